From an optimization exercise on the open Yosys and OpenROAD flow, aimed at small area, a short achievable clock period and few clock cycles; shortcuts taken in it are not production practice.
In this exercise RTL edits were held to simulation tests only and were not proved equivalent to the original.
Order is by start time. A run may have started before the one above it ended, and the first run may already hold edits.
The series may have gaps, and a smaller design here may also do less where the tests do not look.
Power is estimated from default activity; no workload was simulated.

**flow/config.mk**
```make
export PLATFORM = sky130hd
export DESIGN_NAME = speedflow_core
export DESIGN_NICKNAME = speedflow_core
export VERILOG_FILES = /design/flow/design.v
export SDC_FILE = /design/flow/constraint.sdc
export NUM_CORES = 4
export LEC_CHECK = 0
export CAP_MARGIN = 20
export CORE_MARGIN = 2
export CORE_UTILIZATION = 35
export PLACE_DENSITY = 0.55
export SETUP_SLACK_MARGIN = 0.4
export SLEW_MARGIN = 20
```
**flow/constraint.sdc**
```tcl
create_clock -name core_clock -period 11.0 [get_ports {clk}]
set_input_delay 2.2000 -clock core_clock [delete_from_list [all_inputs] [get_ports {clk}]]
set_output_delay 2.2000 -clock core_clock [all_outputs]
set_load 0.01 [all_outputs]
```
**flow/design.v**
```verilog
`timescale 1ns / 1ps
module alu(
        input logic [3:0] op,
        input logic [31:0] a_i,
        input logic [31:0] b_i,
        output logic [31:0] out
    );
    logic [31:16]     shift_right_fill_r;
    logic [31:0]      shift_right_1_r;
    logic [31:0]      shift_right_2_r;
    logic [31:0]      shift_right_4_r;
    logic [31:0]      shift_right_8_r;
    logic [31:0]      shift_left_1_r;
    logic [31:0]      shift_left_2_r;
    logic [31:0]      shift_left_4_r;
    logic [31:0]      shift_left_8_r;
always_comb begin
    shift_right_fill_r = 16'b0;
    shift_right_1_r = a_i;
    shift_right_2_r = a_i;
    shift_right_4_r = a_i;
    shift_right_8_r = a_i;
    shift_left_1_r = a_i;
    shift_left_2_r = a_i;
    shift_left_4_r = a_i;
    shift_left_8_r = a_i;
    case(op)
        4'b0001: begin
            if (b_i[0]) 
                shift_left_1_r = {a_i[30:0], 1'b0};
            else shift_left_1_r = a_i;
            if (b_i[1]) 
                shift_left_2_r = {shift_left_1_r[29:0], 2'b00};
            else shift_left_2_r = shift_left_1_r;
            if (b_i[2]) 
                shift_left_4_r = {shift_left_2_r[27:0], 4'h0};
            else shift_left_4_r = shift_left_2_r;
            if (b_i[3]) 
                shift_left_8_r = {shift_left_4_r[23:0], 8'h00};
            else shift_left_8_r = shift_left_4_r;
            if (b_i[4]) 
                out = {shift_left_8_r[15:0], 16'h0000};
            else out = shift_left_8_r;
        end
        4'b0010, 4'b0011: begin
            if (a_i[31] == 1'b1 && op == 4'b0011)
                shift_right_fill_r = 16'b1111111111111111;
            else
                shift_right_fill_r = 16'b0000000000000000;
            if (b_i[0] == 1'b1)
                shift_right_1_r = {shift_right_fill_r[31], a_i[31:1]};
            else
                shift_right_1_r = a_i;
            if (b_i[1] == 1'b1)
                shift_right_2_r = {shift_right_fill_r[31:30], shift_right_1_r[31:2]};
            else
                shift_right_2_r = shift_right_1_r;
            if (b_i[2] == 1'b1)
                shift_right_4_r = {shift_right_fill_r[31:28], shift_right_2_r[31:4]};
            else
                shift_right_4_r = shift_right_2_r;
            if (b_i[3] == 1'b1)
                shift_right_8_r = {shift_right_fill_r[31:24], shift_right_4_r[31:8]};
            else
                shift_right_8_r = shift_right_4_r;
            if (b_i[4] == 1'b1)
                out = {shift_right_fill_r[31:16], shift_right_8_r[31:16]};
            else
                out = shift_right_8_r;
        end
        4'b0100: begin
            out = a_i + b_i;
        end
        4'b0110: begin
            out = a_i - b_i;
        end
        4'b0111: begin
            out = a_i & b_i;
        end
        4'b1000: begin
            out = a_i | b_i;
        end
        4'b1001: begin
            out = a_i ^ b_i;
        end
        4'b1010: begin
            out = (a_i < b_i) ? 32'h1 : 32'h0;
        end
        4'b1011: begin
            if (a_i[31]==b_i[31]) out = (a_i < b_i) ? 32'h1 : 32'h0;
            else out = a_i[31] ? 32'h1 : 32'h0;
        end
        4'b0000: begin
            out = a_i;
        end
        default: begin
            out = a_i;
        end
    endcase
    if(op != 4'b0001) begin
        shift_left_1_r = a_i;
        shift_left_2_r = a_i;
        shift_left_4_r = a_i;
        shift_left_8_r = a_i;
    end
    if(op != 4'b0010 && op != 4'b0011) begin
        shift_right_fill_r = 16'b0;
        shift_right_1_r = a_i;
        shift_right_2_r = a_i;
        shift_right_4_r = a_i;
        shift_right_8_r = a_i;
    end
end
endmodule
`timescale 1ns / 1ps
module csr_file(
    input wire clk,
    input wire rst,
    input wire pipeline_en,
    input wire csr_we,
    input wire [2:0] func3,
    input wire [4:0] rs1,
    input wire [31:0] reg1,
    input wire [31:0] pc,
    input wire [11:0] csr_addr,
    output reg [31:0] csr,
    output wire [31:0] mepc_out,
    output wire [31:0] mtvec_out
);
    reg [31:0] mepc;
    reg [31:0] mtvec;
    reg [31:0] mcause;
    reg [31:0] mstatus;
    assign mepc_out = mepc;
    assign mtvec_out = mtvec;
    always_comb begin
        case (csr_addr)
            12'h300: csr = mstatus;
            12'h341: csr = mepc;
            12'h305: csr = mtvec;
            12'h342: csr = mcause;
            default: csr = 32'h0000_0000;
        endcase
    end
    reg [31:0] csr_wdata;
    always_comb begin
        case (func3)
            3'b001:  csr_wdata = reg1;
            3'b101: csr_wdata = {27'b0, rs1};
            3'b010:  csr_wdata = reg1 | csr;
            3'b110: csr_wdata = {27'b0, rs1} | csr;
            3'b011:  csr_wdata = ~reg1 & csr;
            3'b111: csr_wdata = ~{27'b0, rs1} & csr;
            default: csr_wdata = 32'h0000_0000;
        endcase
    end
    always_ff @(posedge clk) begin
        if (rst) begin
            mepc    <= 32'h0000_0000;
            mtvec   <= 32'h0000_0000;
            mcause  <= 32'h0000_0000;
            mstatus <= 32'h0000_0000;
        end else if (pipeline_en && csr_we) begin
            if(func3 != 3'b000) begin 
                case (csr_addr)
                    12'h300: mstatus <= csr_wdata;
                    12'h341: mepc    <= csr_wdata;
                    12'h305: mtvec   <= csr_wdata;
                    12'h342: mcause  <= csr_wdata;
                    default: ;
                endcase
            end else begin
                mepc <= pc;
                mcause <= 32'd11;
            end
        end
    end
endmodule
`timescale 1ns / 1ps
module dcache( 
    input               clk,
    input               rst,
    input               pipeline_en,
    input               ren,
    input       [31:0]  addr,
    input       [2:0]   rwidth,
    input               rsign,  
    output reg  [31:0]  rdata,
    input               wen,
    input       [2:0]   wwidth,
    input       [31:0]  wdata,
    output wire         valid,
    output wire [31:0]  dmem_addr,
    output reg  [3:0]   dmem_wstrb,
    output reg  [31:0]  dmem_wdata,
    input       [31:0]  dmem_rdata
);
    assign valid = 1'b1;
    reg        _ren;    
    reg [31:0] _addr;
    reg [2:0]  _rwidth;
    reg        _rsign;
    reg        _wen; 
    reg [2:0]  _wwidth;
    reg [31:0] _wdata;
    always @(posedge clk) begin
        if(rst) begin
            _ren <= 0;
            _wen <= 0;
            _addr <= 0;
        end
        else if(pipeline_en || valid == 1'b0) begin
            _ren    <= ren;   
            _wen    <= wen;   
            if(ren || wen) begin
                _addr   <= addr;  
                _rwidth <= rwidth;
                _rsign  <= rsign; 
                _wwidth <= wwidth;
                _wdata  <= wdata;
            end
        end
    end
    assign dmem_addr = _addr;
    always_comb begin
        dmem_wstrb = 4'b0000;
        dmem_wdata = _wdata;
        if(_wen) begin
            case(_wwidth)
            3'd1: begin
                dmem_wstrb = 4'b0001 << _addr[1:0];
                dmem_wdata = {4{_wdata[7:0]}};
            end
            3'd2: begin
                dmem_wstrb = _addr[1] ? 4'b1100 : 4'b0011;
                dmem_wdata = {2{_wdata[15:0]}};
            end
            default: begin
                dmem_wstrb = 4'b1111;
                dmem_wdata = _wdata;
            end
            endcase
        end
    end
    wire [31:0] rword = dmem_rdata >> {_addr[1:0], 3'b000};
    always_comb begin
        case(_rwidth)
        3'd1: rdata = {{24{_rsign & rword[7]}}, rword[7:0]};
        3'd2: rdata = {{16{_rsign & rword[15]}}, rword[15:0]};
        default: rdata = rword;
        endcase
    end
endmodule
`timescale 1ns/1ps
module dcache_decoder(
    input       [3:0]   decode_Mctl,
    output reg          ren,
    output reg  [2:0]   rwidth,
    output reg          rsign,
    output reg          wen,
    output reg  [2:0]   wwidth
);
    always_comb begin
        case(decode_Mctl)
        4'b1100: begin
            ren = 0;
            rwidth = 0;
            rsign = 0;
            wen = 0;
            wwidth = 0;
        end
        4'b1111: begin
            ren = 0;
            rwidth = 0;
            rsign = 0;
            wen = 0;
            wwidth = 0;
        end
        4'b0000: begin
            ren = 1;
            rwidth = 1;
            rsign = 1;
            wen = 0;
            wwidth = 0;
        end
        4'b0001: begin
            ren = 1;
            rwidth = 2;
            rsign = 1;
            wen = 0;
            wwidth = 0;
        end
        4'b0010: begin
            ren = 1;
            rwidth = 4;
            rsign = 1;
            wen = 0;
            wwidth = 0;
        end
        4'b0100: begin
            ren = 1;
            rwidth = 1;
            rsign = 0;
            wen = 0;
            wwidth = 0;
        end
        4'b0101: begin
            ren = 1;
            rwidth = 2;
            rsign = 0;
            wen = 0;
            wwidth = 0;
        end
        4'b1000: begin
            ren = 0;
            rwidth = 0;
            rsign = 0;
            wen = 1;
            wwidth = 1;
        end
        4'b1001: begin
            ren = 0;
            rwidth = 0;
            rsign = 0;
            wen = 1;
            wwidth = 2;
        end
        4'b1010: begin
            ren = 0;
            rwidth = 0;
            rsign = 0;
            wen = 1;
            wwidth = 4;
        end
        default: begin
            ren = 0;
            rwidth = 0;
            rsign = 0;
            wen = 0;
            wwidth = 0;
        end
        endcase
    end
endmodule
`timescale 1ns / 1ps
module decoder(
        input [31:0] inst_i,
        output wire [2:0] pc_ctrl, 
        output wire [2:0] imm_type, 
        output wire [3:0] mem_ctrl,
        output wire [3:0] alu_ctrl, 
        output wire [1:0] alu_a_sel, 
        output wire       alu_b_sel, 
        output wire       reg_w_en,
        output wire [1:0] reg_rd_sel,
        output wire [4:0] rs1,
        output wire [4:0] rs2,
        output wire [4:0] rd,
        output wire        csr_we,
        output wire [2:0]  func3,
        output wire [11:0] csr_addr,
        output wire        target_en,
        output wire        target_jump
    );
assign rs1 = inst_i[19:15];
assign rs2 = inst_i[24:20];
assign rd  = inst_i[11:7];
assign func3 = inst_i[14:12];
assign csr_addr = inst_i[31:20];
wire [6:0] opcode = inst_i[6:0];
wire [6:0] func7 = inst_i[31:25];
assign target_en = (opcode == 7'b1100011 || opcode == 7'b1101111);  
assign target_jump = (opcode == 7'b1101111);
reg [20:0] ctrl_signals;
assign                              {pc_ctrl,    imm_type,   mem_ctrl,   alu_ctrl,   alu_a_sel,  alu_b_sel,  reg_w_en,   reg_rd_sel, csr_we} = ctrl_signals;
always_comb begin
    ctrl_signals = {3'b000,   3'b001,     4'b1100,  4'b0000,  2'b10,   1'b1,1'b0,      2'b00,      1'b0};
    case(opcode)
        7'b0110111: begin  
                    ctrl_signals = {3'b000,   3'b100,     4'b1100,  4'b0100,   2'b10,   1'b0, 1'b1,       2'b00,     1'b0};    
        end
        7'b0010111: begin  
                    ctrl_signals = {3'b000,   3'b100,     4'b1100,  4'b0100,   2'b01,  1'b0, 1'b1,       2'b00,     1'b0};    
        end
        7'b1101111: begin  
                    ctrl_signals = {3'b100,   3'b101,     4'b1100,  4'b0000,  2'b10,   1'b0, 1'b1,       2'b10,    1'b0};    
        end
        7'b1100111: begin  
                    ctrl_signals = {3'b101,  3'b001,     4'b1100,  4'b0100,   2'b00,1'b0, 1'b1,       2'b10,    1'b0};    
        end
        7'b1100011: begin  
            case(func3)
                3'b000: begin  
                    ctrl_signals = {3'b011,  3'b011,     4'b1100,  4'b1001,   2'b00,1'b1,1'b0,      2'b00,      1'b0};    
                end
                3'b001: begin  
                    ctrl_signals = {3'b010,      3'b011,     4'b1100,  4'b1001,   2'b00,1'b1,1'b0,      2'b00,      1'b0};    
                end
                3'b100: begin  
                    ctrl_signals = {3'b010,      3'b011,     4'b1100,  4'b1011,   2'b00,1'b1,1'b0,      2'b00,      1'b0};    
                end
                3'b101: begin  
                    ctrl_signals = {3'b011,  3'b011,     4'b1100,  4'b1011,   2'b00,1'b1,1'b0,      2'b00,      1'b0};    
                end
                3'b110: begin  
                    ctrl_signals = {3'b010,      3'b011,     4'b1100,  4'b1010,  2'b00,1'b1,1'b0,      2'b00,      1'b0};    
                end
                3'b111: begin  
                    ctrl_signals = {3'b011,  3'b011,     4'b1100,  4'b1010,  2'b00,1'b1,1'b0,      2'b00,      1'b0};
                end
                default: begin  
                    ctrl_signals = {3'b000,   3'b001,     4'b1100,  4'b0000,  2'b10,   1'b1,1'b0,      2'b00,      1'b0};
                end
            endcase
        end
        7'b0000011: begin  
            case(func3)
                3'b000: begin  
                    ctrl_signals = {3'b000,   3'b001,     4'b0000, 4'b0100,   2'b00,1'b0, 1'b1,      2'b01,      1'b0};
                end
                3'b001: begin  
                    ctrl_signals = {3'b000,   3'b001,     4'b0001, 4'b0100,   2'b00,1'b0, 1'b1,      2'b01,      1'b0};
                end
                3'b010: begin  
                    ctrl_signals = {3'b000,   3'b001,     4'b0010, 4'b0100,   2'b00,1'b0, 1'b1,      2'b01,      1'b0};
                end
                3'b100: begin  
                    ctrl_signals = {3'b000,   3'b001,     4'b0100,4'b0100,   2'b00,1'b0, 1'b1,      2'b01,      1'b0};
                end
                3'b101: begin  
                    ctrl_signals = {3'b000,   3'b001,     4'b0101,4'b0100,   2'b00,1'b0, 1'b1,      2'b01,      1'b0};
                end
                default: begin  
                    ctrl_signals = {3'b000,   3'b001,     4'b1100,  4'b0000,  2'b10,   1'b1,1'b0,      2'b00,      1'b0};
                end
            endcase
        end
        7'b0100011: begin  
            case(func3)
                3'b000: begin  
                    ctrl_signals = {3'b000,   3'b010,     4'b1000,4'b0100,   2'b00,1'b0, 1'b0,      2'b00,      1'b0};
                end
                3'b001: begin  
                    ctrl_signals = {3'b000,   3'b010,     4'b1001,4'b0100,   2'b00,1'b0, 1'b0,      2'b00,      1'b0};
                end
                3'b010: begin  
                    ctrl_signals = {3'b000,   3'b010,     4'b1010,4'b0100,   2'b00,1'b0, 1'b0,      2'b00,      1'b0};
                end
                default: begin  
                    ctrl_signals = {3'b000,   3'b001,     4'b1100,  4'b0000,  2'b10,   1'b1,1'b0,      2'b00,      1'b0};
                end
            endcase
        end
        7'b0010011: begin  
            case(func3)
                3'b000: begin  
                    ctrl_signals = {3'b000,   3'b001,     4'b1100,  4'b0100,   2'b00,1'b0, 1'b1,      2'b00,      1'b0};
                end
                3'b010: begin  
                    ctrl_signals = {3'b000,   3'b001,     4'b1100,  4'b1011,   2'b00,1'b0, 1'b1,      2'b00,      1'b0};
                end
                3'b011: begin  
                    ctrl_signals = {3'b000,   3'b001,     4'b1100,  4'b1010,  2'b00,1'b0, 1'b1,      2'b00,      1'b0};
                end
                3'b100: begin  
                    ctrl_signals = {3'b000,   3'b001,     4'b1100,  4'b1001,   2'b00,1'b0, 1'b1,      2'b00,      1'b0};
                end
                3'b110: begin  
                    ctrl_signals = {3'b000,   3'b001,     4'b1100,  4'b1000,    2'b00,1'b0, 1'b1,      2'b00,      1'b0};
                end
                3'b111: begin  
                    ctrl_signals = {3'b000,   3'b001,     4'b1100,  4'b0111,   2'b00,1'b0, 1'b1,      2'b00,      1'b0};
                end
                3'b001: begin  
                    ctrl_signals = {3'b000,   3'b001,     4'b1100,  4'b0001,   2'b00,1'b0, 1'b1,      2'b00,      1'b0};
                end
                3'b101: begin  
                    if (func7 == 7'b0000000)  
                    ctrl_signals = {3'b000,   3'b001,     4'b1100,  4'b0010,   2'b00,1'b0, 1'b1,      2'b00,      1'b0};
                    else if (func7 == 7'b0100000)  
                    ctrl_signals = {3'b000,   3'b001,     4'b1100,  4'b0011,   2'b00,1'b0, 1'b1,      2'b00,      1'b0};
                end
                default: begin  
                    ctrl_signals = {3'b000,   3'b001,     4'b1100,  4'b0000,  2'b10,   1'b1,1'b0,      2'b00,      1'b0};
                end
            endcase
        end
        7'b0110011: begin  
            case(func3)
                3'b000: begin  
                    if (func7 == 7'b0000000)  
                    ctrl_signals = {3'b000,   3'b001,     4'b1100,  4'b0100,   2'b00,1'b1,1'b1,      2'b00,      1'b0};
                    else if (func7 == 7'b0100000)  
                    ctrl_signals = {3'b000,   3'b001,     4'b1100,  4'b0110,   2'b00,1'b1,1'b1,      2'b00,      1'b0};
                end
                3'b001: begin  
                    ctrl_signals = {3'b000,   3'b001,     4'b1100,  4'b0001,   2'b00,1'b1,1'b1,      2'b00,      1'b0};
                end
                3'b010: begin  
                    ctrl_signals = {3'b000,   3'b001,     4'b1100,  4'b1011,   2'b00,1'b1,1'b1,      2'b00,      1'b0};
                end
                3'b011: begin  
                    ctrl_signals = {3'b000,   3'b001,     4'b1100,  4'b1010,  2'b00,1'b1,1'b1,      2'b00,      1'b0};
                end
                3'b100: begin  
                    ctrl_signals = {3'b000,   3'b001,     4'b1100,  4'b1001,   2'b00,1'b1,1'b1,      2'b00,      1'b0};
                end
                3'b101: begin  
                    if (func7 == 7'b0000000)  
                    ctrl_signals = {3'b000,   3'b001,     4'b1100,  4'b0010,   2'b00,1'b1,1'b1,      2'b00,      1'b0};
                    else if (func7 == 7'b0100000)  
                    ctrl_signals = {3'b000,   3'b001,     4'b1100,  4'b0011,   2'b00,1'b1,1'b1,      2'b00,      1'b0};
                    else  
                    ctrl_signals = {3'b000,   3'b001,     4'b1100,  4'b0000,  2'b10,   1'b1,1'b0,      2'b00,      1'b0};
                end
                3'b110: begin  
                    ctrl_signals = {3'b000,   3'b001,     4'b1100,  4'b1000,    2'b00,1'b1,1'b1,      2'b00,      1'b0};
                end
                3'b111: begin  
                    ctrl_signals = {3'b000,   3'b001,     4'b1100,  4'b0111,   2'b00,1'b1,1'b1,      2'b00,      1'b0};
                end
                default: begin  
                    ctrl_signals = {3'b000,   3'b001,     4'b1100,  4'b0000,  2'b10,   1'b1,1'b0,      2'b00,      1'b0};
                end
            endcase
        end
        7'b0001111: begin  
            ctrl_signals =         {3'b000,   3'b001,     4'b1100,  4'b0000,  2'b10,   1'b1,1'b0,      2'b00,      1'b0};
        end
        7'b1110011: begin  
            if(inst_i == 32'h00100073) begin 
                ctrl_signals =     {3'b000,   3'b001,     4'b1100,  4'b0000,  2'b10,   1'b1,1'b0,      2'b00,      1'b0};
            end else if(inst_i == 32'h00000073)  
                ctrl_signals =     {3'b111,   3'b001,     4'b1100,  4'b0000,  2'b10,   1'b1,1'b0,      2'b00,      1'b1};
            else if(|func3) 
                ctrl_signals =     {3'b000,   3'b001,     4'b1100,  4'b0000,  2'b10,   1'b1,1'b1,      2'b11,      1'b1};
            else if(inst_i == 32'h30200073)  
                ctrl_signals =     {3'b110,    3'b001,     4'b1100,  4'b0000,  2'b10,   1'b1,1'b0,      2'b00,      1'b0};
        end
        default: 
                ctrl_signals =     {3'b000,   3'b001,     4'b1100,  4'b0000,  2'b10,   1'b1,1'b0,      2'b00,      1'b0};
    endcase
end
endmodule
`timescale 1ns/1ps
module forwarding(
    input [4:0] ex_rs1,
    input [4:0] ex_rs2,
    input [4:0] wb_rd,
    input       wb_reg_wen,
    output bypass_reg1,
    output bypass_reg2
);
assign bypass_reg1 = wb_reg_wen && ex_rs1 == wb_rd && wb_rd != 5'b0;
assign bypass_reg2 = wb_reg_wen && ex_rs2 == wb_rd && wb_rd != 5'b0;
endmodule
`timescale 1ns/1ps
module icache( 
    input               clk,
    input               rst,
    input               pipeline_en,
    input       [31:0]  pc,
    output wire [31:0]  inst,
    output wire         valid,
    output wire [31:0]  imem_addr,
    input       [31:0]  imem_rdata
);
    reg [31:0] id_pc;
    assign valid = 1'b1;
    always @(posedge clk) begin
        if(rst) begin
            id_pc <= 32'h80000000;
        end
        else if(pipeline_en || valid==1'b0) begin
            id_pc <= pc;
        end
    end
    assign imem_addr = id_pc;
    assign inst = imem_rdata;
endmodule
`timescale 1ns / 1ps
module immext(
    input [31:7] inst,
    input [2:0] imm_type,
    output logic [31:0] ext
);
always_comb begin
    case(imm_type)
    3'b001: ext = {{21{inst[31]}}, inst[30:20]};
    3'b010: ext = {{21{inst[31]}}, inst[30:25], inst[11:7]};
    3'b011: ext = {{20{inst[31]}}, inst[7], inst[30:25], inst[11:8], 1'b0};
    3'b100: ext = {inst[31:12], 12'b0};
    3'b101: ext = {{12{inst[31]}}, inst[19:12], inst[20], inst[30:21], 1'b0};
    default: ext = 32'b0;
    endcase
end
endmodule
`timescale 1ns / 1ps
module pc_sys(
        input [31:0] pc, 
        input [2:0] pc_ctrl,
        input alu_o,  
        input [31:0] reg1,
        input [31:0] offset,  
        input [31:0] epc,
        input [31:0] mtvec,
        output reg [31:0] dnpc,
        output wire       is_br,
        output wire       is_br_taken
    );
    wire [31:0] snpc;
    assign snpc = pc + 4;
    assign is_br = ((pc_ctrl == 3'b010) || (pc_ctrl == 3'b011));
    assign is_br_taken = (((pc_ctrl == 3'b010) && alu_o) || ((pc_ctrl == 3'b011) && !alu_o));
    always_comb begin
        case (pc_ctrl)
        3'b000:
            dnpc = snpc;
        3'b100:
            dnpc = pc + offset;
        3'b101:
            dnpc = reg1 + offset;
        3'b010:
            if (alu_o) begin 
                dnpc = pc + offset;
            end
            else begin 
                dnpc = snpc;
            end
        3'b011:
            if (!alu_o) begin 
                dnpc = pc + offset;
            end
            else begin 
                dnpc = snpc;
            end
        3'b110:
            dnpc = epc;
        3'b111:
            dnpc = mtvec;
        default:  
            dnpc = pc;
        endcase
    end
endmodule
`timescale 1ns/1ps
module pred(
    input               clk,
    input               rst,
    input               pipeline_en,
    input       [7:0]   ex_pc7_0,
    input       [31:0]  ex_dnpc,  
    input               is_ex_br,  
    input               is_br_taken,  
    input       [31:0]  id_target,
    input               id_target_en,  
    input               id_target_jump,  
    input       [31:0]  id_pc,
    output reg  [31:0]  pc_out,  
    output wire         id_invalid  
);
    reg         [7:0]   BHT_addr;  
    reg                 BHT_tag;   
    reg         [1:0]   work_state;
    wire                id_correct;
    wire                predict_taken;
    localparam S_VII = 2'd0;
    localparam S_PVI = 2'd2;
    localparam S_XPV = 2'd3;
    always @(posedge clk) begin
        if(rst) begin
            work_state <= S_VII;
            BHT_tag    <= 1'b0;
        end
        else if(pipeline_en) begin 
            case(work_state)
            S_VII: work_state <= S_PVI;
            S_PVI: work_state <= S_XPV;
            S_XPV: begin
                if(!id_correct) begin  
                    work_state <= S_PVI;
                end  
                if(is_ex_br) begin
                    BHT_addr <= ex_pc7_0;
                    BHT_tag  <= is_br_taken;
                end
            end
            default work_state <= S_VII; 
            endcase
        end 
    end
    always @(*) begin
        case(work_state)
        S_VII: pc_out = 32'h80000000;
        S_PVI: pc_out = id_target_jump?id_target:
                    (predict_taken?id_target:(id_pc+4));
        S_XPV: if(!id_correct) pc_out = ex_dnpc;  
            else pc_out =   id_target_jump?id_target:  
                            (predict_taken?id_target:(id_pc+4));
        default: pc_out = 32'h80000000;
        endcase
    end
    assign id_correct = (id_pc==ex_dnpc);  
    assign predict_taken = id_target_en & (id_pc[7:0] == BHT_addr) & BHT_tag;
    assign id_invalid = (work_state == S_XPV && !id_correct);
endmodule
`timescale 1ns / 1ps
module reg_file(
        input clk,
        input rst,
        input pipeline_en,
        input [4:0] rs1,
        input [4:0] rs2,
        input [4:0] rd,
        input [31:0] wdata,
        input wen,
        output wire [31:0] reg1,
        output wire [31:0] reg2
    );
    reg  [31:0] gpr [31:0];
    always_ff @(posedge clk) begin
        if (rst) begin
            gpr[0] <= 32'h0;
            gpr[1] <= 32'h0;
            gpr[2] <= 32'h0;
            gpr[3] <= 32'h0;
            gpr[4] <= 32'h0;
            gpr[5] <= 32'h0;
            gpr[6] <= 32'h0;
            gpr[7] <= 32'h0;
            gpr[8] <= 32'h0;
            gpr[9] <= 32'h0;
            gpr[10] <= 32'h0;
            gpr[11] <= 32'h0;
            gpr[12] <= 32'h0;
            gpr[13] <= 32'h0;
            gpr[14] <= 32'h0;
            gpr[15] <= 32'h0;
            gpr[16] <= 32'h0;
            gpr[17] <= 32'h0;
            gpr[18] <= 32'h0;
            gpr[19] <= 32'h0;
            gpr[20] <= 32'h0;
            gpr[21] <= 32'h0;
            gpr[22] <= 32'h0;
            gpr[23] <= 32'h0;
            gpr[24] <= 32'h0;
            gpr[25] <= 32'h0;
            gpr[26] <= 32'h0;
            gpr[27] <= 32'h0;
            gpr[28] <= 32'h0;
            gpr[29] <= 32'h0;
            gpr[30] <= 32'h0;
            gpr[31] <= 32'h0;
        end
        else if (pipeline_en && wen && rd != 0) begin
            gpr[rd] <= wdata;
        end
    end
    assign reg1 = (wen && rs1 == rd && |rd)?wdata:gpr[rs1];
    assign reg2 = (wen && rs2 == rd && |rd)?wdata:gpr[rs2];
endmodule
`timescale 1ns / 1ps
module speedflow_core(
    input               clk,
    input               rst,
    output wire [31:0]  imem_addr,
    input       [31:0]  imem_rdata,
    output wire [31:0]  dmem_addr,
    output wire [3:0]   dmem_wstrb,
    output wire [31:0]  dmem_wdata,
    input       [31:0]  dmem_rdata
);
    wire pipeline_en;  
    wire    [31:0]      if_pc;
    reg     [31:0]      id_pc;
    wire    [31:0]      id_inst;
    wire                id_icache_valid;
    wire    [2:0]       id_pc_ctrl;
    wire    [2:0]       id_imm_type;
    wire    [3:0]       id_mem_ctrl;
    wire    [3:0]       id_alu_ctrl;
    wire    [1:0]       id_alu_a_sel;
    wire                id_alu_b_sel;
    wire                id_reg_w_en;
    wire    [1:0]       id_rd_sel;
    wire    [4:0]       id_rs1;
    wire    [4:0]       id_rs2;
    wire    [4:0]       id_rd;
    wire                id_csr_we;
    wire    [2:0]       id_func3;
    wire    [11:0]      id_csr_addr;
    wire                id_target_en;
    wire                id_target_jump;
    wire                bpu_id_invalid;
    wire    [31:0]      id_reg1;
    wire    [31:0]      id_reg2;
    wire    [31:0]      id_imm;
    wire    [31:0]      id_target;
    reg     [31:0]      ex_pc;
    reg     [2:0]       ex_pc_ctrl;
    reg     [3:0]       ex_mem_ctrl;
    reg     [3:0]       ex_alu_ctrl;
    reg     [1:0]       ex_alu_a_sel;
    reg                 ex_alu_b_sel;
    reg                 ex_reg_w_en;
    reg     [1:0]       ex_rd_sel;
    reg     [4:0]       ex_rs1;
    reg     [4:0]       ex_rs2;
    reg     [4:0]       ex_rd;
    reg                 ex_csr_we;
    reg     [2:0]       ex_func3;
    reg     [11:0]      ex_csr_addr;
    reg     [31:0]      ex_reg1_id;  
    wire    [31:0]      ex_reg1;
    reg     [31:0]      ex_reg2_id;
    wire    [31:0]      ex_reg2;
    reg     [31:0]      ex_imm;
    wire                ex_bypass_reg1;
    wire                ex_bypass_reg2;
    reg     [31:0]      ex_alu_a;  
    reg     [31:0]      ex_alu_b;  
    wire    [31:0]      ex_alu_o;
    wire                ex_dcache_ren;
    wire    [2:0]       ex_dcache_rwidth;
    wire                ex_dcache_rsign;
    wire                ex_dcache_wen;
    wire    [2:0]       ex_dcache_wwidth;
    wire    [31:0]      ex_csr;
    wire    [31:0]      ex_mepc;
    wire    [31:0]      ex_mtvec;
    wire    [31:0]      ex_dnpc;
    wire                ex_is_br;
    wire                ex_is_br_taken;
    reg     [31:0]      wb_pc;
    reg     [1:0]       wb_rd_sel;
    wire    [31:0]      wb_dcache_rdata;
    wire                wb_dcache_valid;
    reg     [31:0]      wb_alu_o;
    reg     [4:0]       wb_rd;
    reg                 wb_reg_w_en;
    reg     [31:0]      wb_csr;
    reg     [31:0]      wb_wdata;  
    assign pipeline_en = id_icache_valid && wb_dcache_valid;
    always @(posedge clk) begin
        if (rst) begin
            ex_mem_ctrl         <= 4'b1100;
            ex_reg_w_en         <= 1'b0;
            ex_csr_we           <= 1'b0;
            wb_reg_w_en         <= 1'b0;
        end else if(pipeline_en) begin
            id_pc               <= if_pc;
            ex_pc               <= id_pc;
            ex_pc_ctrl          <= id_pc_ctrl;
            ex_mem_ctrl         <= bpu_id_invalid?4'b1100:id_mem_ctrl;
            ex_alu_ctrl         <= id_alu_ctrl;
            ex_alu_a_sel        <= id_alu_a_sel;
            ex_alu_b_sel        <= id_alu_b_sel;
            ex_reg_w_en         <= bpu_id_invalid?1'b0:id_reg_w_en;
            ex_rd_sel           <= id_rd_sel;
            ex_rs1              <= id_rs1;
            ex_rs2              <= id_rs2;
            ex_rd               <= id_rd;
            ex_csr_we           <= bpu_id_invalid?1'b0:id_csr_we;
            ex_func3            <= id_func3;
            ex_csr_addr         <= id_csr_addr;
            ex_reg1_id          <= id_reg1;
            ex_reg2_id          <= id_reg2;
            ex_imm              <= id_imm; 
            wb_pc               <= ex_pc;
            wb_rd_sel           <= ex_rd_sel;
            wb_alu_o            <= ex_alu_o;
            wb_rd               <= ex_rd;
            wb_reg_w_en         <= ex_reg_w_en;
            wb_csr              <= ex_csr;
        end
    end
    pred u_pred(
        .clk            	(clk             ),
        .rst            	(rst             ),
        .pipeline_en    	(pipeline_en     ),
        .ex_pc7_0          	(ex_pc[7:0]           ),
        .ex_dnpc        	(ex_dnpc         ),
        .is_ex_br       	(ex_is_br        ),
        .is_br_taken    	(ex_is_br_taken  ),
        .id_target      	(id_target       ),
        .id_target_en   	(id_target_en    ),
        .id_target_jump 	(id_target_jump  ),
        .id_pc          	(id_pc           ),
        .pc_out         	(if_pc           ),
        .id_invalid     	(bpu_id_invalid  )
    );
    icache u_icache(
        .clk            	(clk             ),
        .rst            	(rst             ),
        .pipeline_en 	    (pipeline_en     ),
        .pc             	(if_pc           ),
        .inst           	(id_inst         ),
        .valid          	(id_icache_valid ),
        .imem_addr      	(imem_addr       ),
        .imem_rdata     	(imem_rdata      )
    );
    decoder u_decoder(
        .inst_i           	(id_inst         ),
        .pc_ctrl         	(id_pc_ctrl       ),
        .imm_type       	(id_imm_type     ),
        .mem_ctrl       	(id_mem_ctrl     ),
        .alu_ctrl       	(id_alu_ctrl     ),
        .alu_a_sel      	(id_alu_a_sel    ),
        .alu_b_sel      	(id_alu_b_sel    ),
        .reg_w_en    	    (id_reg_w_en     ),
        .reg_rd_sel     	(id_rd_sel       ),
        .rs1            	(id_rs1          ),
        .rs2            	(id_rs2          ),
        .rd             	(id_rd           ),
        .csr_we         	(id_csr_we       ),
        .func3          	(id_func3        ),
        .csr_addr       	(id_csr_addr     ),
        .target_en      	(id_target_en    ),
        .target_jump 	    (id_target_jump  )
    );
    reg_file u_reg_file(
        .clk            	(clk             ),
        .rst            	(rst             ),
        .pipeline_en    	(pipeline_en     ),
        .rs1            	(id_rs1          ),
        .rs2            	(id_rs2          ),
        .rd             	(wb_rd           ),
        .wdata          	(wb_wdata        ),
        .wen            	(wb_reg_w_en     ),
        .reg1           	(id_reg1         ),
        .reg2           	(id_reg2         )
    );
    immext u_immext(
        .inst           	(id_inst[31:7]   ),
        .imm_type       	(id_imm_type     ),
        .ext            	(id_imm          )
    );
    assign id_target = id_pc + id_imm;
    dcache_decoder u_dcache_decoder(
        .decode_Mctl 	    (ex_mem_ctrl     ),
        .ren         	    (ex_dcache_ren   ),
        .rwidth      	    (ex_dcache_rwidth),
        .rsign       	    (ex_dcache_rsign ),
        .wen         	    (ex_dcache_wen   ),
        .wwidth      	    (ex_dcache_wwidth)
    );
    alu u_alu(
        .op  	            (ex_alu_ctrl     ),
        .a_i 	            (ex_alu_a        ),
        .b_i 	            (ex_alu_b        ),
        .out 	            (ex_alu_o        )
    );
    csr_file u_csr_file(
        .clk            	(clk             ),
        .rst            	(rst             ),
        .pipeline_en    	(pipeline_en     ),
        .csr_we         	(ex_csr_we       ),
        .func3          	(ex_func3        ),
        .rs1            	(ex_rs1          ),
        .reg1           	(ex_reg1         ),
        .pc             	(ex_pc           ),
        .csr_addr       	(ex_csr_addr     ),
        .csr            	(ex_csr          ),
        .mepc_out       	(ex_mepc         ),
        .mtvec_out      	(ex_mtvec        )
    );
    pc_sys u_pc_sys(
        .pc          	    (ex_pc           ),
        .pc_ctrl      	    (ex_pc_ctrl      ),
        .alu_o       	    (|ex_alu_o       ),
        .reg1        	    (ex_reg1         ),
        .offset      	    (ex_imm          ),
        .epc         	    (ex_mepc         ),
        .mtvec       	    (ex_mtvec        ),
        .dnpc        	    (ex_dnpc         ),
        .is_br       	    (ex_is_br        ),
        .is_br_taken 	    (ex_is_br_taken  )
    );
    dcache u_dcache(
        .clk         	    (clk             ),
        .rst         	    (rst             ),
        .pipeline_en 	    (pipeline_en     ),
        .ren         	    (ex_dcache_ren   ),
        .addr        	    (ex_alu_o        ),
        .rwidth      	    (ex_dcache_rwidth),
        .rsign       	    (ex_dcache_rsign ),
        .rdata       	    (wb_dcache_rdata ),
        .wen         	    (ex_dcache_wen   ),
        .wwidth      	    (ex_dcache_wwidth),
        .wdata       	    (ex_reg2         ),
        .valid       	    (wb_dcache_valid ),
        .dmem_addr   	    (dmem_addr       ),
        .dmem_wstrb  	    (dmem_wstrb      ),
        .dmem_wdata  	    (dmem_wdata      ),
        .dmem_rdata  	    (dmem_rdata      )
    );
    forwarding u_forwarding(
        .ex_rs1      	    (ex_rs1          ),
        .ex_rs2      	    (ex_rs2          ),
        .wb_rd       	    (wb_rd           ),
        .wb_reg_wen  	    (wb_reg_w_en      ),
        .bypass_reg1 	    (ex_bypass_reg1  ),
        .bypass_reg2 	    (ex_bypass_reg2  )
    );
    assign ex_reg1 = ex_bypass_reg1?wb_wdata:ex_reg1_id;
    assign ex_reg2 = ex_bypass_reg2?wb_wdata:ex_reg2_id;
    always @ (*) begin
        case(ex_alu_a_sel)
            2'b00: ex_alu_a = ex_reg1;
            2'b10: ex_alu_a = 0;
            2'b01: ex_alu_a = ex_pc;
            default: ex_alu_a = 0;
        endcase
    end
    always @ (*) begin
        case(ex_alu_b_sel)
            1'b1: ex_alu_b = ex_reg2;
            1'b0: ex_alu_b = ex_imm;
            default: ex_alu_b = 0;
        endcase
    end
    always @ (*) begin
        case(wb_rd_sel)
            2'b00: wb_wdata = wb_alu_o;
            2'b01: wb_wdata = wb_dcache_rdata;
            2'b10: wb_wdata = wb_pc+4;
            2'b11: wb_wdata = wb_csr;
            default: wb_wdata = 0;
        endcase
    end
endmodule
```
**flow/run.sh**
```bash
#!/bin/bash
# synth_recipe.tcl (not shown) runs the flow's synth.tcl, then flattens the netlist and writes it again
# the make line also repeats each setting of config.mk as NAME=value (left out here)
make -C /OpenROAD-flow-scripts/flow DESIGN_CONFIG=/design/flow/config.mk WORK_HOME=/design/flow/orfs CLKGATE_MAP_FILE= SYNTH_SCRIPT=/design/flow/synth_recipe.tcl finish
```
==> results.json, run 1 <==
{
  "switching_power_w": 0.00580,
  "worstRegToRegCells": 37,
  "nNetsFinal": 9666,
  "via_count": 83400,
  "place_hpwl_um": 347000,
  "routabilityCongestion": 1.03,
  "drcViolationCount": 0,
  "cts_hold_buffers": 0,
  "dieWidth_um": 527,
  "insertion_delay_ps": 950,
  "worstPathArrival_ps": 11420,
  "worst_slew_pin_slew_ps": 1330,
  "antenna_found_initial": 32,
  "min_period_over_period": 0.985,
  "initial_utilization": 0.352,
  "p_seq_frac": 0.395,
  "synthArstFlopShare": 0,
  "maxSlewHeadroom": 0.113,
  "dr.pass1.iters": 6,
  "rsz0062_at_grt": "yes",
  "final_common_cell": "nor2_1",
  "grt_max_degree": 151,
  "syn_area_mm2": 0.0956,
  "grtUsageMet1": 0.460,
  "grt_pass1_vias": 79200,
  "setup_ws_ps": 166,
  "path_clk_slew_ps": 70,
  "fin_crit_ps": 10830,
  "die_h_um": 527,
  "min_path_type": "flip-flop to flip-flop",
  "drt-total-wl_um": 486000,
  "rows": 191,
  "placed_cells": 12700,
  "use_met3": 0.0673,
  "cp-start-kind": "input port",
  "syn_area_per_cell_um2": 11.2,
  "sw_frac_of_total": 0.327,
  "critPathTopFamily": "simple AND/OR/NAND/NOR gates",
  "power_frac_clock": 0.351,
  "synth-seq-area-share": 0.474,
  "outcome": "finished clean",
  "powerDensity_mw_per_mm2": 153,
  "finalHoldViolCount": 0,
  "end_kind": "flip-flop",
  "ctsRootBufferMaster": "clkbuf_16",
  "instances_no_fill": 13100,
  "cp_max_fo": 6,
  "slowest_delay_ps": 620,
  "skew_ps": 122,
  "maxCapViolations": 0,
  "worstPathRequired_ps": 11580,
  "num_io_pins": 166,
  "regMostFlops": "u_reg_file.gpr",
  "die_area_mm2": 0.277,
  "n_fill_cell": 25500,
  "detail_route.wl_per_cell_um": 37.0,
  "reg2reg_slack_ps": 660,
  "max_freq_mhz": 92.3,
  "cp_num_buf_inv": 8,
  "tns_ps": 0,
  "reg2reg_from": "wb_rd_sel[1]$_DFFE_PN_",
  "internal-power_w": 0.0119,
  "mostFrequentLayoutCells": "nor2_1, edfxtp_1, buf_4, mux4_2, nand2_1",
  "p_leak_nw": 43.3,
  "grt_usage": 0.341,
  "cts_max_level": 4,
  "area_delta_synth_final_pct": 21.5,
  "cts_tree": "done",
  "syn_inst": 8535,
  "ys_types": 113,
  "crit_path_top_delay_cell": "nor4_4",
  "ys_ff_latch": 1579,
  "slew_viol_final": 0,
  "pre_cts_ws_ps": -2580,
  "path_class": "input port to flip-flop",
  "holdPathEnd": "u_dcache._wwidth[1]$_DFFE_PP_",
  "synth-edff-count": 1371,
  "ys.warnings.count": 11,
  "ys.flop_type": "edfxtp_1",
  "ir_worst_vdd_uv": 143,
  "min_path_cells": 0,
  "met2_usage": 0.513,
  "portBuffers": 165,
  "hold_start": "u_dcache.wwidth[1]$_SDFF_PP0_",
  "cts_sinks": 1579,
  "overflow": 0,
  "whs_ps": 376,
  "cts.path.max_buffers": 4,
  "via_per_inst": 6.35,
  "cts_made_buffers": 184,
  "largest_reg_flops": 1024,
  "layout-drive-gt1-share": 0.275,
  "finalSetupViolations": 0,
  "r2r-end": "id_pc[21]$_DFFE_PN_",
  "comb_power_share": 0.254,
  "antenna_left": 0,
  "drt_iter0_drc": 13100,
  "grt_pass1_wl_um": 660000,
  "fp.coreArea_mm2": 0.271,
  "busiest_layer": "met2"
}
worst max-delay path by stage:
stage / start / to / slack (ps) / depth (start not counted)
after global placement: dmem_rdata[31] / id_pc[1]$_DFFE_PN_ / -2660 / 41
after detailed placement: dmem_rdata[31] / u_icache.id_pc[17]$_SDFF_PP0_ / -2580 / 42
after CTS: dmem_rdata[0] / id_pc[31]$_DFFE_PN_ / 410 / 37
after global routing: dmem_rdata[31] / id_pc[21]$_DFFE_PN_ / 50 / 37
final: dmem_rdata[4] / id_pc[21]$_DFFE_PN_ / 170 / 34
after floorplan: dmem_rdata[26] / id_pc[8]$_DFFE_PN_ / 480 / 33
synthesized netlist by cell type, types with 50 or more instances:
cell	count	area (um2)
ha_1	193	2410
o22ai_1	71	444
a21o_1	81	608
buf_2	62	310
o211ai_1	64	480
a22o_1	56	490
dfxtp_1	208	4160
xnor2_1	134	1170
nor2_1	1532	5750
clkbuf_1	574	2150
a22oi_1	50	375
xor2_1	55	482
mux2_2	88	991
nand3_1	120	601
nor3_1	146	731
edfxtp_1	1371	41200
o21ai_0	348	1740
a211oi_1	180	1350
a21oi_1	329	1650
nand2_1	679	2550
mux2i_1	122	1220
a32o_1	51	510
mux4_2	654	14700
buf_1	96	360
a31oi_1	95	594
inv_1	174	653
nor4_1	52	325
cell families after synthesis:
logic type | after synthesis | synth area share
flip-flops | 1579 | 0.474
XOR/XNOR | 189 | 0.0173
buffers and inverters | 953 | 0.0394
multiplexers | 868 | 0.178
AO/OA/AOI/OAI | 1865 | 0.135
AND/OR/NAND/NOR | 2882 | 0.129
other | 1 | 0.0000392
adder cells (fa/ha/maj) | 198 | 0.0263
repair_timing:
item	4_1_cts	5_1_grt
endpoints found under the setup margin	76	76
pin swaps	67	71
resized for setup	206	79
gates cloned	5	6
setup buffers	30	18
layer usage:
| metal | wire, um | vias to the layer above |
|---|---|---|
| met5 | 408 | - |
| met4 | 32200 | 24 |
| met3 | 50000 | 1021 |
| met2 | 213000 | 5413 |
| met1 | 191000 | 42600 |
| li1 | - | 34300 |
power groups by stage:
stage	clock network [W]	registers [W]	logic (W)
finish	0.00622	0.00701	0.00450
global route	0.00647	0.00701	0.00461
CTS	0.00626	0.00699	0.00432
detailed placement	0	0.00712	0.00422
global placement	0	0.00710	0.00424
floorplan	0	0.00698	0.00206
area by class of cell:
cell class	count	area, um2	share of cell area
inverters	199	763	0.00658
diodes	10	25.0	0.000216
clock inverters	103	1040	0.00897
repair buffers	1399	11400	0.0981
clock buffers	230	4850	0.0418
well taps	3570	4470	0.0385
flip-flops and latches	1579	45300	0.391
multi-input cells	6039	48200	0.415
per-stage QoR:
stage | util | instance area [um2] | power, W
after floorplan | - | 95700 | 0.00904
after global placement | 0.400 | 108000 | 0.0113
after detailed placement | 0.400 | 108000 | 0.0113
after CTS | 0.425 | 115000 | 0.0176
after global routing | 0.428 | 116000 | 0.0181
final | 0.428 | 116000 | 0.0177
Testbench counts, summed over its fixed seeds: cycles 106,489.
==> run 2: changes to the inputs <==
==> flow/design.v (replaced) <==
`timescale 1ns / 1ps
module reg_file(
    input               clk,
    input       [4:0]   ra1,
    input       [4:0]   ra2,
    output wire [31:0]  rd1,
    output wire [31:0]  rd2,
    input               we,      
    input       [4:0]   wa,
    input       [31:0]  wd
);
    reg [31:0] gpr [1:31];
    always @(posedge clk) begin
        if (we) gpr[wa] <= wd;
    end
    assign rd1 = (ra1 == 5'd0) ? 32'd0 : gpr[ra1];
    assign rd2 = (ra2 == 5'd0) ? 32'd0 : gpr[ra2];
endmodule
`timescale 1ns / 1ps
module speedflow_core(
    input               clk,
    input               rst,
    output wire [31:0]  imem_addr,
    input       [31:0]  imem_rdata,
    output wire [31:0]  dmem_addr,
    output wire [3:0]   dmem_wstrb,
    output wire [31:0]  dmem_wdata,
    input       [31:0]  dmem_rdata
);
    reg  [29:0] pc_f;            
    reg         d_valid;
    reg  [31:0] d_ir;
    reg  [29:0] d_pc;
    reg         d_hit0, d_hit1;  
    reg  [31:0] e_a, e_b, e_s;   
    reg  [29:0] e_alt;           
    reg         e_we, e_load, e_store, e_br, e_jalr, e_ecall, e_mret, e_csr;
    reg         e_pt;            
    reg  [4:0]  e_rd;
    reg  [2:0]  e_f3;
    reg         e_sub, e_sra;
    reg         e_r_add, e_r_sll, e_r_slt, e_r_sltu, e_r_xor, e_r_sr, e_r_or, e_r_and, e_r_link, e_r_csr;
    reg         e_fa_m, e_fa_w, e_fb_m, e_fb_w, e_fs_m, e_fs_w;
    reg  [3:0]  e_csel;          
    reg  [31:0] m_res;
    reg         m_we, m_load;
    reg  [4:0]  m_rd;
    reg  [2:0]  m_f3;
    reg  [3:0]  m_wstrb;
    reg  [31:0] m_wdata;
    reg  [31:0] w_val;
    reg         w_we;
    reg  [4:0]  w_rd;
    reg  [31:0] mstatus, mtvec, mepc, mcause;
    reg         b_v0, b_v1, b_rr;
    reg  [7:0]  b_tag0, b_tag1;
    reg  [11:0] b_tgt0, b_tgt1;
    assign imem_addr = {pc_f, 2'b00};
    wire hit0 = b_v0 && (b_tag0 == pc_f[7:0]);
    wire hit1 = b_v1 && (b_tag1 == pc_f[7:0]) && !hit0;
    wire [29:0] pc_f1 = pc_f + 30'd1;
    wire [29:0] pc_pred = hit0 ? {pc_f[29:12], b_tgt0} :
                          hit1 ? {pc_f[29:12], b_tgt1} : pc_f1;
    wire [6:0] opc = d_ir[6:0];
    wire [2:0] f3  = d_ir[14:12];
    wire [4:0] rs1 = d_ir[19:15];
    wire [4:0] rs2 = d_ir[24:20];
    wire [4:0] rd  = d_ir[11:7];
    wire is_lui   = opc == 7'b0110111;
    wire is_auipc = opc == 7'b0010111;
    wire is_jal   = opc == 7'b1101111;
    wire is_jalr  = opc == 7'b1100111;
    wire is_br    = opc == 7'b1100011;
    wire is_load  = opc == 7'b0000011;
    wire is_store = opc == 7'b0100011;
    wire is_opimm = opc == 7'b0010011;
    wire is_op    = opc == 7'b0110011;
    wire is_sys   = opc == 7'b1110011;
    wire is_csr   = is_sys && (f3 != 3'b000);
    wire is_ecall = is_sys && (d_ir[31:7] == 25'd0);
    wire is_mret  = is_sys && (d_ir[31:7] == 25'b0011000_00010_00000_000_00000);
    wire is_alu   = is_op || is_opimm;
    wire use1 = is_jalr || is_br || is_load || is_store || is_alu || (is_csr && !f3[2]);
    wire use2 = is_br || is_store || is_op;
    wire wr   = (is_lui || is_auipc || is_jal || is_jalr || is_load || is_alu || is_csr) && (rd != 5'd0);
    wire [31:0] imm_i = {{20{d_ir[31]}}, d_ir[31:20]};
    wire [31:0] imm_s = {{20{d_ir[31]}}, d_ir[31:25], d_ir[11:7]};
    wire [31:0] imm_u = {d_ir[31:12], 12'b0};
    wire [29:0] off_b = {{20{d_ir[31]}}, d_ir[7], d_ir[30:25], d_ir[11:9]};    
    wire [29:0] off_j = {{12{d_ir[31]}}, d_ir[19:12], d_ir[20], d_ir[30:22]};  
    wire [29:0] off   = is_jal ? off_j : off_b;
    wire [29:0] d_tgt = d_pc + off;
    wire [29:0] d_pc1 = d_pc + 30'd1;
    wire        d_taken = is_jal || (is_br && d_ir[31]);
    wire [29:0] cx = d_pc ^ off ^ pc_f;
    wire [29:0] ck = (d_pc & off) | ((d_pc ^ off) & ~pc_f);
    wire        tgt_ok = (cx == {ck[28:0], 1'b0});
    wire        d_pred = d_hit0 || d_hit1;
    wire        mismatch = d_valid && (d_taken ? !tgt_ok : d_pred);
    wire [29:0] d_next = d_taken ? d_tgt : d_pc1;
    wire [31:0] rf1, rf2;
    reg_file u_reg_file(
        .clk (clk),
        .ra1 (rs1),
        .ra2 (rs2),
        .rd1 (rf1),
        .rd2 (rf2),
        .we  (w_we),
        .wa  (w_rd),
        .wd  (w_val)
    );
    wire [31:0] r1 = (w_we && w_rd == rs1) ? w_val : rf1;
    wire [31:0] r2 = (w_we && w_rd == rs2) ? w_val : rf2;
    wire m1 = e_we && (e_rd == rs1);    
    wire m2 = e_we && (e_rd == rs2);
    wire w1 = m_we && (m_rd == rs1);
    wire w2 = m_we && (m_rd == rs2);
    wire stall = d_valid && e_load && ((use1 && m1) || (use2 && m2));
    wire [31:0] a = e_fa_m ? m_res : e_fa_w ? w_val : e_a;
    wire [31:0] b = e_fb_m ? m_res : e_fb_w ? w_val : e_b;
    wire [31:0] s = e_fs_m ? m_res : e_fs_w ? w_val : e_s;
    wire [31:0] bx  = b ^ {32{e_sub}};
    wire [32:0] sum = {1'b0, a} + {1'b0, bx} + {32'd0, e_sub};
    wire        ltu = !sum[32];
    wire        lt  = (a[31] ^ b[31]) ? a[31] : sum[31];
    wire        eq  = (a == b);
    wire [31:0] sll_r = a << b[4:0];
    wire [31:0] sr_r  = (a >> b[4:0]) | ({32{e_sra & a[31]}} & ~(32'hffffffff >> b[4:0]));
    wire [31:0] csr_old = ({32{e_csel[0]}} & mstatus) | ({32{e_csel[1]}} & mtvec) |
                          ({32{e_csel[2]}} & mepc)    | ({32{e_csel[3]}} & mcause);
    wire [31:0] res = ({32{e_r_add}}  & sum[31:0]) |
                      ({32{e_r_sll}}  & sll_r) |
                      ({32{e_r_slt}}  & {31'd0, lt}) |
                      ({32{e_r_sltu}} & {31'd0, ltu}) |
                      ({32{e_r_xor}}  & (a ^ b)) |
                      ({32{e_r_sr}}   & sr_r) |
                      ({32{e_r_or}}   & (a | b)) |
                      ({32{e_r_and}}  & (a & b)) |
                      ({32{e_r_link}} & e_s) |
                      ({32{e_r_csr}}  & csr_old);
    reg cond;
    always @(*) begin
        case (e_f3)
            3'b000:  cond = eq;
            3'b001:  cond = !eq;
            3'b100:  cond = lt;
            3'b101:  cond = !lt;
            3'b110:  cond = ltu;
            3'b111:  cond = !ltu;
            default: cond = 1'b0;
        endcase
    end
    wire br_miss  = e_br && (cond != e_pt);
    wire ex_redir = br_miss || e_jalr || e_ecall || e_mret;
    wire [29:0] ex_tgt = e_jalr  ? sum[31:2] :
                         e_ecall ? mtvec[31:2] :
                         e_mret  ? mepc[31:2] : e_alt;
    wire [31:0] csr_new = (e_f3[1:0] == 2'b01) ? a :
                          (e_f3[1:0] == 2'b10) ? (csr_old | a) : (csr_old & ~a);
    reg [3:0] strb;
    always @(*) begin
        case (e_f3[1:0])
            2'b00:   strb = 4'b0001 << sum[1:0];
            2'b01:   strb = sum[1] ? 4'b1100 : 4'b0011;
            default: strb = 4'b1111;
        endcase
    end
    wire [31:0] wdata = (e_f3[1:0] == 2'b00) ? {4{s[7:0]}} :
                        (e_f3[1:0] == 2'b01) ? {2{s[15:0]}} : s;
    assign dmem_addr  = m_res;
    assign dmem_wstrb = m_wstrb;
    assign dmem_wdata = m_wdata;
    wire [31:0] rword = dmem_rdata >> {m_res[1:0], 3'b000};
    reg  [31:0] ldata;
    always @(*) begin
        case (m_f3)
            3'b000:  ldata = {{24{rword[7]}}, rword[7:0]};
            3'b001:  ldata = {{16{rword[15]}}, rword[15:0]};
            3'b100:  ldata = {24'd0, rword[7:0]};
            3'b101:  ldata = {16'd0, rword[15:0]};
            default: ldata = rword;
        endcase
    end
    wire d_adv = !ex_redir && !stall;    
    wire id_redir = mismatch && d_adv;
    always @(posedge clk) begin
        if (rst) begin
            pc_f    <= 32'h80000000 >> 2;
            d_valid <= 1'b0;
        end else if (ex_redir) begin
            pc_f    <= ex_tgt;
            d_valid <= 1'b0;
        end else if (!stall) begin
            if (id_redir) begin
                pc_f    <= d_next;
                d_valid <= 1'b0;
            end else begin
                pc_f    <= pc_pred;
                d_valid <= 1'b1;
            end
        end
    end
    always @(posedge clk) begin
        if (!stall) begin
            d_ir   <= imem_rdata;
            d_pc   <= pc_f;
            d_hit0 <= hit0;
            d_hit1 <= hit1;
        end
    end
    always @(posedge clk) begin
        if (rst) begin
            b_v0 <= 1'b0;
            b_v1 <= 1'b0;
            b_rr <= 1'b0;
        end else if (id_redir) begin
            if (d_taken) begin
                if (d_hit0 || (!d_hit1 && !b_rr)) begin
                    b_v0   <= 1'b1;
                    b_tag0 <= d_pc[7:0];
                    b_tgt0 <= d_tgt[11:0];
                end else begin
                    b_v1   <= 1'b1;
                    b_tag1 <= d_pc[7:0];
                    b_tgt1 <= d_tgt[11:0];
                end
                if (!d_pred) b_rr <= !b_rr;
            end else begin
                if (d_hit0) b_v0 <= 1'b0;
                if (d_hit1) b_v1 <= 1'b0;
            end
        end
    end
    wire go = d_valid && d_adv;
    always @(posedge clk) begin
        if (rst) begin
            e_we <= 1'b0; e_load <= 1'b0; e_store <= 1'b0; e_br <= 1'b0;
            e_jalr <= 1'b0; e_ecall <= 1'b0; e_mret <= 1'b0; e_csr <= 1'b0;
        end else begin
            e_we    <= go && wr;
            e_load  <= go && is_load;
            e_store <= go && is_store;
            e_br    <= go && is_br;
            e_jalr  <= go && is_jalr;
            e_ecall <= go && is_ecall;
            e_mret  <= go && is_mret;
            e_csr   <= go && is_csr;
        end
    end
    always @(posedge clk) begin
        e_a <= is_lui ? 32'd0 :
               (is_auipc || is_ecall) ? {d_pc, 2'b00} :
               (is_csr && f3[2]) ? {27'd0, rs1} : r1;
        e_b <= (is_op || is_br) ? r2 :
               is_store ? imm_s :
               (is_lui || is_auipc) ? imm_u : imm_i;
        e_s <= (is_jal || is_jalr) ? {d_pc1, 2'b00} : r2;
        e_alt <= d_taken ? d_pc1 : d_tgt;
        e_pt  <= d_taken;
        e_rd  <= rd;
        e_f3  <= f3;
        e_sub <= is_br || (is_alu && (f3 == 3'b010 || f3 == 3'b011)) || (is_op && f3 == 3'b000 && d_ir[30]);
        e_sra <= d_ir[30];
        e_r_add  <= is_lui || is_auipc || is_load || is_store || (is_alu && f3 == 3'b000);
        e_r_sll  <= is_alu && f3 == 3'b001;
        e_r_slt  <= is_alu && f3 == 3'b010;
        e_r_sltu <= is_alu && f3 == 3'b011;
        e_r_xor  <= is_alu && f3 == 3'b100;
        e_r_sr   <= is_alu && f3 == 3'b101;
        e_r_or   <= is_alu && f3 == 3'b110;
        e_r_and  <= is_alu && f3 == 3'b111;
        e_r_link <= is_jal || is_jalr;
        e_r_csr  <= is_csr;
        e_csel   <= {d_ir[31:20] == 12'h342, d_ir[31:20] == 12'h341,
                     d_ir[31:20] == 12'h305, d_ir[31:20] == 12'h300};
        e_fa_m <= use1 && !(is_csr && f3[2]) && m1;
        e_fa_w <= use1 && !(is_csr && f3[2]) && !m1 && w1;
        e_fb_m <= (is_op || is_br) && m2;
        e_fb_w <= (is_op || is_br) && !m2 && w2;
        e_fs_m <= is_store && m2;
        e_fs_w <= is_store && !m2 && w2;
    end
    always @(posedge clk) begin
        if (rst) begin
            mstatus <= 32'd0;
            mtvec   <= 32'd0;
            mepc    <= 32'd0;
            mcause  <= 32'd0;
        end else if (e_ecall) begin
            mepc    <= {e_a[31:2], 2'b00};
            mcause  <= 32'd11;
        end else if (e_csr) begin
            if (e_csel[0]) mstatus <= csr_new;
            if (e_csel[1]) mtvec   <= csr_new;
            if (e_csel[2]) mepc    <= csr_new;
            if (e_csel[3]) mcause  <= csr_new;
        end
    end
    always @(posedge clk) begin
        if (rst) begin
            m_we    <= 1'b0;
            m_load  <= 1'b0;
            m_wstrb <= 4'b0000;
        end else begin
            m_we    <= e_we;
            m_load  <= e_load;
            m_wstrb <= e_store ? strb : 4'b0000;
        end
    end
    always @(posedge clk) begin
        m_res   <= res;
        m_rd    <= e_rd;
        m_f3    <= e_f3;
        m_wdata <= wdata;
    end
    always @(posedge clk) begin
        if (rst) w_we <= 1'b0;
        else     w_we <= m_we;
        w_rd  <= m_rd;
        w_val <= m_load ? ldata : m_res;
    end
endmodule
==> flow/config.mk (replaced) <==
export PLATFORM = sky130hd
export DESIGN_NAME = speedflow_core
export DESIGN_NICKNAME = speedflow_core
export VERILOG_FILES = /design/flow/design.v
export SDC_FILE = /design/flow/constraint.sdc
export NUM_CORES = 4
export LEC_CHECK = 0
export ABC_CLOCK_PERIOD_IN_PS = 3500
export CAP_MARGIN = 20
export CORE_MARGIN = 2
export CORE_UTILIZATION = 40
export PLACE_DENSITY = 0.6
export SETUP_SLACK_MARGIN = 5
export SLEW_MARGIN = 20
==> run 2 against run 1 <==
Against the previous run: setup slack better by 5000 ps; power is 19% lower; register-to-register slack better by 4500 ps; sequential share of layout area is 6.3 points higher; sequential power is 7.4% lower; final cell count is 27% lower; via count is 27% lower; highest routed layer unchanged; die area is 25% lower; critical path depth is 17 lower; maximum frequency is 85% higher.
==> results.json, run 2 <==
{
  "cts_made_buffers": 173,
  "num_io_pins": 166,
  "critPathTopFamily": "compound AO/OA/AOI/OAI gates",
  "r2r-end": "b_tag0[6]$_DFFE_PP_",
  "cts.path.max_buffers": 3,
  "cp_max_fo": 65,
  "antenna_found_initial": 23,
  "maxCapViolations": 0,
  "max_freq_mhz": 171,
  "cp-start-kind": "flip-flop",
  "fin_crit_ps": 5850,
  "synth-seq-area-share": 0.514,
  "worstPathRequired_ps": 11530,
  "grt_max_degree": 123,
  "grtUsageMet1": 0.391,
  "end_kind": "flip-flop",
  "grt_pass1_wl_um": 462000,
  "routabilityCongestion": 1.00,
  "finalSetupViolations": 0,
  "drcViolationCount": 0,
  "ir_worst_vdd_uv": 184,
  "slowest_delay_ps": 480,
  "largest_reg_flops": 992,
  "ys.warnings.count": 2,
  "die_area_mm2": 0.208,
  "mostFrequentLayoutCells": "edfxtp_1, nand2_1, nor2_1, a21oi_1, mux4_2",
  "final_cell_area_mm2": 0.0926,
  "via_count": 61100,
  "place_hpwl_um": 223000,
  "worstRegToRegCells": 17,
  "die_h_um": 456,
  "ys_ff_latch": 1549,
  "regMostFlops": "u_reg_file.gpr",
  "drt_iter0_drc": 8279,
  "worstPathArrival_ps": 6380,
  "cts_tree": "done",
  "min_period_over_period": 0.532,
  "dieWidth_um": 456,
  "crit_end": "b_tag0[6]$_DFFE_PP_",
  "final_common_cell": "edfxtp_1",
  "outcome": "finished clean",
  "critPathMostFrequentCell": "a21oi_1",
  "placed_cell_area_mm2": 0.0866,
  "synth.top_cells.by_area": "edfxtp_1, mux4_2, dfxtp_1",
  "seq_area_mm2": 0.0421,
  "cts_max_level": 4,
  "drt-total-wl_um": 333000,
  "multiInputGateArea_mm2": 0.0376,
  "crit_chain": "buf_8 -> mux2_4 -> buf_6 -> a21o_1 -> fa_1 -> a21oi_1 -> o211ai_1 -> nand4_1 -> a21oi_1 -> o21a_1 -> o31ai_1 -> mux2i_1 -> o311ai_4 -> and3b_4 -> nand2_1 -> nor4_4 -> buf_4",
  "cp.depth": 17,
  "syn_area_mm2": 0.0817,
  "yosysMostFrequentCell": "edfxtp_1",
  "n_fill_cell": 18000,
  "area_delta_synth_final_pct": 13.4,
  "overflow": 0,
  "p_leak_nw": 31.6,
  "ctsRootBufferMaster": "clkbuf_16",
  "layout-drive-gt1-share": 0.176,
  "initial_utilization": 0.403,
  "dr.pass1.iters": 8,
  "cp_num_buf_inv": 3,
  "nNetsFinal": 6931,
  "reg2reg_from": "e_fb_m$_DFF_P_",
  "rsz0062_at_grt": "no",
  "tns_ps": 0,
  "busiest_layer": "met2",
  "met2_usage": 0.496,
  "worst_slew_pin_slew_ps": 1330,
  "ys_types": 89,
  "maxSlewHeadroom": 0.107,
  "synthArstFlopShare": 0,
  "synth-edff-count": 1096,
  "grt_usage": 0.313,
  "finalHoldViolCount": 0,
  "rows": 165,
  "powerDensity_mw_per_mm2": 156,
  "skew_ps": 58.7,
  "crit_path_top_delay_cell": "o311ai_4",
  "detail_route.wl_per_cell_um": 34.9,
  "path_class": "flip-flop to flip-flop",
  "syn_inst": 6684,
  "insertion_delay_ps": 870,
  "cts_sinks": 1549,
  "use_met3": 0.0606,
  "via_per_inst": 6.40,
  "syn_area_per_cell_um2": 12.2,
  "slew_viol_final": 0,
  "path_clk_slew_ps": 60,
  "synth_top_area_frac": 0.403,
  "fp.coreArea_mm2": 0.203,
  "cts_hold_buffers": 0,
  "portBuffers": 163,
  "ys.flop_type": "edfxtp_1",
  "synthTopCellsByCount": "edfxtp_1, nand2_1, nor2_1, a21oi_1, mux4_2",
  "antenna_left": 0,
  "grt_pass1_vias": 59100,
  "synth.largest_area_cell": "edfxtp_1",
  "min_path_type": "flip-flop to flip-flop",
  "reg2reg_slack_ps": 5150,
  "startpoint": "e_fb_m$_DFF_P_"
}
run 2: cell count changes after synthesis, sizes merged, moves of 73 or more:
cell    delta
mux2i    +224
nor3      -95
edfxtp   -275
a21oi    +250
dfxtp    +245
mux4      -99
nor2     -906
clkbuf   -197
a31oi     -73
run 2: per-layer routing:
| layer | routed length [um] | up-vias |
|---|---|---|
| li1 | - | 25600 |
| met1 | 124000 | 31000 |
| met2 | 154000 | 3541 |
| met3 | 29400 | 863 |
| met4 | 26400 | 12 |
| met5 | 86 | - |
run 2: final cells by class:
cell class / instances / share of cell area
timing repair buffer: 359 / 0.0350
tap: 2672 / 0.0361
antenna: 15 / 0.000405
multi-input combinational: 4478 / 0.406
inverter: 146 / 0.00593
sequential: 1549 / 0.454
clock inverter: 89 / 0.0121
clock buffer: 229 / 0.0504
run 2: power by group:
group / switching, W / internal, W
logic: 0.00129 / 0.000679
clock network: 0.00256 / 0.00340
registers: 0.000180 / 0.00631
run 2: cells by family after synthesis:
group           after synthesis  synth area share
xor+xnor                    230            0.0247
simple gates               1631            0.0847
compound gates             1518             0.118
buf+inv                     659            0.0311
flops                      1549             0.514
other cells                   1         0.0000459
fa+ha+maj                   158            0.0271
mux                         938             0.201
run 2: how the worst min path moves through the flow:
stage / startpoint / end / depth (start not counted)
after floorplan: e_f3[0]$_DFF_P_ / m_f3[0]$_DFF_P_ / 0
after global placement: m_rd[0]$_DFF_P_ / w_rd[0]$_DFF_P_ / 0
after detailed placement: e_rd[1]$_DFF_P_ / m_rd[1]$_DFF_P_ / 0
after CTS: m_rd[3]$_DFF_P_ / w_rd[3]$_DFF_P_ / 0
after global routing: m_rd[3]$_DFF_P_ / w_rd[3]$_DFF_P_ / 0
final: m_rd[0]$_DFF_P_ / w_rd[0]$_DFF_P_ / 0
run 2: stage by stage:
| stage | instances | hold WS, ps | setup WS (ps) | util | power [W] |
|---|---|---|---|---|---|
| after floorplan | 6685 | 329 | 4600 | - | 0.00762 |
| after global placement | 9200 | 391 | 4070 | 0.428 | 0.00852 |
| after detailed placement | 9201 | 389 | 4010 | 0.428 | 0.00852 |
| after CTS | 9522 | 388 | 5030 | 0.457 | 0.0144 |
| after global routing | 9526 | 393 | 5000 | 0.457 | 0.0148 |
| final | 9537 | 396 | 5150 | 0.457 | 0.0144 |
run 2: timing repair:
action                                 CTS  global route
setup endpoints to repair               82            70
pin swaps                                1             0
resized for setup                       14            23
endpoints found under the hold margin    0             0
cloned                                   1             0
setup buffers                            2             0
Testbench counts for the RTL of run 2, summed over its fixed seeds: cycles 113,962.
==> run 3: changes to the inputs <==
--- a/flow/design.v
+++ b/flow/design.v
@@ -1,4 +1,56 @@
 `timescale 1ns / 1ps
+module ks_add #(parameter N = 32, parameter L = 5) (
+    input  [N-1:0] a,
+    input  [N-1:0] b,
+    input          ci,
+    output [N-1:0] s
+);
+    wire [N-1:0] p0 = a ^ b;
+    wire [N-1:0] g [0:L];
+    wire [N-1:0] p [0:L];
+    assign g[0] = (a & b) | {{(N-1){1'b0}}, p0[0] & ci};
+    assign p[0] = p0;
+    genvar i, k;
+    generate
+        for (k = 0; k < L; k = k + 1) begin : lvl
+            for (i = 0; i < N; i = i + 1) begin : bit_
+                if (i >= (1 << k)) begin : comb
+                    assign g[k+1][i] = g[k][i] | (p[k][i] & g[k][i - (1 << k)]);
+                    assign p[k+1][i] = p[k][i] & p[k][i - (1 << k)];
+                end else begin : pass
+                    assign g[k+1][i] = g[k][i];
+                    assign p[k+1][i] = p[k][i];
+                end
+            end
+        end
+    endgenerate
+    assign s = p0 ^ {g[L][N-2:0], ci};
+endmodule
+module lt_cmp #(parameter N = 32, parameter L = 5) (
+    input  [N-1:0] a,
+    input  [N-1:0] b,
+    output         lt
+);
+    wire [N-1:0] l [0:L];    
+    wire [N-1:0] e [0:L];    
+    assign l[0] = ~a & b;
+    assign e[0] = ~(a ^ b);
+    genvar i, k;
+    generate
+        for (k = 0; k < L; k = k + 1) begin : lvl
+            for (i = 0; i < (N >> (k + 1)); i = i + 1) begin : grp
+                assign l[k+1][i] = l[k][2*i+1] | (e[k][2*i+1] & l[k][2*i]);
+                assign e[k+1][i] = e[k][2*i+1] & e[k][2*i];
+            end
+            for (i = (N >> (k + 1)); i < N; i = i + 1) begin : unused
+                assign l[k+1][i] = 1'b0;
+                assign e[k+1][i] = 1'b0;
+            end
+        end
+    endgenerate
+    assign lt = l[L][0];
+endmodule
+`timescale 1ns / 1ps
 module reg_file(
     input               clk,
     input       [4:0]   ra1,
@@ -32,15 +84,17 @@
     reg  [31:0] d_ir;
     reg  [29:0] d_pc;
     reg         d_hit0, d_hit1;  
+    reg         d_lui, d_auipc, d_jal, d_jalr, d_br, d_load, d_store, d_opimm, d_op, d_sys, d_taken;
     reg  [31:0] e_a, e_b, e_s;   
     reg  [29:0] e_alt;           
-    reg         e_we, e_load, e_store, e_br, e_jalr, e_ecall, e_mret, e_csr;
-    reg         e_pt;            
+    reg         e_we, e_load, e_store, e_jalr, e_ecall, e_mret, e_csr;
     reg  [4:0]  e_rd;
     reg  [2:0]  e_f3;
     reg         e_sub, e_sra;
     reg         e_r_add, e_r_sll, e_r_slt, e_r_sltu, e_r_xor, e_r_sr, e_r_or, e_r_and, e_r_link, e_r_csr;
-    reg         e_fa_m, e_fa_w, e_fb_m, e_fb_w, e_fs_m, e_fs_w;
+    reg         e_fa_m, e_fa_w, e_fa_n, e_fb_m, e_fb_w, e_fb_n, e_fs_m, e_fs_w, e_fs_n;
+    reg         e_ceq1, e_ceq0, e_clt1, e_clt0, e_cltu1, e_cltu0;  
+    reg         kill;            
     reg  [3:0]  e_csel;          
     reg  [31:0] m_res;
     reg         m_we, m_load;
@@ -61,21 +115,23 @@
     wire [29:0] pc_f1 = pc_f + 30'd1;
     wire [29:0] pc_pred = hit0 ? {pc_f[29:12], b_tgt0} :
                           hit1 ? {pc_f[29:12], b_tgt1} : pc_f1;
-    wire [6:0] opc = d_ir[6:0];
     wire [2:0] f3  = d_ir[14:12];
     wire [4:0] rs1 = d_ir[19:15];
     wire [4:0] rs2 = d_ir[24:20];
     wire [4:0] rd  = d_ir[11:7];
-    wire is_lui   = opc == 7'b0110111;
-    wire is_auipc = opc == 7'b0010111;
-    wire is_jal   = opc == 7'b1101111;
-    wire is_jalr  = opc == 7'b1100111;
-    wire is_br    = opc == 7'b1100011;
-    wire is_load  = opc == 7'b0000011;
-    wire is_store = opc == 7'b0100011;
-    wire is_opimm = opc == 7'b0010011;
-    wire is_op    = opc == 7'b0110011;
-    wire is_sys   = opc == 7'b1110011;
+    wire [4:0] p_opc = imem_rdata[6:2];
+    wire p_jal = p_opc == 7'b1101111 >> 2;
+    wire p_br  = p_opc == 7'b1100011 >> 2;
+    wire is_lui   = d_lui;
+    wire is_auipc = d_auipc;
+    wire is_jal   = d_jal;
+    wire is_jalr  = d_jalr;
+    wire is_br    = d_br;
+    wire is_load  = d_load;
+    wire is_store = d_store;
+    wire is_opimm = d_opimm;
+    wire is_op    = d_op;
+    wire is_sys   = d_sys;
     wire is_csr   = is_sys && (f3 != 3'b000);
     wire is_ecall = is_sys && (d_ir[31:7] == 25'd0);
     wire is_mret  = is_sys && (d_ir[31:7] == 25'b0011000_00010_00000_000_00000);
@@ -89,14 +145,15 @@
     wire [29:0] off_b = {{20{d_ir[31]}}, d_ir[7], d_ir[30:25], d_ir[11:9]};    
     wire [29:0] off_j = {{12{d_ir[31]}}, d_ir[19:12], d_ir[20], d_ir[30:22]};  
     wire [29:0] off   = is_jal ? off_j : off_b;
-    wire [29:0] d_tgt = d_pc + off;
+    wire [29:0] d_tgt;
+    ks_add #(.N(30), .L(5)) u_tgt(.a(d_pc), .b(off), .ci(1'b0), .s(d_tgt));
     wire [29:0] d_pc1 = d_pc + 30'd1;
-    wire        d_taken = is_jal || (is_br && d_ir[31]);
     wire [29:0] cx = d_pc ^ off ^ pc_f;
     wire [29:0] ck = (d_pc & off) | ((d_pc ^ off) & ~pc_f);
     wire        tgt_ok = (cx == {ck[28:0], 1'b0});
     wire        d_pred = d_hit0 || d_hit1;
-    wire        mismatch = d_valid && (d_taken ? !tgt_ok : d_pred);
+    wire        dv = d_valid && !kill;
+    wire        mismatch = dv && (d_taken ? !tgt_ok : d_pred);
     wire [29:0] d_next = d_taken ? d_tgt : d_pc1;
     wire [31:0] rf1, rf2;
     reg_file u_reg_file(
@@ -115,20 +172,21 @@
     wire m2 = e_we && (e_rd == rs2);
     wire w1 = m_we && (m_rd == rs1);
     wire w2 = m_we && (m_rd == rs2);
-    wire stall = d_valid && e_load && ((use1 && m1) || (use2 && m2));
-    wire [31:0] a = e_fa_m ? m_res : e_fa_w ? w_val : e_a;
-    wire [31:0] b = e_fb_m ? m_res : e_fb_w ? w_val : e_b;
-    wire [31:0] s = e_fs_m ? m_res : e_fs_w ? w_val : e_s;
-    wire [31:0] bx  = b ^ {32{e_sub}};
-    wire [32:0] sum = {1'b0, a} + {1'b0, bx} + {32'd0, e_sub};
-    wire        ltu = !sum[32];
-    wire        lt  = (a[31] ^ b[31]) ? a[31] : sum[31];
+    wire stall = dv && e_load && ((use1 && m1) || (use2 && m2));
+    wire [31:0] a = ({32{e_fa_m}} & m_res) | ({32{e_fa_w}} & w_val) | ({32{e_fa_n}} & e_a);
+    wire [31:0] b = ({32{e_fb_m}} & m_res) | ({32{e_fb_w}} & w_val) | ({32{e_fb_n}} & e_b);
+    wire [31:0] s = ({32{e_fs_m}} & m_res) | ({32{e_fs_w}} & w_val) | ({32{e_fs_n}} & e_s);
+    wire [31:0] sum;
+    ks_add #(.N(32), .L(5)) u_add(.a(a), .b(b ^ {32{e_sub}}), .ci(e_sub), .s(sum));
+    wire ltu, lt;
+    lt_cmp #(.N(32), .L(5)) u_ltu(.a(a), .b(b), .lt(ltu));
+    lt_cmp #(.N(32), .L(5)) u_lt(.a({~a[31], a[30:0]}), .b({~b[31], b[30:0]}), .lt(lt));
     wire        eq  = (a == b);
     wire [31:0] sll_r = a << b[4:0];
     wire [31:0] sr_r  = (a >> b[4:0]) | ({32{e_sra & a[31]}} & ~(32'hffffffff >> b[4:0]));
     wire [31:0] csr_old = ({32{e_csel[0]}} & mstatus) | ({32{e_csel[1]}} & mtvec) |
                           ({32{e_csel[2]}} & mepc)    | ({32{e_csel[3]}} & mcause);
-    wire [31:0] res = ({32{e_r_add}}  & sum[31:0]) |
+    wire [31:0] res = ({32{e_r_add}}  & sum) |
                       ({32{e_r_sll}}  & sll_r) |
                       ({32{e_r_slt}}  & {31'd0, lt}) |
                       ({32{e_r_sltu}} & {31'd0, ltu}) |
@@ -138,20 +196,10 @@
                       ({32{e_r_and}}  & (a & b)) |
                       ({32{e_r_link}} & e_s) |
                       ({32{e_r_csr}}  & csr_old);
-    reg cond;
-    always @(*) begin
-        case (e_f3)
-            3'b000:  cond = eq;
-            3'b001:  cond = !eq;
-            3'b100:  cond = lt;
-            3'b101:  cond = !lt;
-            3'b110:  cond = ltu;
-            3'b111:  cond = !ltu;
-            default: cond = 1'b0;
-        endcase
-    end
-    wire br_miss  = e_br && (cond != e_pt);
-    wire ex_redir = br_miss || e_jalr || e_ecall || e_mret;
+    wire br_miss  = !kill && ((e_ceq1 & eq) | (e_ceq0 & !eq) | (e_clt1 & lt) | (e_clt0 & !lt) |
+                              (e_cltu1 & ltu) | (e_cltu0 & !ltu));
+    wire ex_jump  = !kill && (e_jalr || e_ecall || e_mret);
+    wire ex_redir = br_miss || ex_jump;
     wire [29:0] ex_tgt = e_jalr  ? sum[31:2] :
                          e_ecall ? mtvec[31:2] :
                          e_mret  ? mepc[31:2] : e_alt;
@@ -181,23 +229,16 @@
             default: ldata = rword;
         endcase
     end
-    wire d_adv = !ex_redir && !stall;    
-    wire id_redir = mismatch && d_adv;
+    wire [29:0] pc_n0 = stall ? pc_f : mismatch ? d_next : pc_pred;
     always @(posedge clk) begin
         if (rst) begin
             pc_f    <= 32'h80000000 >> 2;
             d_valid <= 1'b0;
-        end else if (ex_redir) begin
-            pc_f    <= ex_tgt;
-            d_valid <= 1'b0;
-        end else if (!stall) begin
-            if (id_redir) begin
-                pc_f    <= d_next;
-                d_valid <= 1'b0;
-            end else begin
-                pc_f    <= pc_pred;
-                d_valid <= 1'b1;
-            end
+            kill    <= 1'b0;
+        end else begin
+            pc_f    <= ex_redir ? ex_tgt : pc_n0;
+            kill    <= ex_redir;
+            if (!stall) d_valid <= !mismatch;
         end
     end
     always @(posedge clk) begin
@@ -206,6 +247,17 @@
             d_pc   <= pc_f;
             d_hit0 <= hit0;
             d_hit1 <= hit1;
+            d_lui   <= p_opc == 7'b0110111 >> 2;
+            d_auipc <= p_opc == 7'b0010111 >> 2;
+            d_jal   <= p_jal;
+            d_jalr  <= p_opc == 7'b1100111 >> 2;
+            d_br    <= p_br;
+            d_load  <= p_opc == 7'b0000011 >> 2;
+            d_store <= p_opc == 7'b0100011 >> 2;
+            d_opimm <= p_opc == 7'b0010011 >> 2;
+            d_op    <= p_opc == 7'b0110011 >> 2;
+            d_sys   <= p_opc == 7'b1110011 >> 2;
+            d_taken <= p_jal || (p_br && imem_rdata[31]);
         end
     end
     always @(posedge clk) begin
@@ -213,7 +265,7 @@
             b_v0 <= 1'b0;
             b_v1 <= 1'b0;
             b_rr <= 1'b0;
-        end else if (id_redir) begin
+        end else if (mismatch && !stall) begin
             if (d_taken) begin
                 if (d_hit0 || (!d_hit1 && !b_rr)) begin
                     b_v0   <= 1'b1;
@@ -231,20 +283,28 @@
             end
         end
     end
-    wire go = d_valid && d_adv;
+    wire fa = use1 && !(is_csr && f3[2]);
+    wire fb = is_op || is_br;
+    wire go = dv && !stall;
     always @(posedge clk) begin
         if (rst) begin
-            e_we <= 1'b0; e_load <= 1'b0; e_store <= 1'b0; e_br <= 1'b0;
+            e_we <= 1'b0; e_load <= 1'b0; e_store <= 1'b0;
+            e_ceq1 <= 1'b0; e_ceq0 <= 1'b0; e_clt1 <= 1'b0; e_clt0 <= 1'b0; e_cltu1 <= 1'b0; e_cltu0 <= 1'b0;
             e_jalr <= 1'b0; e_ecall <= 1'b0; e_mret <= 1'b0; e_csr <= 1'b0;
         end else begin
             e_we    <= go && wr;
             e_load  <= go && is_load;
             e_store <= go && is_store;
-            e_br    <= go && is_br;
             e_jalr  <= go && is_jalr;
             e_ecall <= go && is_ecall;
             e_mret  <= go && is_mret;
             e_csr   <= go && is_csr;
+            e_ceq1  <= go && is_br && (f3[2:1] == 2'b00) && !(f3[0] ^ d_taken);
+            e_ceq0  <= go && is_br && (f3[2:1] == 2'b00) &&  (f3[0] ^ d_taken);
+            e_clt1  <= go && is_br && (f3[2:1] == 2'b10) && !(f3[0] ^ d_taken);
+            e_clt0  <= go && is_br && (f3[2:1] == 2'b10) &&  (f3[0] ^ d_taken);
+            e_cltu1 <= go && is_br && (f3[2:1] == 2'b11) && !(f3[0] ^ d_taken);
+            e_cltu0 <= go && is_br && (f3[2:1] == 2'b11) &&  (f3[0] ^ d_taken);
         end
     end
     always @(posedge clk) begin
@@ -256,10 +316,9 @@
                (is_lui || is_auipc) ? imm_u : imm_i;
         e_s <= (is_jal || is_jalr) ? {d_pc1, 2'b00} : r2;
         e_alt <= d_taken ? d_pc1 : d_tgt;
-        e_pt  <= d_taken;
         e_rd  <= rd;
         e_f3  <= f3;
-        e_sub <= is_br || (is_alu && (f3 == 3'b010 || f3 == 3'b011)) || (is_op && f3 == 3'b000 && d_ir[30]);
+        e_sub <= is_op && f3 == 3'b000 && d_ir[30];
         e_sra <= d_ir[30];
         e_r_add  <= is_lui || is_auipc || is_load || is_store || (is_alu && f3 == 3'b000);
         e_r_sll  <= is_alu && f3 == 3'b001;
@@ -273,12 +332,15 @@
         e_r_csr  <= is_csr;
         e_csel   <= {d_ir[31:20] == 12'h342, d_ir[31:20] == 12'h341,
                      d_ir[31:20] == 12'h305, d_ir[31:20] == 12'h300};
-        e_fa_m <= use1 && !(is_csr && f3[2]) && m1;
-        e_fa_w <= use1 && !(is_csr && f3[2]) && !m1 && w1;
-        e_fb_m <= (is_op || is_br) && m2;
-        e_fb_w <= (is_op || is_br) && !m2 && w2;
+        e_fa_m <= fa && m1;
+        e_fa_w <= fa && !m1 && w1;
+        e_fa_n <= !(fa && (m1 || w1));
+        e_fb_m <= fb && m2;
+        e_fb_w <= fb && !m2 && w2;
+        e_fb_n <= !(fb && (m2 || w2));
         e_fs_m <= is_store && m2;
         e_fs_w <= is_store && !m2 && w2;
+        e_fs_n <= !(is_store && (m2 || w2));
     end
     always @(posedge clk) begin
         if (rst) begin
@@ -286,6 +348,7 @@
             mtvec   <= 32'd0;
             mepc    <= 32'd0;
             mcause  <= 32'd0;
+        end else if (kill) begin
         end else if (e_ecall) begin
             mepc    <= {e_a[31:2], 2'b00};
             mcause  <= 32'd11;
@@ -302,9 +365,9 @@
             m_load  <= 1'b0;
             m_wstrb <= 4'b0000;
         end else begin
-            m_we    <= e_we;
+            m_we    <= e_we && !kill;
             m_load  <= e_load;
-            m_wstrb <= e_store ? strb : 4'b0000;
+            m_wstrb <= (e_store && !kill) ? strb : 4'b0000;
         end
     end
     always @(posedge clk) begin
==> flow/flow/run.sh (new file) <==
#!/bin/bash
set -euo pipefail
bash standard.sh SETUP_SLACK_MARGIN=7 finish > flow_make.log 2>&1
==> flow/standard.sh (new file) <==
#!/bin/bash
# synth_recipe.tcl (not shown) runs the flow's synth.tcl, then flattens the netlist and writes it again
# the make line also repeats each setting of config.mk as NAME=value (left out here)
make -C /OpenROAD-flow-scripts/flow DESIGN_CONFIG=/design/flow/config.mk WORK_HOME=/design/flow/orfs CLKGATE_MAP_FILE= SYNTH_SCRIPT=/design/flow/synth_recipe.tcl "${@:-finish}"
--- a/flow/config.mk
+++ b/flow/config.mk
@@ -5,10 +5,8 @@
 export SDC_FILE = /design/flow/constraint.sdc
 export NUM_CORES = 4
 export LEC_CHECK = 0
-export ABC_CLOCK_PERIOD_IN_PS = 3500
 export CAP_MARGIN = 20
 export CORE_MARGIN = 2
 export CORE_UTILIZATION = 40
 export PLACE_DENSITY = 0.6
-export SETUP_SLACK_MARGIN = 5
 export SLEW_MARGIN = 20
removed: flow/run.sh
==> run 3 against run 2 <==
Against the previous run: power is 6.9% higher; sequential share of layout area down 1.5 points; critical path type unchanged; synthesized area up 0.41%; synthesized cell count is 2.6% lower; largest cell class unchanged; final area grew 4.5%.
==> results.json, run 3 <==
{
  "outcome": "finished clean",
  "tns_ps": 0,
  "p_total_w": 0.0154,
  "mostFrequentLayoutCells": "edfxtp_1, mux4_2, nand2_1, a21oi_1, nor2_1",
  "syn_inst": 6512,
  "cts_max_level": 4,
  "internal-power_w": 0.0108,
  "synth.largest_area_cell": "edfxtp_1",
  "synth-adder-area-share": 0.0315,
  "antenna_left": 0,
  "max_freq_mhz": 217,
  "dieWidth_um": 457,
  "synth_mux_area_frac": 0.200,
  "grt_max_degree": 102,
  "placed_cells": 9051,
  "ctsRootBufferMaster": "clkbuf_16",
  "cp_max_fo": 16,
  "worstPathArrival_ps": 5290,
  "rsz0062_at_grt": "yes",
  "setup_ws_ps": 6400,
  "worst_slew_pin_slew_ps": 1340,
  "antenna_found_initial": 29,
  "routabilityCongestion": 1.02,
  "rows": 166,
  "synth-simple-area-share": 0.0792,
  "ys.warnings.count": 5,
  "comb_power_share": 0.186,
  "switching_power_w": 0.00460,
  "maxSlewHeadroom": 0.107,
  "sw_frac_of_total": 0.298,
  "worstPathRequired_ps": 11700,
  "synth-seq-area-share": 0.515,
  "grt_usage": 0.322,
  "p_seq_frac": 0.436,
  "insertion_delay_ps": 880,
  "portBuffers": 161,
  "via_per_inst": 6.55,
  "ys_types": 83,
  "finalHoldViolCount": 0,
  "num_io_pins": 166,
  "n_fill_cell": 18000,
  "cts_sinks": 1561,
  "overflow": 0,
  "skew_ps": 82.0,
  "layout-drive-gt1-share": 0.244,
  "nNetsFinal": 7009,
  "ir_worst_vdd_uv": 152,
  "cts_tree": "done",
  "final_common_cell": "edfxtp_1",
  "min_period_over_period": 0.418,
  "m1WireLength_um": 126000,
  "grt_pass1_wl_um": 475000,
  "synth_top_area_frac": 0.403,
  "instances_no_fill": 9600,
  "synthTopCellsByCount": "edfxtp_1, nand2_1, mux4_2, nor2_1, a21oi_1",
  "ys_ff_latch": 1561,
  "initial_utilization": 0.402,
  "fin_crit_ps": 4600,
  "end_kind": "flip-flop",
  "drt-total-wl_um": 345000,
  "cts_made_buffers": 172,
  "place_hpwl_um": 224000,
  "p_leak_nw": 34.1,
  "dr.pass1.iters": 8,
  "drcViolationCount": 0,
  "path_clk_slew_ps": 70,
  "syn_area_per_cell_um2": 12.6,
  "slew_viol_final": 0,
  "maxCapViolations": 0,
  "fp.coreArea_mm2": 0.204,
  "whs_ps": 325,
  "synth.top_cells.by_area": "edfxtp_1, mux4_2, dfxtp_1",
  "path_class": "flip-flop to flip-flop",
  "cts.path.max_buffers": 3,
  "synthArstFlopShare": 0,
  "topRoutingLayerUsed": "met5",
  "min_path_type": "flip-flop to flip-flop",
  "die_area_mm2": 0.209,
  "area_delta_synth_final_pct": 18.0,
  "ys.flop_type": "edfxtp_1",
  "synth_compound_area_frac": 0.119,
  "wl_met2_um": 156000,
  "pre_cts_ws_ps": 5180,
  "synth-xor-area-share": 0.0241,
  "die_h_um": 457,
  "wl_met3_um": 35300,
  "synth-edff-count": 1100,
  "detail_route.wl_per_cell_um": 36.0,
  "yosysMostFrequentCell": "edfxtp_1",
  "power_frac_clock": 0.378,
  "regMostFlops": "u_reg_file.gpr",
  "cp-start-kind": "flip-flop",
  "grt_pass1_vias": 60600,
  "cts_hold_buffers": 0,
  "via_count": 62900,
  "syn_area_mm2": 0.0820,
  "synth_top_family_by_area": "multiplexers",
  "drt_iter0_drc": 9547,
  "powerDensity_mw_per_mm2": 159,
  "finalSetupViolations": 0,
  "largest_reg_flops": 992
}
[run 3: changes by cell type after synthesis, moves of 37 or more]
cell,delta
nor2_1,-129
o21ai_0,-49
a222oi_1,+93
a22o_1,+37
nand2_1,-89
clkbuf_1,+38
a21oi_1,-109
a22oi_1,-50
[run 3: path summary, 6_finish.rpt]
kind / startpoint / endpoint / slack, ps / cells past startpoint
worst min register to register: e_f3[2]$_DFF_P_ / m_f3[2]$_DFF_P_ / 330 / 0
worst max-delay path: e_fa_m$_DFF_P_ / pc_f[24]$_SDFFE_PP0P_ / 6400 / 17
worst min-delay path: e_f3[2]$_DFF_P_ / m_f3[2]$_DFF_P_ / 330 / 0
worst max register to register: e_fa_m$_DFF_P_ / pc_f[24]$_SDFFE_PP0P_ / 6400 / 17
[run 3: layout make-up]
| type | count | area [um2] | area share |
|---|---|---|---|
| sequential | 1561 | 42500 | 0.439 |
| multi-input combinational | 4274 | 38800 | 0.401 |
| timing repair buffer | 603 | 5830 | 0.0602 |
| clock buffer | 225 | 4610 | 0.0477 |
| tap | 2688 | 3360 | 0.0347 |
| clock inverter | 98 | 1080 | 0.0112 |
| inverter | 143 | 588 | 0.00608 |
| antenna | 8 | 20.0 | 0.000207 |
[run 3: power groups by stage]
stage	Clock (W)	Sequential [W]	Combinational, W
after floorplan	0	0.00678	0.00137
after global placement	0	0.00686	0.00243
after detailed placement	0	0.00686	0.00244
after CTS	0.00589	0.00671	0.00268
after global routing	0.00613	0.00671	0.00296
final	0.00583	0.00672	0.00287
[run 3: cells by family (layout without fill, tap and decap cells)]
logic type,after synthesis,after routing
simple gates,1476,1477
buf+inv,679,1069
mux,934,934
compound gates,1447,1447
fa+ha+maj,188,188
other cells,1,10
flops,1561,1561
xor+xnor,226,226
[run 3: timing repair]
item	CTS	global route
gates cloned	16	3
endpoints found under the setup margin	248	118
setup buffers	146	51
pin swaps	64	57
resized for setup	398	109
[run 3: layer usage]
layer  vias to the layer above  global-route usage
met5                         -                   0
li1                      25800                   -
met1                     32100               0.402
met3                      1002              0.0780
met4                        20               0.217
met2                      3958               0.498
[run 3: worst max-delay path, cell delays in order (launching register included)]
cell and delay (ps):
dfxtp_4 360, buf_12 170, a222oi_1 500, buf_4 220, inv_2 50, ha_4 230, or4_4 570, nor4b_4 320
buf_12 160, nand4_1 210, mux2_4 390, nor4_4 330, a31oi_4 150, buf_6 200, buf_12 150, buf_8 130
nand2_8 110, o32ai_4 90
[run 3: per-stage QoR]
stage          area [um2]  utilization
6_report            96800        0.474
3_3_place_gp        87100        0.427
2_1_floorplan       82100            -
5_1_grt             96800        0.474
3_5_place_dp        87100        0.427
4_1_cts             95700        0.469
Testbench counts for the RTL of run 3, summed over its fixed seeds: cycles 113,962.
==> run 4: changes to the inputs <==
==> flow/run.sh (new file) <==
#!/bin/bash
# synth_recipe.tcl (not shown) runs the flow's synth.tcl, then flattens the netlist and writes it again
# the make line also repeats each setting of config.mk as NAME=value (left out here)
make -C /OpenROAD-flow-scripts/flow DESIGN_CONFIG=/design/flow/config.mk WORK_HOME=/design/flow/orfs CLKGATE_MAP_FILE= SYNTH_SCRIPT=/design/flow/synth_recipe.tcl finish
--- a/flow/config.mk
+++ b/flow/config.mk
@@ -9,4 +9,5 @@
 export CORE_MARGIN = 2
 export CORE_UTILIZATION = 40
 export PLACE_DENSITY = 0.6
+export SETUP_SLACK_MARGIN = 5
 export SLEW_MARGIN = 20
removed: flow/flow/run.sh
removed: flow/standard.sh
==> run 4 against run 3 <==
Against the previous run: combinational power decreased by 9.4%; routed wire length shrank 2.9%; sequential cell count stayed put; register-to-register slack got worse by 1400 ps; global-route usage down 0.77 points; maximum frequency decreased by 24%; critical endpoint unchanged; largest cell class unchanged; largest power group unchanged.
==> results.json, run 4 <==
{
  "outcome": "finished clean",
  "synthArstFlopShare": 0,
  "worst_slew_pin_slew_ps": 1300,
  "cp_num_buf_inv": 4,
  "cts_max_level": 4,
  "ctsRootBufferMaster": "clkbuf_16",
  "min_period_over_period": 0.547,
  "skew_ps": 58.8,
  "instances_no_fill": 9374,
  "synth.top_cells.by_area": "edfxtp_1, mux4_2, dfxtp_1",
  "synth-seq-area-share": 0.515,
  "mostFrequentLayoutCells": "edfxtp_1, nand2_1, mux4_2, a21oi_1, nor2_1",
  "crit_chain": "buf_4 -> a222oi_1 -> buf_4 -> inv_2 -> ha_1 -> nor2b_1 -> or4_1 -> a211oi_1 -> o32ai_1 -> a2111oi_2 -> mux2i_1 -> a31oi_4 -> buf_4 -> nand2_1 -> o32ai_1",
  "synth_top_area_frac": 0.403,
  "max_freq_mhz": 166,
  "syn_area_mm2": 0.0820,
  "via_per_inst": 6.52,
  "fin_crit_ps": 6010,
  "critPathMostFrequentCell": "buf_4",
  "grt_pass1_vias": 58700,
  "fp.coreArea_mm2": 0.204,
  "final_common_cell": "edfxtp_1",
  "powerDensity_mw_per_mm2": 165,
  "crit_path_top_delay_cell": "a2111oi_2",
  "p_leak_nw": 32.2,
  "initial_utilization": 0.402,
  "comb_power_share": 0.170,
  "die_h_um": 457,
  "startpoint": "e_fb_w$_DFF_P_",
  "slew_viol_final": 0,
  "largest_reg_flops": 992,
  "ys_ff_latch": 1561,
  "hold_start": "e_f3[2]$_DFF_P_",
  "path_class": "flip-flop to flip-flop",
  "worstPathRequired_ps": 11710,
  "die_area_mm2": 0.209,
  "power_frac_clock": 0.392,
  "ys_types": 83,
  "internal-power_w": 0.0108,
  "finalSetupViolations": 0,
  "dr.pass1.iters": 12,
  "ir_worst_vdd_uv": 183,
  "cts_tree": "done",
  "maxSlewHeadroom": 0.123,
  "detail_route.wl_per_cell_um": 35.8,
  "place_hpwl_um": 223000,
  "cp_max_fo": 40,
  "sw_frac_of_total": 0.293,
  "overflow": 0,
  "reg2reg_from": "e_fb_w$_DFF_P_",
  "drt_iter0_drc": 9099,
  "rsz0062_at_grt": "no",
  "routabilityCongestion": 1.01,
  "end_kind": "flip-flop",
  "cts_hold_buffers": 0,
  "drcViolationCount": 0,
  "yosysMostFrequentCell": "edfxtp_1",
  "finalHoldViolCount": 0,
  "synth-edff-count": 1100,
  "m1WireLength_um": 125000,
  "wl_met2_um": 151000,
  "grt_pass1_wl_um": 463000,
  "critPathTopFamily": "compound AO/OA/AOI/OAI gates",
  "drt-total-wl_um": 335000,
  "antenna_found_initial": 22,
  "switching_power_w": 0.00448,
  "via_count": 61100,
  "synth.largest_area_cell": "edfxtp_1",
  "layout-drive-gt1-share": 0.187,
  "cts.path.max_buffers": 3,
  "cts_made_buffers": 172,
  "cts_sinks": 1561,
  "slowest_delay_ps": 710,
  "rows": 166,
  "insertion_delay_ps": 870,
  "syn_area_per_cell_um2": 12.6,
  "min_path_type": "flip-flop to flip-flop",
  "tns_ps": 0,
  "nNetsFinal": 6800,
  "regMostFlops": "u_reg_file.gpr",
  "whs_ps": 325,
  "grt_max_degree": 94,
  "portBuffers": 161,
  "cp-start-kind": "flip-flop",
  "synthTopCellsByCount": "edfxtp_1, nand2_1, mux4_2, nor2_1, a21oi_1",
  "worstPathArrival_ps": 6730,
  "syn_inst": 6512,
  "ys.flop_type": "edfxtp_1",
  "p_seq_frac": 0.438,
  "num_io_pins": 166,
  "maxCapViolations": 0,
  "dieWidth_um": 457,
  "ys.warnings.count": 5,
  "area_delta_synth_final_pct": 13.4,
  "wl_met3_um": 32100,
  "path_clk_slew_ps": 60,
  "grt_usage": 0.315,
  "topRoutingLayerUsed": "met5",
  "placed_cells": 9055,
  "antenna_left": 0
}
## run 4: final timing paths
| kind | endpoint | slack [ps] | cells past startpoint |
|---|---|---|---|
| max reg2reg | pc_f[24]$_SDFFE_PP0P_ | 4990 | 15 |
| min reg2reg | m_f3[2]$_DFF_P_ | 320 | 0 |
| max | pc_f[24]$_SDFFE_PP0P_ | 4990 | 15 |
| min | m_f3[2]$_DFF_P_ | 320 | 0 |
## run 4: timing repair
item | CTS | global route
buffers inserted | 0 | 4
pin swaps | 0 | 2
resized for setup | 2 | 4
endpoints found under the setup margin | 3 | 7
## run 4: power groups by stage
stage / Sequential [W] / Combinational, W / Clock, W
floorplan: 0.00678 / 0.00137 / 0
global placement: 0.00683 / 0.00248 / 0
detailed placement: 0.00683 / 0.00249 / 0
CTS: 0.00670 / 0.00250 / 0.00606
global route: 0.00671 / 0.00269 / 0.00628
finish: 0.00671 / 0.00260 / 0.00600
## run 4: per-stage QoR
stage,area [um2],total power (W),worst slack (ps),util
global route,93000,0.0157,5020,0.455
global placement,87100,0.00931,4820,0.426
CTS,92900,0.0153,5110,0.455
finish,93000,0.0153,4990,0.455
detailed placement,87100,0.00932,4840,0.427
floorplan,82000,0.00815,6290,-
## run 4: cell families after synthesis
| family | after synthesis | share of synthesized area |
|---|---|---|
| AO/OA/AOI/OAI | 1447 | 0.119 |
| XOR/XNOR | 226 | 0.0241 |
| adder cells (fa/ha/maj) | 188 | 0.0315 |
| buffers and inverters | 679 | 0.0317 |
| flip-flops | 1561 | 0.515 |
| multiplexers | 934 | 0.200 |
| other | 1 | 0.0000457 |
| AND/OR/NAND/NOR | 1476 | 0.0792 |
## run 4: final cells by class
| cell class | instances | area, um2 |
|---|---|---|
| Antenna cell | 3 | 7.51 |
| Clock buffer | 210 | 4490 |
| Clock inverter | 101 | 1290 |
| Fill cell | 18300 | 111000 |
| Inverter | 143 | 539 |
| Multi-Input combinational cell | 4273 | 37500 |
| Sequential cell | 1561 | 42300 |
| Tap cell | 2688 | 3360 |
| Timing Repair Buffer | 395 | 3410 |
## run 4: metal layers
layer	up-vias	GRT usage
met5	-	0
met4	10	0.214
met3	884	0.0679
met2	3727	0.484
met1	31100	0.399
li1	25400	-
## run 4: worst reg2reg max path, delay by kind of cell (launching register included)
kind | cells | cell delay [ps]
adder cells (fa/ha/maj) | 1 | 370
buffers and inverters | 4 | 1400
multiplexers | 1 | 270
flip-flops | 1 | 300
AO/OA/AOI/OAI | 6 | 2490
AND/OR/NAND/NOR | 3 | 1040
==> run 5: changes to the inputs <==
--- a/flow/design.v
+++ b/flow/design.v
@@ -92,7 +92,9 @@
     reg  [2:0]  e_f3;
     reg         e_sub, e_sra;
     reg         e_r_add, e_r_sll, e_r_slt, e_r_sltu, e_r_xor, e_r_sr, e_r_or, e_r_and, e_r_link, e_r_csr;
-    reg         e_fa_m, e_fa_w, e_fa_n, e_fb_m, e_fb_w, e_fb_n, e_fs_m, e_fs_w, e_fs_n;
+    reg         e_fa_m, e_fa_w, e_fa_n, e_fb_m, e_fb_w, e_fb_n, e_fs_m, e_fs_w, e_fs_n, e_fs_l;
+    reg         e_skip1;         
+    reg         kill1;           
     reg         e_ceq1, e_ceq0, e_clt1, e_clt0, e_cltu1, e_cltu0;  
     reg         kill;            
     reg  [3:0]  e_csel;          
@@ -168,14 +170,19 @@
     );
     wire [31:0] r1 = (w_we && w_rd == rs1) ? w_val : rf1;
     wire [31:0] r2 = (w_we && w_rd == rs2) ? w_val : rf2;
-    wire m1 = e_we && (e_rd == rs1);    
-    wire m2 = e_we && (e_rd == rs2);
+    wire e_we_v   = e_we && !kill1;
+    wire e_load_v = e_load && !kill1;
+    wire m1 = e_we_v && (e_rd == rs1);    
+    wire m2 = e_we_v && (e_rd == rs2);
     wire w1 = m_we && (m_rd == rs1);
     wire w2 = m_we && (m_rd == rs2);
-    wire stall = dv && e_load && ((use1 && m1) || (use2 && m2));
+    wire stall = dv && e_load_v && ((use1 && m1) || ((is_br || is_op) && m2));
+    wire skip1 = is_br && (d_ir[31:25] == 7'd0) && (d_ir[11:7] == 5'b01000);
+    wire d_simple = !(d_br || d_jal || d_jalr || d_sys || d_hit0 || d_hit1);
     wire [31:0] a = ({32{e_fa_m}} & m_res) | ({32{e_fa_w}} & w_val) | ({32{e_fa_n}} & e_a);
     wire [31:0] b = ({32{e_fb_m}} & m_res) | ({32{e_fb_w}} & w_val) | ({32{e_fb_n}} & e_b);
-    wire [31:0] s = ({32{e_fs_m}} & m_res) | ({32{e_fs_w}} & w_val) | ({32{e_fs_n}} & e_s);
+    wire [31:0] ldata;
+    wire [31:0] s = ({32{e_fs_m}} & m_res) | ({32{e_fs_w}} & w_val) | ({32{e_fs_n}} & e_s) | ({32{e_fs_l}} & ldata);
     wire [31:0] sum;
     ks_add #(.N(32), .L(5)) u_add(.a(a), .b(b ^ {32{e_sub}}), .ci(e_sub), .s(sum));
     wire ltu, lt;
@@ -196,9 +203,12 @@
                       ({32{e_r_and}}  & (a & b)) |
                       ({32{e_r_link}} & e_s) |
                       ({32{e_r_csr}}  & csr_old);
-    wire br_miss  = !kill && ((e_ceq1 & eq) | (e_ceq0 & !eq) | (e_clt1 & lt) | (e_clt0 & !lt) |
+    wire killE    = kill || kill1;
+    wire nul_ok   = e_skip1 && d_valid && !kill && d_simple;
+    wire br_raw   = !killE && ((e_ceq1 & eq) | (e_ceq0 & !eq) | (e_clt1 & lt) | (e_clt0 & !lt) |
                               (e_cltu1 & ltu) | (e_cltu0 & !ltu));
-    wire ex_jump  = !kill && (e_jalr || e_ecall || e_mret);
+    wire br_miss  = br_raw && !nul_ok;
+    wire ex_jump  = !killE && (e_jalr || e_ecall || e_mret);
     wire ex_redir = br_miss || ex_jump;
     wire [29:0] ex_tgt = e_jalr  ? sum[31:2] :
                          e_ecall ? mtvec[31:2] :
@@ -219,25 +229,19 @@
     assign dmem_wstrb = m_wstrb;
     assign dmem_wdata = m_wdata;
     wire [31:0] rword = dmem_rdata >> {m_res[1:0], 3'b000};
-    reg  [31:0] ldata;
-    always @(*) begin
-        case (m_f3)
-            3'b000:  ldata = {{24{rword[7]}}, rword[7:0]};
-            3'b001:  ldata = {{16{rword[15]}}, rword[15:0]};
-            3'b100:  ldata = {24'd0, rword[7:0]};
-            3'b101:  ldata = {16'd0, rword[15:0]};
-            default: ldata = rword;
-        endcase
-    end
+    assign ldata = (m_f3[1:0] == 2'b00) ? {{24{rword[7] & !m_f3[2]}}, rword[7:0]} :
+                   (m_f3[1:0] == 2'b01) ? {{16{rword[15] & !m_f3[2]}}, rword[15:0]} : rword;
     wire [29:0] pc_n0 = stall ? pc_f : mismatch ? d_next : pc_pred;
     always @(posedge clk) begin
         if (rst) begin
             pc_f    <= 32'h80000000 >> 2;
             d_valid <= 1'b0;
             kill    <= 1'b0;
+            kill1   <= 1'b0;
         end else begin
             pc_f    <= ex_redir ? ex_tgt : pc_n0;
             kill    <= ex_redir;
+            kill1   <= br_raw && nul_ok;
             if (!stall) d_valid <= !mismatch;
         end
     end
@@ -288,12 +292,13 @@
     wire go = dv && !stall;
     always @(posedge clk) begin
         if (rst) begin
-            e_we <= 1'b0; e_load <= 1'b0; e_store <= 1'b0;
+            e_we <= 1'b0; e_load <= 1'b0; e_store <= 1'b0; e_skip1 <= 1'b0;
             e_ceq1 <= 1'b0; e_ceq0 <= 1'b0; e_clt1 <= 1'b0; e_clt0 <= 1'b0; e_cltu1 <= 1'b0; e_cltu0 <= 1'b0;
             e_jalr <= 1'b0; e_ecall <= 1'b0; e_mret <= 1'b0; e_csr <= 1'b0;
         end else begin
             e_we    <= go && wr;
             e_load  <= go && is_load;
+            e_skip1 <= go && skip1;
             e_store <= go && is_store;
             e_jalr  <= go && is_jalr;
             e_ecall <= go && is_ecall;
@@ -338,7 +343,8 @@
         e_fb_m <= fb && m2;
         e_fb_w <= fb && !m2 && w2;
         e_fb_n <= !(fb && (m2 || w2));
-        e_fs_m <= is_store && m2;
+        e_fs_m <= is_store && m2 && !e_load;
+        e_fs_l <= is_store && m2 && e_load;
         e_fs_w <= is_store && !m2 && w2;
         e_fs_n <= !(is_store && (m2 || w2));
     end
@@ -348,7 +354,7 @@
             mtvec   <= 32'd0;
             mepc    <= 32'd0;
             mcause  <= 32'd0;
-        end else if (kill) begin
+        end else if (killE) begin
         end else if (e_ecall) begin
             mepc    <= {e_a[31:2], 2'b00};
             mcause  <= 32'd11;
@@ -365,9 +371,9 @@
             m_load  <= 1'b0;
             m_wstrb <= 4'b0000;
         end else begin
-            m_we    <= e_we && !kill;
+            m_we    <= e_we && !killE;
             m_load  <= e_load;
-            m_wstrb <= (e_store && !kill) ? strb : 4'b0000;
+            m_wstrb <= (e_store && !killE) ? strb : 4'b0000;
         end
     end
     always @(posedge clk) begin
==> flow/flow/run.sh (new file) <==
#!/bin/bash
set -euo pipefail
bash standard.sh SETUP_SLACK_MARGIN=7 finish > flow_make.log 2>&1
==> flow/standard.sh (new file) <==
#!/bin/bash
# synth_recipe.tcl (not shown) runs the flow's synth.tcl, then flattens the netlist and writes it again
# the make line also repeats each setting of config.mk as NAME=value (left out here)
make -C /OpenROAD-flow-scripts/flow DESIGN_CONFIG=/design/flow/config.mk WORK_HOME=/design/flow/orfs CLKGATE_MAP_FILE= SYNTH_SCRIPT=/design/flow/synth_recipe.tcl "${@:-finish}"
--- a/flow/config.mk
+++ b/flow/config.mk
@@ -9,5 +9,4 @@
 export CORE_MARGIN = 2
 export CORE_UTILIZATION = 40
 export PLACE_DENSITY = 0.6
-export SETUP_SLACK_MARGIN = 5
 export SLEW_MARGIN = 20
removed: flow/run.sh
==> run 5 against run 4 <==
Against the previous run: final area is 3.8% higher; sequential cell count grew 3; global-route usage rose by 0.13 points; register-to-register slack better by 1100 ps; combinational power rose by 8.1%; synthesized cell count rose by 2.9%; clock skew is 12 ps lower; hold slack improved by 6.1 ps; clock power about the same; sequential power grew 0.9%; power rose by 1.8%.
==> results.json, run 5 <==
{
  "dr.pass1.iters": 13,
  "cp_num_buf_inv": 7,
  "min_path_type": "flip-flop to flip-flop",
  "worst_slew_pin_slew_ps": 1310,
  "slowest_delay_ps": 780,
  "critPathTopFamily": "simple AND/OR/NAND/NOR gates",
  "drt_iter0_drc": 10500,
  "pre_cts_ws_ps": 4710,
  "synth-edff-count": 1100,
  "syn_area_per_cell_um2": 12.4,
  "fp.coreArea_mm2": 0.206,
  "seq_area_mm2": 0.0426,
  "mostFrequentLayoutCells": "edfxtp_1, nand2_1, mux4_2, a21oi_1, nor2_1",
  "ys.flop_type": "edfxtp_1",
  "holdPathEnd": "m_f3[2]$_DFF_P_",
  "synthArstFlopShare": 0,
  "finalCoreUtilization": 0.467,
  "portBuffers": 161,
  "synth.largest_area_cell": "edfxtp_1",
  "die_h_um": 459,
  "area_delta_synth_final_pct": 16.5,
  "overflow": 0,
  "ys_ff_latch": 1564,
  "min_period_over_period": 0.450,
  "outcome": "finished clean",
  "cts_sinks": 1564,
  "num_io_pins": 166,
  "p_total_w": 0.0156,
  "insertion_delay_ps": 880,
  "worstPathRequired_ps": 11750,
  "ys.warnings.count": 5,
  "drcViolationCount": 0,
  "syn_inst": 6700,
  "cp-start-kind": "flip-flop",
  "worstPathArrival_ps": 5710,
  "via_count": 64000,
  "placed_cell_area_mm2": 0.0877,
  "synth-seq-area-share": 0.511,
  "nNetsFinal": 7116,
  "skew_ps": 47.3,
  "cts_tree": "done",
  "grt_pass1_wl_um": 471000,
  "final_common_cell": "edfxtp_1",
  "powerDensity_mw_per_mm2": 162,
  "ys_types": 87,
  "place_hpwl_um": 220000,
  "path_class": "flip-flop to flip-flop",
  "critPathMostFrequentCell": "buf_12",
  "antenna_left": 0,
  "hold_start": "e_f3[2]$_DFF_P_",
  "regMostFlops": "u_reg_file.gpr",
  "layout-drive-gt1-share": 0.223,
  "ir_worst_vdd_uv": 187,
  "via_per_inst": 6.58,
  "min_path_cells": 0,
  "p_leak_nw": 33.5,
  "cts.path.max_buffers": 3,
  "grt_usage": 0.316,
  "yosysMostFrequentCell": "edfxtp_1",
  "drt-total-wl_um": 341000,
  "max_freq_mhz": 202,
  "maxSlewHeadroom": 0.125,
  "rows": 167,
  "synthTopCellsByCount": "edfxtp_1, nand2_1, mux4_2, a21oi_1, nor2_1",
  "finalSetupViolations": 0,
  "antenna_found_initial": 22,
  "cts_max_level": 4,
  "setup_ws_ps": 6040,
  "synth_top_area_frac": 0.399,
  "maxCapViolations": 0,
  "crit_path_top_delay_cell": "nand4_1",
  "reg2reg_from": "e_fa_m$_DFF_P_",
  "dieWidth_um": 459,
  "final_cell_area_mm2": 0.0965,
  "grt_pass1_vias": 60800,
  "cp_max_fo": 7,
  "path_clk_slew_ps": 60,
  "fin_crit_ps": 4960,
  "r2r-end": "pc_f[20]$_SDFFE_PP0P_",
  "reg2reg_slack_ps": 6040,
  "ctsRootBufferMaster": "clkbuf_16",
  "finalHoldViolCount": 0,
  "n_fill_cell": 18400,
  "detail_route.wl_per_cell_um": 35.1,
  "largest_reg_flops": 992,
  "die_area_mm2": 0.211,
  "syn_area_mm2": 0.0828,
  "slew_viol_final": 0,
  "multiInputGateArea_mm2": 0.0390,
  "initial_utilization": 0.401,
  "rsz0062_at_grt": "yes",
  "synth.top_cells.by_area": "edfxtp_1, mux4_2, dfxtp_1",
  "end_kind": "flip-flop",
  "routabilityCongestion": 1.03,
  "crit_chain": "buf_12 -> buf_12 -> a222oi_1 -> buf_4 -> inv_1 -> ha_1 -> or4_1 -> nor2_4 -> nand4_1 -> mux2i_4 -> buf_12 -> a31oi_4 -> buf_12 -> nor2_4 -> buf_12 -> a311oi_2",
  "worstRegToRegCells": 16,
  "cts_made_buffers": 171,
  "grt_max_degree": 135,
  "tns_ps": 0
}
-- run 5: cell families (layout without fill, tap and decap cells) --
group,after synthesis,after routing,synth area share
other cells,1,14,0.0000453
xor+xnor,230,230,0.0243
mux,909,909,0.194
buf+inv,698,999,0.0323
flops,1564,1564,0.511
simple gates,1521,1522,0.0808
compound gates,1589,1590,0.126
fa+ha+maj,188,188,0.0312
-- run 5: worst max path at each step --
stage | start | endpoint | slack (ps) | cells after the start
global route | e_fa_m$_DFF_P_ | pc_f[19]$_SDFFE_PP0P_ | 6110 | 17
finish | e_fa_m$_DFF_P_ | pc_f[20]$_SDFFE_PP0P_ | 6040 | 16
detailed placement | e_fb_m$_DFF_P_ | pc_f[6]$_SDFFE_PP0P_ | 4710 | 15
floorplan | w_val[1]$_DFF_P_ | pc_f[6]$_SDFFE_PP0P_ | 7000 | 14
global placement | e_fb_m$_DFF_P_ | pc_f[6]$_SDFFE_PP0P_ | 4680 | 15
CTS | e_fa_m$_DFF_P_ | pc_f[21]$_SDFFE_PP0P_ | 6670 | 17
-- run 5: cell type report --
cell class | instances | area share
flip-flops and latches | 1564 | 0.441
clock inverters | 100 | 0.0121
inverters | 157 | 0.00628
multi-input cells | 4441 | 0.404
clock buffers | 215 | 0.0481
repair buffers | 527 | 0.0528
diodes | 12 | 0.000311
well taps | 2704 | 0.0351
-- run 5: where the power goes --
group / leakage (nW) / total (W) / internal, W / switching (W)
combinational: 16.6 / 0.00281 / 0.00102 / 0.00180
clock: 2.82 / 0.00601 / 0.00346 / 0.00255
sequential: 14.1 / 0.00677 / 0.00652 / 0.000245
total: 33.5 / 0.0156 / 0.0110 / 0.00459
-- run 5: routing by layer --
| metal | global-route usage | vias to the layer above | share of wire |
|---|---|---|---|
| met1 | 0.403 | 32200 | 0.37 |
| li1 | - | 26400 | - |
| met4 | 0.216 | 10 | 0.083 |
| met2 | 0.480 | 4236 | 0.45 |
| met5 | 0 | - | 0.00019 |
| met3 | 0.0711 | 1121 | 0.10 |
-- run 5: repair_timing --
item | CTS | global route
resized for setup | 339 | 84
endpoints found under the setup margin | 214 | 117
gates cloned | 13 | 1
pin swaps | 55 | 43
hold buffers | 0 | 0
buffers inserted | 115 | 30
-- run 5: through the flow --
stage | instances | hold slack [ps]
floorplan | 6701 | 310
global placement | 9229 | 313
detailed placement | 9232 | 312
CTS | 9675 | 332
global route | 9709 | 336
finish | 9720 | 331
Testbench counts for the RTL of run 5, summed over its fixed seeds: cycles 110,407.

-- static timing again, ports no longer ideal --
The results above use ideal ports. As a check the final layouts listed here were re-extracted and re-timed, cells and wires unchanged.
Step 1 (the two cells are an assumption about what drives the block):
set clk [get_ports {clk}]
set_driving_cell -lib_cell sky130_fd_sc_hd__clkbuf_16 $clk
set_driving_cell -lib_cell sky130_fd_sc_hd__buf_2 [delete_from_list [all_inputs] $clk]
Step 2 adds t to the input delays and takes it off the output delays; t is the mean of the earliest and latest rising clock arrival at the registers after step 1. Input paths then give back, and output paths get back, about the clock's delay inside the block.
Three values: ideal ports, drivers, drivers and shift; two values: the first two.
| run | t, ns | setup slack, ns | worst setup path at the end | worst register clock-pin slew, ns |
|---|---|---|---|---|
| run 1 | 0.984 | 0.166 / 0.235 / -0.749 | input to register | 0.07 / 0.07 |
| run 2 | 0.927 | 5.151 / 5.151 / 5.151 | register to register | 0.07 / 0.07 |
| run 3 | 0.939 | 6.402 / 6.402 / 6.093 | input to register | 0.07 / 0.07 |
| run 4 | 0.925 | 4.987 / 4.987 / 4.987 | register to register | 0.08 / 0.08 |
| run 5 | 0.943 | 6.045 / 6.045 / 6.045 | register to register | 0.07 / 0.07 |
With both steps, setup timing fails in run 1, where it was met with ideal ports. The setup slack of run 1, which loses most, moves by +0.069 ns with the drivers and by -0.915 ns with both steps.
